Context: an optimization exercise on an open-source flow, tuned for small area. The choices shown serve that exercise and are no tape-out recipe.
RTL that was checked went through simulation tests only; none was proved equivalent to the original.
The runs stand in the order in which they began. Some may have run side by side, so a run need not build on the results above it, and the first need not be the original design.
Not every run is shown, and edits may drop behaviour that the tests do not exercise.
Function not checked in runs 1 and 5 to 8: the RTL went through the layout flow alone.
Power and IR drop assume default switching activity.

File: flow/config.mk
export PLATFORM = sky130hd
export DESIGN_NAME = ReactionGame
export DESIGN_NICKNAME = ReactionGame
export VERILOG_FILES = /design/flow/design.v
export SDC_FILE = /design/flow/constraint.sdc
export NUM_CORES = 4
export LEC_CHECK = 0
export CAP_MARGIN = 20
export CORE_MARGIN = 2
export CORE_UTILIZATION = 40
export SLEW_MARGIN = 20
File: flow/constraint.sdc
create_clock -name core_clock -period 10.0 [get_ports {clk}]
set_input_delay 2.0000 -clock core_clock [delete_from_list [all_inputs] [get_ports {clk}]]
set_output_delay 2.0000 -clock core_clock [all_outputs]
set_load 0.01 [all_outputs]
File: flow/design.v
module Debouncer(
    input wire clk,
    input wire btn,
    output wire btn_db
);
reg [1:0] counter;
reg btn_db_tmp;
always @(posedge clk) begin
    if (btn) begin
        if (counter == 2'h3) begin
            btn_db_tmp <= 1;
        end
        else begin
            counter <= counter + 1;
        end
    end
    else begin
        counter <= 0;
        btn_db_tmp <= 0;
    end
end
assign btn_db = btn_db_tmp;
endmodule
module ClockFactory(
    input  wire clk,
    input  wire rst,
    output wire clk_1kHz,
    output wire clk_display,
    output wire clk_blink,
    output wire clk_countdown,
    output wire tick_1kHz,
    output wire tick_display,
    output wire tick_countdown
);
    reg [26:0] counter_1kHz;
    reg clk_1kHz_tmp;
    always @(posedge clk) begin
        if (rst) begin
            counter_1kHz <= 0;
            clk_1kHz_tmp <= 0;
        end else begin
            if (counter_1kHz == 2 - 1) begin
                counter_1kHz <= 0;
                clk_1kHz_tmp <= ~clk_1kHz_tmp;
            end else begin
                counter_1kHz <= counter_1kHz + 1;
            end
        end
    end
    reg [26:0] counter_display;
    reg clk_display_tmp;
    always @(posedge clk) begin
        if (rst) begin
            counter_display <= 0;
            clk_display_tmp <= 0;
        end else begin
            if (counter_display == 4 - 1) begin
                counter_display <= 0;
                clk_display_tmp <= ~clk_display_tmp;
            end else begin
                counter_display <= counter_display + 1;
            end
        end
    end
    reg [26:0] counter_blink;
    reg clk_blink_tmp;
    always @(posedge clk) begin
        if (rst) begin
            counter_blink <= 0;
            clk_blink_tmp <= 0;
        end else begin
            if (counter_blink == 1_000 - 1) begin
                counter_blink <= 0;
                clk_blink_tmp <= ~clk_blink_tmp;
            end else begin
                counter_blink <= counter_blink + 1;
            end
        end
    end
    reg [26:0] counter_countdown;
    reg clk_countdown_tmp;
    always @(posedge clk) begin
        if (rst) begin
            counter_countdown <= 0;
            clk_countdown_tmp <= 0;
        end else begin
            if (counter_countdown == 2_000 - 1) begin
                counter_countdown <= 0;
                clk_countdown_tmp <= ~clk_countdown_tmp;
            end else begin
                counter_countdown <= counter_countdown + 1;
            end
        end
    end
    assign clk_1kHz = clk_1kHz_tmp;
    assign clk_display = clk_display_tmp;
    assign clk_blink = clk_blink_tmp;
    assign clk_countdown = clk_countdown_tmp;
    assign tick_1kHz = !rst && (counter_1kHz == 2 - 1) && !clk_1kHz_tmp;
    assign tick_display = !rst && (counter_display == 4 - 1) && !clk_display_tmp;
    assign tick_countdown = !rst && (counter_countdown == 2_000 - 1) && !clk_countdown_tmp;
endmodule
module Countdown(
    input wire clk,
    input wire tick_countdown,
    input wire rst,
    input wire start,
    output reg [1:0] anode,
    output reg countdown_done,
    output reg countdown_in_action
);
always @(posedge clk) begin
    if (rst) begin
        anode <= 2'b00;
        countdown_done <= 0;
        countdown_in_action <= 0;
    end else if (start) begin
        anode <= 2'b00;
        countdown_done <= 0;
        countdown_in_action <= 1;
    end else if (tick_countdown) begin
        if (countdown_in_action) begin
            if (anode == 2'd3) begin
                countdown_done <= 1;
                countdown_in_action <= 0;
            end else begin
                anode <= anode + 1;
                countdown_done <= 0;
            end
        end else begin
            countdown_done <= 0;
        end
    end
end
endmodule
module RandomDelay(
    input wire clk,
    input wire clk_1kHz,
    input wire rst,
    input wire start,
    output wire done
);
reg [15:0] lfsr;
reg [12:0] counter;
reg [12:0] delay_ms;
reg delay_active;
reg done_reg;
reg clk_1kHz_prev;
wire feedback = lfsr[15] ^ lfsr[14] ^ lfsr[12] ^ lfsr[3];
always @(posedge clk) begin
    if (rst) begin
        lfsr <= 16'hACE1;
        delay_active <= 0;
        done_reg <= 0;
        counter <= 0;
        delay_ms <= 0;
        clk_1kHz_prev <= 0;
    end else if (start) begin
        delay_active <= 1;
        counter <= 0;
        delay_ms <= (lfsr[11:0] % 4000) + 1000;
    end else begin
        lfsr <= {lfsr[14:0], feedback};
        clk_1kHz_prev <= clk_1kHz;
        if (done_reg)
            done_reg <= 0;
        if (clk_1kHz && !clk_1kHz_prev && delay_active) begin
            if (counter == delay_ms - 1) begin
                delay_active <= 0;
                counter <= 0;
                done_reg <= 1;
            end else begin
                counter <= counter + 1;
            end
        end
    end
end
assign done = done_reg;
endmodule
module ScoreTracker(
    input wire clk,
    input wire rst,
    input wire countdown_in_action,
    input wire delay_done,
    input wire round_in_action,
    input wire switchP1,
    input wire switchP2,
    output wire [3:0] p1Score_left,
    output wire [3:0] p1Score_right,
    output wire [3:0] p2Score_left,
    output wire [3:0] p2Score_right,
    output wire round_over,
    output wire jump_start,
    output wire [1:0] winner
);
reg [6:0] p1Score_tmp;
reg [6:0] p2Score_tmp;
reg round_over_tmp;
reg jump_start_tmp;
reg [1:0] winner_tmp;
reg legal_to_end;
reg countdown_prev;
always @(posedge clk) begin
    if (rst) begin
        p1Score_tmp <= 7'b0000000;
        p2Score_tmp <= 7'b0000000;
        round_over_tmp <= 0;
        jump_start_tmp <= 0;
        winner_tmp <= 2'b00;
        legal_to_end <= 0;
    end else begin
        if (countdown_in_action && !countdown_prev) begin
            round_over_tmp <= 0;
            jump_start_tmp <= 0;
            winner_tmp <= 2'b00;
            legal_to_end <= 0;
        end else if (delay_done) begin
            legal_to_end <= 1;
        end else if (round_in_action && !round_over_tmp) begin
            if (!legal_to_end) begin
                if (switchP1 && !switchP2) begin
                    p2Score_tmp <= p2Score_tmp + 1;
                    round_over_tmp <= 1;
                    jump_start_tmp <= 1;
                    winner_tmp <= 2'b10;  
                end else if (switchP2 && !switchP1) begin
                    p1Score_tmp <= p1Score_tmp + 1;
                    round_over_tmp <= 1;
                    jump_start_tmp <= 1;
                    winner_tmp <= 2'b01;  
                end
            end else begin
                if (switchP1 && !switchP2) begin
                    p1Score_tmp <= p1Score_tmp + 1;
                    round_over_tmp <= 1;
                    winner_tmp <= 2'b01;  
                end else if (switchP2 && !switchP1) begin
                    p2Score_tmp <= p2Score_tmp + 1;
                    round_over_tmp <= 1;
                    winner_tmp <= 2'b10;  
                end
            end
        end
        countdown_prev <= countdown_in_action;
    end
end
assign p1Score_left = p1Score_tmp / 10;
assign p1Score_right = p1Score_tmp % 10;
assign p2Score_left = p2Score_tmp / 10;
assign p2Score_right = p2Score_tmp % 10;
assign round_over = round_over_tmp;
assign jump_start = jump_start_tmp;
assign winner = winner_tmp;
endmodule
module Stopwatch(
    input wire clk,
    input wire tick_1kHz,
    input wire rst,
    input wire pause,
    output wire [3:0] sec0,
    output wire [3:0] ms2,
    output wire [3:0] ms1,
    output wire [3:0] ms0
);
reg [3:0] seconds;
reg [9:0] ms;
always @(posedge clk) begin
    if (rst) begin
        seconds <= 4'd0;
        ms <= 10'd0;
    end else if (tick_1kHz) begin
        if (!pause) begin
            if (ms == 10'd999) begin
                ms <= 10'd0;
                if (seconds == 4'd10) begin
                    seconds <= 4'd0;
                end else begin
                    seconds <= seconds + 1;
                end
            end else begin
                ms <= ms + 1;
            end
        end
    end
end
assign sec0 = seconds;
assign ms2 = ms / 100;
assign ms1 = (ms % 100) / 10;
assign ms0 = ms % 10;
endmodule
module SevenSegment(
    input wire [3:0] digit,
    output wire [6:0] seg
);
reg [6:0] seg_tmp;
always @(digit) begin
    case (digit)
        4'h0: seg_tmp = 7'b0000001;
        4'h1: seg_tmp = 7'b1001111;
        4'h2: seg_tmp = 7'b0010010;
        4'h3: seg_tmp = 7'b0000110;
        4'h4: seg_tmp = 7'b1001100;
        4'h5: seg_tmp = 7'b0100100;
        4'h6: seg_tmp = 7'b0100000;
        4'h7: seg_tmp = 7'b0001111;
        4'h8: seg_tmp = 7'b0000000;
        default: seg_tmp = 7'b0000100;  
    endcase
end
assign seg = seg_tmp;
endmodule 
module Display(
    input wire clk,
    input wire tick_display,
    input wire clk_blink,
    input wire rst,
    input wire [1:0] game_mode,  
    input wire [1:0] winner,  
    input wire [6:0] p1Score_left, 
    input wire [6:0] p1Score_right, 
    input wire [6:0] p2Score_left,
    input wire [6:0] p2Score_right,
    input wire [6:0] sec0,
    input wire [6:0] ms2,
    input wire [6:0] ms1,
    input wire [6:0] ms0,
    input wire jump_start,
    input wire [1:0] anode_countdown,
    output wire [6:0] cathode,
    output wire [3:0] anode,
    output wire dp
);
    reg [6:0] cathode_tmp;
    reg [3:0] anode_tmp;
    reg dp_tmp;
    reg [1:0] screen;
    always @(posedge clk) begin
      if (rst) begin
        screen <= 0;
        cathode_tmp <= 7'b1111111;
        anode_tmp <= 4'b1111;
        dp_tmp <= 1;
      end else if (tick_display) begin
        screen <= screen + 1;
        if (game_mode == 0) begin
            dp_tmp <= 1;
            case (screen)
                0: begin
                    anode_tmp <= 4'b1110;
                    if (anode_countdown >= 0) begin
                        cathode_tmp <= 7'b0011100;
                    end else begin
                        cathode_tmp <= 7'b1111111;
                    end
                end
                1: begin
                    anode_tmp <= 4'b1101;
                    if (anode_countdown >= 1) begin
                        cathode_tmp <= 7'b0011100;
                    end else begin
                        cathode_tmp <= 7'b1111111;
                    end
                end
                2: begin
                    anode_tmp <= 4'b1011;
                    if (anode_countdown >= 2) begin
                        cathode_tmp <= 7'b0011100;
                    end else begin
                        cathode_tmp <= 7'b1111111;
                    end
                end
                3: begin
                    anode_tmp <= 4'b0111;
                    if (anode_countdown >= 3) begin
                        cathode_tmp <= 7'b0011100;
                    end else begin
                        cathode_tmp <= 7'b1111111;
                    end
                end
                default: begin
                    anode_tmp <= 4'b1111;
                    cathode_tmp <= 7'b1111111;
                end
            endcase
        end
        if (game_mode == 1 || game_mode == 2) begin
            if (jump_start) begin
                dp_tmp <= 1;
                cathode_tmp <= 7'b1111110;  
                case(screen)
                    2'd0: begin
                        anode_tmp <= 4'b1110;
                    end
                    2'd1: begin
                        anode_tmp <= 4'b1101;
                    end
                    2'd2: begin
                        anode_tmp <= 4'b1011;
                    end
                    2'd3: begin
                        anode_tmp <= 4'b0111;
                    end
                    default: begin
                        anode_tmp <= 4'b1111;
                    end
                endcase
            end else begin
                case (screen)
                    2'd0: begin
                        cathode_tmp <= sec0;
                        anode_tmp <= 4'b1110;
                        dp_tmp <= 0;
                    end
                    2'd1: begin
                        cathode_tmp <= ms2;
                        anode_tmp <= 4'b1101;
                        dp_tmp <= 1;
                    end
                    2'd2: begin
                        cathode_tmp <= ms1;
                        anode_tmp <= 4'b1011;
                        dp_tmp <= 1;
                    end
                    2'd3: begin
                        cathode_tmp <= ms0;
                        anode_tmp <= 4'b0111;
                        dp_tmp <= 1;
                    end
                    default: begin
                        cathode_tmp <= 7'b1111111;
                        anode_tmp <= 4'b1111;
                        dp_tmp <= 1;
                    end
                endcase
            end
        end
        if (game_mode == 3) begin
            dp_tmp <= 1;
            case (screen)
                2'd0: begin
                    cathode_tmp <= p1Score_left;
                    anode_tmp <= 4'b1110;
                    if (winner == 1 && !clk_blink) begin
                        cathode_tmp <= 7'b1111111;
                    end
                end
                2'd1: begin
                    cathode_tmp <= p1Score_right;
                    anode_tmp <= 4'b1101;
                    if (winner == 1 && !clk_blink) begin
                        cathode_tmp <= 7'b1111111;
                    end
                end
                2'd2: begin
                    cathode_tmp <= p2Score_left;
                    anode_tmp <= 4'b1011;
                    if (winner == 2 && !clk_blink) begin
                        cathode_tmp <= 7'b1111111;
                    end
                end
                2'd3: begin
                    cathode_tmp <= p2Score_right;
                    anode_tmp <= 4'b0111;
                    if (winner == 2 && !clk_blink) begin
                        cathode_tmp <= 7'b1111111;
                    end
                end
                default: begin
                    cathode_tmp <= 7'b1111111;
                    anode_tmp <= 4'b1111;
                end
            endcase
        end
      end
    end
    assign cathode = cathode_tmp;
    assign anode = anode_tmp;
    assign dp = dp_tmp;
endmodule
module ReactionGame(
    input wire clk,
    input wire rst,
    input wire start,
    input wire switchP1,
    input wire switchP2,
    output wire [6:0] cathode,
    output wire [3:0] anode,
    output wire dp
);
wire start_db;
wire switchP1_db;
wire switchP2_db;
reg start_countdown;
reg start_reaction;
reg [1:0] game_mode;  
Debouncer start_debouncer(
    .clk(clk),
    .btn(start),
    .btn_db(start_db)
);
Debouncer switchP1_debouncer(
    .clk(clk),
    .btn(switchP1),
    .btn_db(switchP1_db)
);
Debouncer switchP2_debouncer(
    .clk(clk),
    .btn(switchP2),
    .btn_db(switchP2_db)
);
wire clk_1kHz, clk_display, clk_blink, clk_countdown;
wire tick_1kHz, tick_display, tick_countdown;
ClockFactory clock_factory(
    .clk(clk),
    .rst(rst),
    .clk_1kHz(clk_1kHz),
    .clk_display(clk_display),
    .clk_blink(clk_blink),
    .clk_countdown(clk_countdown),
    .tick_1kHz(tick_1kHz),
    .tick_display(tick_display),
    .tick_countdown(tick_countdown)
);
wire [1:0] anode_countdown;
wire countdown_done, countdown_in_action;
Countdown countdown(
    .clk(clk),
    .tick_countdown(tick_countdown),
    .rst(rst),
    .start(start_db),
    .anode(anode_countdown),
    .countdown_done(countdown_done),
    .countdown_in_action(countdown_in_action)
);
wire delay_done;
RandomDelay random_delay(
    .clk(clk),
    .clk_1kHz(clk_1kHz),
    .rst(rst),
    .start(countdown_done),
    .done(delay_done)
);
wire round_in_action;
assign round_in_action = (game_mode == 2'b00 || game_mode == 2'b01);
wire [3:0] p1Score_left, p1Score_right, p2Score_left, p2Score_right;
wire round_over, jump_start;
wire [1:0] winner;
ScoreTracker score_tracker(
    .clk(clk),
    .rst(rst),
    .countdown_in_action(countdown_in_action),
    .delay_done(delay_done),
    .round_in_action(round_in_action),
    .switchP1(switchP1_db),
    .switchP2(switchP2_db),
    .p1Score_left(p1Score_left),
    .p1Score_right(p1Score_right),
    .p2Score_left(p2Score_left),
    .p2Score_right(p2Score_right),
    .round_over(round_over),
    .jump_start(jump_start),
    .winner(winner)
);
wire stopwatch_rst;
assign stopwatch_rst = rst || delay_done;
wire stopwatch_pause;
assign stopwatch_pause = (game_mode == 2'b10);
wire [3:0] sec0, ms2, ms1, ms0;
Stopwatch stopwatch(
    .clk(clk),
    .tick_1kHz(tick_1kHz),
    .rst(stopwatch_rst),
    .pause(stopwatch_pause),
    .sec0(sec0),
    .ms2(ms2),
    .ms1(ms1),
    .ms0(ms0)
);
wire [6:0] p1Score_left_7seg, p1Score_right_7seg, p2Score_left_7seg, p2Score_right_7seg;
SevenSegment p1Score_left_encoder(
    .digit(p1Score_left),
    .seg(p1Score_left_7seg)
);
SevenSegment p1Score_right_encoder(
    .digit(p1Score_right),
    .seg(p1Score_right_7seg)
);
SevenSegment p2Score_left_encoder(
    .digit(p2Score_left),
    .seg(p2Score_left_7seg)
);
SevenSegment p2Score_right_encoder(
    .digit(p2Score_right),
    .seg(p2Score_right_7seg)
);
wire [6:0] sec0_7seg, ms2_7seg, ms1_7seg, ms0_7seg;
SevenSegment sec0_encoder(
    .digit(sec0),
    .seg(sec0_7seg)
);
SevenSegment ms2_encoder(
    .digit(ms2),
    .seg(ms2_7seg)
);
SevenSegment ms1_encoder(
    .digit(ms1),
    .seg(ms1_7seg)
);
SevenSegment ms0_encoder(
    .digit(ms0),
    .seg(ms0_7seg)
);
wire [6:0] cathode_tmp;
wire [3:0] anode_tmp;
wire dp_tmp;
Display display(
    .clk(clk),
    .tick_display(tick_display),
    .clk_blink(clk_blink),
    .rst(rst),
    .game_mode(game_mode),
    .winner(winner),
    .p1Score_left(p1Score_left_7seg),
    .p1Score_right(p1Score_right_7seg),
    .p2Score_left(p2Score_left_7seg),
    .p2Score_right(p2Score_right_7seg),
    .sec0(sec0_7seg),
    .ms2(ms2_7seg),
    .ms1(ms1_7seg),
    .ms0(ms0_7seg),
    .jump_start(jump_start),
    .anode_countdown(anode_countdown),
    .cathode(cathode_tmp),
    .anode(anode_tmp),
    .dp(dp_tmp)
);
reg [31:0] stopwatch_display_timer;
always @(posedge clk) begin
    if (rst) begin
        game_mode <= 2'b11;
    end else begin
        case(game_mode)
            2'b00: begin
                if (delay_done) begin
                    game_mode <= 2'b01;
                end else if (round_over) begin
                    game_mode <= 2'b10;
                    stopwatch_display_timer <= 0;
                end
            end
            2'b01: begin
                if (round_over) begin
                    game_mode <= 2'b10;
                    stopwatch_display_timer <= 0;
                end
            end
            2'b10: begin
                if (stopwatch_display_timer >= 8_000) begin
                    game_mode <= 2'b11;
                end else begin
                    stopwatch_display_timer <= stopwatch_display_timer + 1;
                end
            end
            2'b11: begin
                if (start_db) begin
                    game_mode <= 2'b00;
                end
            end
        endcase
    end
end
assign cathode = cathode_tmp;
assign anode = anode_tmp;
assign dp = dp_tmp;
endmodule
File: flow/run.sh
#!/bin/bash
# synth_recipe.tcl (not shown) runs the flow's synth.tcl, then flattens the netlist and writes it again
# the make line also repeats each setting of config.mk as NAME=value (left out here)
make -C /OpenROAD-flow-scripts/flow DESIGN_CONFIG=/design/flow/config.mk WORK_HOME=/design/flow/orfs CLKGATE_MAP_FILE= SYNTH_SCRIPT=/design/flow/synth_recipe.tcl finish
==> results.txt, run 1 <==
Global routing
The total grt overflow is 0. The number of global-route vias before repair is 13800. Across every metal layer, demand over resource in global routing totals 0.175. Entering global routing, the biggest net connects 39 pins.

The wire length of the first global-routing pass is 66900 um. The initial antenna violation count came to 0.

Outcome
The flow ran to the end and the layout has no timing, DRC or antenna violations.

Clock network
The number of setup buffers added after CTS is 0. The clock passes through at most 3 buffers. The clock tree root buffer cell is sky130_fd_sc_hd__clkbuf_16.

The clock input transition at the sequential cells of the worst setup and hold paths is 60 ps. The number of gates resized after cts is 0. The CTS H-tree depth is 1. TritonCTS built the clock tree. Buffers inserted during clock tree synthesis total 30. The sink count of the clock tree is 259. The post-cts hold buffer count is 0. The insertion delay to the later sink of the worst-skew pair is 580 ps.

Synthesis
The most used flip-flop cell after synthesis is sky130_fd_sc_hd__dfxtp_1. Yosys mapped the design onto 119 distinct sky130hd cell types. The largest area contributor in the synthesized netlist is sky130_fd_sc_hd__dfxtp_1. In the post-synthesis netlist, the biggest area contributors are sky130_fd_sc_hd__dfxtp_1, sky130_fd_sc_hd__ha_1, sky130_fd_sc_hd__nor2_1, sky130_fd_sc_hd__edfxtp_1, sky130_fd_sc_hd__xor2_1. The share of synthesized registers carrying an async set or reset is 0.

The top cell type's share of synthesized area is 0.260. Yosys mapped a number of flops with a built-in enable equal to 33. For this run, the number of Yosys warnings is 9. After synthesis, the mean cell area works out to 8.05 um2.

The synthesized netlist net count is 2261. Of the synthesized area, sequential elements account for 0.317. The synthesized instance count is 2163. The flip-flop and latch count after synthesis is 259. In this run the cell area of the synthesized design comes to 17400 um2.

Timing
The count of final setup violators is 0. The final worst setup slack is 2710 ps. The worst path in the final design needs a cycle of 7290 ps, including I/O delays and setup. The number of slew-limit violations in the final report is 0.

Setup total negative slack on the finished layout was measured at 0 ps. In the finished design, the share of the clock period the worst path needs comes to 0.729. The final-report hold violation count is 0.

Timing would allow up to 137 MHz. Measured against its own limit, the worst slew margin works out to 0.304. The maximum clock skew at final layout is 18.1 ps. At the pin with the least slew margin, the transition time is 1040 ps. Setup repair after global routing left no endpoint under its margin.

Routing
After detailed routing, the number of remaining DRC violations is 0. Once detail routing completed, the nets flagged for antenna violations numbered 0. Using the TritonRoute via totals, the vias-per-cell ratio works out to 5.49. The number of violations reported at the end of detailed-routing iteration 0 is 956. The routed length per instance is 14.5 um. For this run, the detailed router's first-pass iteration total came to 5. Wires add up to 39900 um.

The via count is 15000.

Layout
The register with the most flip-flops in the layout has 32 of them. In the final layout, the share of cells above drive strength 1 is 0.0649. The number of antenna cells inserted is 0. In the layout the commonest cells are sky130_fd_sc_hd__nor2_1, sky130_fd_sc_hd__dfxtp_1, sky130_fd_sc_hd__nand2_1. The net count of the finished layout is 2230.

Relative to the synthesized area, the layout overhead comes to 9.17%. Leaving out fill and tap cells, the most frequent cell in the layout is sky130_fd_sc_hd__nor2_1. The register containing the most flip-flops in the final layout is stopwatch_display_timer.

Floorplan
The total die area is 45200 um2. The die is 213 um tall. The width of the die is 213 um.

The region available for standard cell placement spans 43100 um2. The initial standard-cell utilization of the core is 0.404. The number of primary I/O pins is 17. The standard-cell row count is 76.

Setup path
At the worst endpoint, the required time is 10490 ps. The worst setup path is launched from a flop. Data arrives at the worst endpoint at 7780 ps. The maximum fanout along the worst path is 25. The setup check on the worst reg-to-reg path leaves a slack of 2710 ps. The kind of critical path is flop to flop. STA classifies the critical path endpoint as a flop.

Place
At the placement stage, the worst setup path has a slack of 2870 ps. The count of input and output buffers is 16. The routability congestion estimate is 0.856.

The wire-length estimate of the detail-placed layout is 28700 um.

Power and ir drop
The static power due to leakage is 0.00690 uW. The power density over the cells is 124 nW/um2. VDD sags by at most 0.127 mV.

Min path
The worst hold-check path type is flop to flop.

Run
The count of maximum capacitance violations is 0.
final timing paths:
kind	cells past startpoint	start	end
min	2	random_delay.lfsr[1]	random_delay.lfsr[2]
min reg2reg	2	random_delay.lfsr[1]	random_delay.lfsr[2]
max	24	stopwatch.ms[6]	display.cathode_tmp[4]
max reg2reg	24	stopwatch.ms[6]	display.cathode_tmp[4]
metal layers:
layer  vias to the layer above  wire, um  track usage
li1                       7608         -            -
met4                         0       989       0.0492
met5                         -         0            0
met1                      7057     19500        0.244
met3                        65      1540       0.0235
met2                       308     17800        0.282
worst max-delay path, cell delays in order (launching register included):
cell	delay, ps
sky130_fd_sc_hd__dfxtp_1	860
sky130_fd_sc_hd__nor3_2	170
sky130_fd_sc_hd__nor2b_1	150
sky130_fd_sc_hd__ha_1	250
sky130_fd_sc_hd__nand2b_1	180
sky130_fd_sc_hd__o21ai_1	430
sky130_fd_sc_hd__nand2_1	250
sky130_fd_sc_hd__a221oi_1	560
sky130_fd_sc_hd__a2111oi_4	120
sky130_fd_sc_hd__a2111o_1	480
sky130_fd_sc_hd__and2_1	200
sky130_fd_sc_hd__xnor2_1	700
sky130_fd_sc_hd__a211oi_1	220
sky130_fd_sc_hd__o21a_1	290
sky130_fd_sc_hd__o311a_1	340
sky130_fd_sc_hd__o22a_2	300
sky130_fd_sc_hd__nor2_1	300
sky130_fd_sc_hd__o211ai_1	140
sky130_fd_sc_hd__nand3_1	120
sky130_fd_sc_hd__and4_1	290
sky130_fd_sc_hd__ha_1	170
sky130_fd_sc_hd__a21o_1	100
sky130_fd_sc_hd__o31ai_1	60
sky130_fd_sc_hd__a311o_1	360
sky130_fd_sc_hd__a31oi_1	160
metrics by stage:
stage               hold slack, ps  area, um2  total power [uW]   util  cells
global route                   487      19000              2460  0.442   2741
detailed placement             444      18000              1300  0.418   2685
finish                         455      19000              2370  0.442   2741
global placement               432      18000              1300  0.418   2685
floorplan                      418      17400              1250      -   2163
CTS                            459      19000              2400  0.441   2741
cell type report:
cell class              instances  area, um2
multi-input cells            1721      11200
clock inverters                21        194
repair buffers                 31        268
clock buffers                  35        800
fillers                      4243      24100
inverters                      89        334
well taps                     585        732
flip-flops and latches        259       5520
Yosys cell counts, types with 32 or more instances:
cell type	instances
sky130_fd_sc_hd__clkbuf_1	62
sky130_fd_sc_hd__edfxtp_1	33
sky130_fd_sc_hd__nor2b_1	32
sky130_fd_sc_hd__nand2_1	207
sky130_fd_sc_hd__nand4_1	32
sky130_fd_sc_hd__nand3_1	86
sky130_fd_sc_hd__dfxtp_1	226
sky130_fd_sc_hd__nor4_1	33
sky130_fd_sc_hd__and3_1	47
sky130_fd_sc_hd__nor2_1	297
sky130_fd_sc_hd__o21ai_0	84
sky130_fd_sc_hd__a21oi_1	99
sky130_fd_sc_hd__xor2_1	108
sky130_fd_sc_hd__inv_1	86
sky130_fd_sc_hd__mux2i_1	37
sky130_fd_sc_hd__nor3_1	57
sky130_fd_sc_hd__xnor2_1	104
sky130_fd_sc_hd__ha_1	93
kinds of logic (layout without fill, tap and decap cells):
family | after synthesis | after routing | share of synthesized area
muxes | 42 | 42 | 0.0246
and+or+nand+nor | 924 | 924 | 0.258
DFF | 259 | 259 | 0.317
adders and majority gates | 99 | 99 | 0.0702
AOI/OAI and AO/OA | 443 | 443 | 0.180
buffers and inverters | 183 | 176 | 0.0429
xor gates and xnor gates | 213 | 213 | 0.108
where the power goes:
part / internal, uW / total [uW] / switching (uW)
Combinational: 67.1 / 170 / 102
Sequential: 1080 / 1110 / 27.5
Clock: 629 / 1090 / 460
==> inputs of run 2 (changes only) <==
==> flow/design.v (replaced) <==
module ReactionGame(
    input  wire clk,
    input  wire rst,
    input  wire start,
    input  wire switchP1,
    input  wire switchP2,
    output wire [6:0] cathode,
    output wire [3:0] anode,
    output wire dp
);
reg [1:0] st_c, p1_c, p2_c;
reg st_db, p1_db, p2_db;
always @(posedge clk) begin
    st_c  <= {start & (st_c[0] | st_c[1]), start & ~st_c[1]};
    st_db <= start & st_c[1] & ~st_c[0];
    p1_c  <= {switchP1 & (p1_c[0] | p1_c[1]), switchP1 & ~p1_c[1]};
    p1_db <= switchP1 & p1_c[1] & ~p1_c[0];
    p2_c  <= {switchP2 & (p2_c[0] | p2_c[1]), switchP2 & ~p2_c[1]};
    p2_db <= switchP2 & p2_c[1] & ~p2_c[0];
end
reg [2:0] L;
reg [6:0] M;
reg [1:0] T;
wire L_end = (L == 3'd7);
wire M_end = (M == 7'd124);
always @(posedge clk) begin
    if (rst) begin
        L <= 3'd0;
        M <= 7'd0;
        T <= 2'd0;
    end else begin
        L <= L + 3'd1;
        if (L_end) begin
            if (M_end) begin
                M <= 7'd0;
                T <= T + 2'd1;
            end else begin
                M <= M + 7'd1;
            end
        end
    end
end
wire tick_1k   = (L[1:0] == 2'b01);         
wire clk_1k    = L[1];                      
wire tick_disp = (L == 3'd3);               
wire tick_cd   = L_end & M_end & (T == 2'd1);  
wire blink     = T[0];                      
wire [1:0] scr = M[1:0] + T;                
reg [1:0] cd_step;
reg cd_done, cd_act;
always @(posedge clk) begin
    if (rst) begin
        cd_step <= 2'd0;
        cd_done <= 1'b0;
        cd_act  <= 1'b0;
    end else if (st_db) begin
        cd_step <= 2'd0;
        cd_done <= 1'b0;
        cd_act  <= 1'b1;
    end else if (tick_cd) begin
        if (cd_act) begin
            if (cd_step == 2'd3) begin
                cd_done <= 1'b1;
                cd_act  <= 1'b0;
            end else begin
                cd_step <= cd_step + 2'd1;
            end
        end else begin
            cd_done <= 1'b0;
        end
    end
end
reg [15:0] lfsr;
reg [12:0] rem;
reg dl_act, dl_done, prev_1k;
wire fb = lfsr[15] ^ lfsr[14] ^ lfsr[12] ^ lfsr[3];
wire [11:0] x = lfsr[11:0];
wire x_big = (&x[11:7]) & (x[6] | x[5]);
wire [11:0] y = x_big ? {5'd0, x[6:5] - 2'd1, x[4:0]} : x;
wire rem_end = (rem == 13'd7193);
always @(posedge clk) begin
    if (rst) begin
        lfsr    <= 16'hACE1;
        rem     <= 13'd0;
        dl_act  <= 1'b0;
        dl_done <= 1'b0;
        prev_1k <= 1'b0;
    end else if (cd_done) begin
        dl_act <= 1'b1;
        rem    <= {1'b0, y};
    end else begin
        lfsr    <= {lfsr[14:0], fb};
        prev_1k <= clk_1k;
        if (dl_done)
            dl_done <= 1'b0;
        if (clk_1k && !prev_1k && dl_act) begin
            if (rem_end) begin
                dl_act  <= 1'b0;
                dl_done <= 1'b1;
            end else begin
                rem <= rem - 13'd1;
            end
        end
    end
end
reg [1:0] mode;
reg [12:0] timer;
reg [1:0] winner;
wire round_over = |winner;
always @(posedge clk) begin
    if (rst) begin
        mode <= 2'b11;
    end else begin
        case (mode)
            2'b00: begin
                if (dl_done)
                    mode <= 2'b01;
                else if (round_over)
                    mode <= 2'b10;
            end
            2'b01: begin
                if (round_over)
                    mode <= 2'b10;
            end
            2'b10: begin
                if (timer[12] & timer[11] & timer[10] & timer[9] & timer[8] & timer[6])
                    mode <= 2'b11;
            end
            2'b11: begin
                if (st_db)
                    mode <= 2'b00;
            end
        endcase
    end
end
always @(posedge clk) begin
    if (!mode[1] && round_over)
        timer <= 13'd0;
    else
        timer <= timer + 13'd1;
end
reg [3:0] p1u, p1t, p2u, p2t;
reg jump, legal, cd_prev;
wire sw1 = p1_db & ~p2_db;
wire sw2 = p2_db & ~p1_db;
wire can_score = ~(cd_act & ~cd_prev) & ~dl_done & ~mode[1] & ~round_over;
wire inc1 = can_score & ((sw1 & legal) | (sw2 & ~legal));
wire inc2 = can_score & ((sw2 & legal) | (sw1 & ~legal));
always @(posedge clk) begin
    if (rst) begin
        p1u <= 4'd0; p1t <= 4'd0;
        p2u <= 4'd0; p2t <= 4'd0;
        winner <= 2'b00;
        jump   <= 1'b0;
        legal  <= 1'b0;
    end else begin
        if (cd_act && !cd_prev) begin
            winner <= 2'b00;
            jump   <= 1'b0;
            legal  <= 1'b0;
        end else if (dl_done) begin
            legal <= 1'b1;
        end else if (!mode[1] && !round_over) begin
            if (sw1 || sw2) begin
                winner <= {inc2, inc1};
                jump   <= ~legal;
            end
        end
        if (inc1) begin
            if (p1u == 4'd9) begin
                p1u <= 4'd0;
                p1t <= p1t + 4'd1;
            end else if (p1t == 4'd12 && p1u == 4'd7) begin
                p1u <= 4'd0;
                p1t <= 4'd0;
            end else begin
                p1u <= p1u + 4'd1;
            end
        end
        if (inc2) begin
            if (p2u == 4'd9) begin
                p2u <= 4'd0;
                p2t <= p2t + 4'd1;
            end else if (p2t == 4'd12 && p2u == 4'd7) begin
                p2u <= 4'd0;
                p2t <= 4'd0;
            end else begin
                p2u <= p2u + 4'd1;
            end
        end
        cd_prev <= cd_act;
    end
end
reg [3:0] sec, m2, m1, m0;
always @(posedge clk) begin
    if (rst || dl_done) begin
        sec <= 4'd0; m2 <= 4'd0; m1 <= 4'd0; m0 <= 4'd0;
    end else if (tick_1k && mode != 2'b10) begin
        if (m0 == 4'd9) begin
            m0 <= 4'd0;
            if (m1 == 4'd9) begin
                m1 <= 4'd0;
                if (m2 == 4'd9) begin
                    m2 <= 4'd0;
                    sec <= (sec == 4'd10) ? 4'd0 : sec + 4'd1;
                end else begin
                    m2 <= m2 + 4'd1;
                end
            end else begin
                m1 <= m1 + 4'd1;
            end
        end else begin
            m0 <= m0 + 4'd1;
        end
    end
end
localparam C_LIT = 4'd10, C_SLASH = 4'd11, C_BLANK = 4'd12, C_RST = 4'd15;
reg [3:0] code;
reg dpr;
reg [3:0] dsel;
always @(*) begin
    if (mode == 2'b11) begin
        case (scr)
            2'd0: dsel = p1t;
            2'd1: dsel = p1u;
            2'd2: dsel = p2t;
            default: dsel = p2u;
        endcase
    end else begin
        case (scr)
            2'd0: dsel = sec;
            2'd1: dsel = m2;
            2'd2: dsel = m1;
            default: dsel = m0;
        endcase
    end
end
wire [3:0] dclamp = (dsel[3] & (dsel[2] | dsel[1])) ? 4'd9 : dsel;
reg [3:0] code_n;
reg dp_n;
always @(*) begin
    dp_n = 1'b1;
    case (mode)
        2'b00: code_n = (cd_step >= scr) ? C_LIT : C_BLANK;
        2'b01, 2'b10: begin
            if (jump) begin
                code_n = C_SLASH;
            end else begin
                code_n = dclamp;
                dp_n = (scr == 2'd0) ? 1'b0 : 1'b1;
            end
        end
        default: begin
            if (!blink && ((winner == 2'b01 && !scr[1]) || (winner == 2'b10 && scr[1])))
                code_n = C_BLANK;
            else
                code_n = dclamp;
        end
    endcase
end
always @(posedge clk) begin
    if (rst) begin
        code <= C_RST;
        dpr  <= 1'b1;
    end else if (tick_disp) begin
        code <= code_n;
        dpr  <= dp_n;
    end
end
reg [6:0] seg;
always @(*) begin
    case (code)
        4'd0: seg = 7'b0000001;
        4'd1: seg = 7'b1001111;
        4'd2: seg = 7'b0010010;
        4'd3: seg = 7'b0000110;
        4'd4: seg = 7'b1001100;
        4'd5: seg = 7'b0100100;
        4'd6: seg = 7'b0100000;
        4'd7: seg = 7'b0001111;
        4'd8: seg = 7'b0000000;
        4'd9: seg = 7'b0000100;
        C_LIT: seg = 7'b0011100;
        C_SLASH: seg = 7'b1111110;
        default: seg = 7'b1111111;
    endcase
end
wire [1:0] dshow = M[1:0] + T - {1'b0, ~L[2]};
assign cathode = seg;
assign anode = (code == C_RST) ? 4'b1111 : ~(4'b0001 << dshow);
assign dp = dpr;
endmodule
==> results.txt, run 2 <==
Outcome
The run finished with no timing, DRC or antenna violations.

Clock network
No sink is reached through more buffers than the 2 on the longest clock path. The clock tree root buffer cell is sky130_fd_sc_hd__clkbuf_16. In this run the post-CTS setup repair buffer count came out at 0. The number of hold buffers added after CTS was 0. The clock tree from TritonCTS is built.

The clock input transition at the sequential cells of the worst setup and hold paths is 60 ps. The H-tree generated during clock tree synthesis spans 4 levels. Post-CTS repair changed the size of 0 cells. Counting the buffers created by CTS gives 17. The insertion delay to the later sink of the worst-skew pair is 420 ps.

Clock tree synthesis found a total of 121 sinks.

Synthesis
Synthesis instantiated 61 different standard cells from the library. The synthesized netlist net count is 754. Of the total synthesized cell area, the portion taken by XOR and XNOR cells is 0.0602. In the post-synthesis netlist, the biggest area contributors are sky130_fd_sc_hd__dfxtp_1, sky130_fd_sc_hd__ha_1, sky130_fd_sc_hd__nor2_1, sky130_fd_sc_hd__mux2i_1, sky130_fd_sc_hd__nand2_1. The number of warnings printed during yosys synthesis is 1. The simple logic cell fraction of the synthesized area is 0.228. The share of synthesized registers carrying an async set or reset is 0.

The cell count after synthesis came out at 714. The flip-flop and latch count after synthesis is 121. sky130_fd_sc_hd__dfxtp_1 takes more of the synthesized area than any other cell.

The average instance area after synthesis is 8.73 um2. After synthesis, the most frequently instantiated cells are sky130_fd_sc_hd__dfxtp_1, sky130_fd_sc_hd__nor2_1, sky130_fd_sc_hd__nand2_1. The mux cell area share after synthesis is 0.0722.

After synthesis, the largest family of logic cells by area is simple AND/OR/NAND/NOR gates. Of the synthesized area, sequential elements account for 0.390. The leading cell type by number of instances after synthesis is sky130_fd_sc_hd__dfxtp_1. Of the post-synthesis cell area, the dominant cell type holds 0.385. Of the total synthesized cell area, the portion taken by full adders, half adders and majority gates is 0.0702.

Counting flops with a built-in enable in the synthesized netlist gives 1. For this run, the leading register cell type out of synthesis is sky130_fd_sc_hd__dfxtp_1. The post-synthesis compound-gate area fraction is 0.137. The cell area that synthesis handed to floorplanning was 6230 um2.

Global routing
Global routing finished with a remaining overflow of 0. The initial antenna violation count is 0. Entering global routing, the biggest net connects 56 pins.

The number of global-route vias before repair was 4577. The wire length of the first global-routing pass is 22100 um. In the global route stage, overall resource usage came out at 0.168.

Layout
The net count of the finished layout is 766. The final instance area is 7130 um2. The top cell types in the final layout, fill and taps aside, are sky130_fd_sc_hd__dfxtp_1, sky130_fd_sc_hd__nor2_1, sky130_fd_sc_hd__nand2_1. In the final layout, the share of cells above drive strength 1 is 0.0717. The number of flip-flops in the largest register is 16. In the final layout, the registers with the most flip-flops are lfsr x16, rem x13, timer x13. The library cell used most frequently in the layout, excluding fill and tap cells, is sky130_fd_sc_hd__dfxtp_1. The area growth from synthesis to layout is 14.4%.

The register containing the most flip-flops in the final layout is lfsr. The layout has 1400 filler cells. The number of antenna cells inserted is 0.

Timing
The smallest clock period supported by the final layout is computed as 4630 ps. The final-report hold violation count is 0. The number of slew-limit violations in the final report was 0. The aggregate negative setup slack is 0 ps. Of the available clock period, the critical path in the final layout requires 0.463. Setup repair after global routing left no endpoint under its margin. The count of final setup violators is 0. The worst-margin pin slew is 887 ps. The maximum clock skew at final layout is 6.57 ps. Derived from the worst setup path, the maximum achievable clock frequency is 216 MHz.

The worst slew slack as a fraction of its limit is 0.404.

Routing
The number of violations reported at the end of detailed-routing iteration 0 is 277. The routed design has 13500 um of wire. The detailed-route DRC error count is 0. The first detailed-routing pass took 6 iterations. The via count is 5057. In the final routed layout, each cell accounts on average for 14.5 um.

Using the TritonRoute via totals, the vias-per-cell ratio works out to 5.46. The remaining antenna violation count is 0.

Floorplan
The width of the die is 129 um. For this design the top-level I/O count stands at 17. The die span in y is 129 um.

The initial standard-cell utilization of the core is 0.410. The region available for standard cell placement spans 15200 um2. The standard-cell row count is 45. The total die area is 16600 um2.

Setup path
The reg-to-reg critical path startpoint is T[0]. The arrival time reported for the critical path endpoint is 2630 ps. In this run the register-to-register setup slack is 6050 ps.

The setup path with the least slack is of type flop to primary output. For the worst setup path, the data required time is 8000 ps. The kind of capture point of the worst setup path is a primary output. The endpoint identified for the worst register-to-register timing path is cathode[3]. Of all nets on the critical path, the largest fanout is 14. STA classifies the critical path startpoint as a flop. The depth of the worst register-to-register path is 9.

Power and ir drop
Dividing total power by cell area gives a power density of 180 nW/um2. The static power due to leakage is 0.00264 uW. The maximum vdd ir drop is 0.126 mV.

Place
The wire-length estimate of the detail-placed layout is 9580 um. The congestion estimate from routability-driven global placement came to 0.932. Summing all placed instances gives a cell area of 6540 um2. The count of input and output buffers is 16.

Min path
The cell count of the worst hold path is 1. The startpoint identified for the worst hold timing path is p1_c[0]. The endpoint of the worst hold path is p1_db. The worst hold-check path type is flop to flop.

Run
Max-cap violations in this run came to 0.
[run 2: cell count changes in the layout (fill, tap and decap cells not counted), moves of 42 or more]
cell and delta:
sky130_fd_sc_hd__nor2_1 -215, sky130_fd_sc_hd__nand2_1 -148, sky130_fd_sc_hd__dfxtp_1 -106, sky130_fd_sc_hd__xor2_1 -92, sky130_fd_sc_hd__xnor2_1 -80, sky130_fd_sc_hd__nand3_1 -66, sky130_fd_sc_hd__a21oi_1 -59, sky130_fd_sc_hd__ha_1 -58
sky130_fd_sc_hd__o21ai_0 -53, sky130_fd_sc_hd__inv_1 -48, sky130_fd_sc_hd__and3_1 -42
[run 2: layout make-up]
| cell class | count | area, um2 | area share |
|---|---|---|---|
| well taps | 188 | 235 | 0.0330 |
| repair buffers | 20 | 181 | 0.0254 |
| flip-flops and latches | 121 | 2430 | 0.341 |
| clock inverters | 15 | 165 | 0.0232 |
| inverters | 39 | 151 | 0.0212 |
| clock buffers | 17 | 425 | 0.0597 |
| multi-input cells | 527 | 3540 | 0.496 |
[run 2: metal layers]
metal	vias to the layer above	share of wire	global-route usage
met5	-	0	0
met4	0	0.017	0.0703
met3	18	0.039	0.0462
met2	98	0.47	0.270
met1	2400	0.47	0.214
li1	2541	-	-
[run 2: power by group]
group | internal [uW] | total (uW) | switching [uW]
Sequential | 520 | 551 | 31.5
Clock | 371 | 609 | 238
Combinational | 55.5 | 122 | 66.9
[run 2: logic make-up (layout without fill, tap and decap cells)]
| family | count (synthesis) | after routing |
|---|---|---|
| compound gates | 133 | 133 |
| flops | 121 | 121 |
| simple gates | 282 | 282 |
| mux | 36 | 36 |
| fa+ha+maj | 35 | 35 |
| buf+inv | 66 | 91 |
| xor+xnor | 41 | 41 |
[run 2: how the worst max path moves through the flow]
stage,from,to
global route,T[0],anode[1]
finish,T[0],anode[1]
detailed placement,rst,cathode[3]
global placement,rst,cathode[3]
floorplan,rst,cathode[3]
CTS,T[0],anode[1]
[run 2: critical path, cell delays in order (launching register included)]
cell and delay, ps:
sky130_fd_sc_hd__dfxtp_1 490, sky130_fd_sc_hd__ha_1 250, sky130_fd_sc_hd__xor3_2 480, sky130_fd_sc_hd__inv_6 180
sky130_fd_sc_hd__nor3_1 60, sky130_fd_sc_hd__o21ai_0 190, sky130_fd_sc_hd__clkdlybuf4s50_1 560
[run 2: per-stage QoR]
| step | power (uW) | setup WS, ps | instances | hold WS [ps] | utilization |
|---|---|---|---|---|---|
| after floorplan | 648 | 5930 | 714 | 391 | - |
| after global placement | 677 | 5480 | 894 | 400 | 0.430 |
| after detailed placement | 683 | 5410 | 895 | 407 | 0.430 |
| after CTS | 1300 | 5330 | 927 | 415 | 0.469 |
| after global routing | 1340 | 5190 | 927 | 425 | 0.469 |
| final | 1280 | 5370 | 927 | 412 | 0.469 |
==> inputs of run 3 (changes only) <==
--- a/flow/config.mk
+++ b/flow/config.mk
@@ -7,2 +7,3 @@
 export LEC_CHECK = 0
+export ABC_AREA = 1
 export CAP_MARGIN = 20
==> results.txt, run 3 <==
Setup path
The critical path starts at M[0]. At the worst endpoint, the required time is 8000 ps. The arrival time reported for the critical path endpoint is 2450 ps. STA classifies the critical path endpoint as a primary output. The kind of start point of the critical path is a flop.

The reg-to-reg critical path startpoint is M[0]. The buffering stage count on the worst path with inverters included is 2. The signal on the critical path passes through ha_1 -> nor2_1 -> xor2_1 -> inv_1 -> nand2_1 -> clkdlybuf4s50_1. On the worst path, the slowest cell contributes a delay of 670 ps. The maximum fanout along the worst path is 17. The gate family responsible for the most delay along the worst path is adder cells. The slowest stage of the critical path belongs to the cell sky130_fd_sc_hd__ha_1.

The setup path with the least slack is of type flop to primary output.

Global routing
The first global-routing pass estimated 23600 um of wire. The number of global-route vias before repair came to 5161. The initial antenna violation count came to 0. Summed over all layers, the global routing overflow is 0.

The largest net degree at the start of global routing is 37. The total global routing track utilization is 0.177.

Timing
Across all hold checks on the routed design, the worst slack comes to 404 ps. The number of slew-limit violations in the final report was 0. Setup violations remaining at the end of the flow were counted as 0. The share of the clock period used by the worst path is 0.445.

Setup repair after global routing left no endpoint under its margin. The final worst setup slack is 5550 ps. The highest clock frequency the design can meet is 225 MHz. The smallest clock period supported by the final layout is computed as 4450 ps.

On the final layout, the worst clock skew is 18.6 ps. The worst slew slack as a fraction of its limit is 0.409. At the pin with the least slew margin, the transition time is 886 ps. After routing, the total negative slack on setup checks comes to 0 ps. The final-report hold violation count is 0.

Routing
Dividing the detail-routed wire length by the instance count gives 12.7 um. In this run the remaining antenna-violating nets after routing total 0. In the routed layout, each cell is associated on average with a via count of 5.01. The total routed wirelength is 13700 um. In this run, the number of DRC markers left after iteration 0 of detailed routing was 288. The detailed-route DRC error count is 0. The first-pass iteration count of the detailed router is 5.

The via count is 5395.

Layout
In the final layout, the registers with the most flip-flops are lfsr x16, rem x13, timer x13. The most common cell after layout, fill and taps aside is sky130_fd_sc_hd__nand2_1. The area taken by multi-input logic gates is 3210 um2. In the layout the commonest cells are sky130_fd_sc_hd__nand2_1, sky130_fd_sc_hd__dfxtp_1, sky130_fd_sc_hd__inv_1. The register with the most flip-flops in the layout has 16 of them. From synthesis to final layout, the design area changed by 14.0%. The final standard cell count with taps included and fillers excluded is 1077. The sequential standard cell area is 2430 um2. The register containing the most flip-flops in the final layout is lfsr. The number of antenna cells inserted is 0. The net count of the finished layout is 918.

Measured on the finished design, the core utilization comes to 0.467. In the final layout, the share of cells above drive strength 1 is 0.0754. The fill cell total of the finished layout is 1561.

Synthesis
By area the synthesized netlist is led by sky130_fd_sc_hd__dfxtp_1, sky130_fd_sc_hd__nand2_1, sky130_fd_sc_hd__inv_1, sky130_fd_sc_hd__ha_1, sky130_fd_sc_hd__nor2_1. The top cell type's share of synthesized area is 0.386. The share of synthesized registers carrying an async set or reset is 0.

The biggest area contributor in the post-synthesis netlist is sky130_fd_sc_hd__dfxtp_1. The synthesized instance count is 859. The count of flip-flops with a built-in enable after synthesis is 1.

The synthesized netlist occupies a cell area of 6230 um2. The average instance area after synthesis is 7.25 um2. The number of distinct library cells after synthesis is 49. When the netlist entered floorplanning its net count stood at 899. Counting flops and latches in the post-synthesis netlist gives 121. The leading cell type by number of instances after synthesis is sky130_fd_sc_hd__nand2_1. For this run, the number of Yosys warnings is 1. In the synthesized netlist the dominant register cell turns out to be sky130_fd_sc_hd__dfxtp_1. The sequential area share after synthesis is 0.390. After synthesis, the most frequently instantiated cells are sky130_fd_sc_hd__nand2_1, sky130_fd_sc_hd__dfxtp_1, sky130_fd_sc_hd__inv_1.

Clock network
The buffers inserted during post-CTS setup optimization is 0. Hold repair after CTS inserted 0 buffers. TritonCTS built the clock tree.

The tree is rooted in a sky130_fd_sc_hd__clkbuf_16. In this run the deepest clock path goes through 2 buffers. Post-CTS repair changed the size of 0 cells. The clock input transition at the sequential cells of the worst setup and hold paths is 50 ps.

The sink count of the clock tree is 121. The insertion delay to the later sink of the worst-skew pair is 420 ps. In this run, CTS created clock tree buffers numbering 17. CTS built an H-tree with a depth of 4.

Place
Summed over all nets, the half-perimeter wirelength after detailed placement is 9720 um. The count of input and output buffers is 16. The routability congestion estimate is 0.836.

In this run, placement finished with an instance count of 1047. Prior to clock tree synthesis, the placed netlist has a worst setup slack of 5960 ps.

Floorplan
The width of the die is 129 um. The die covers 16600 um2. The initial standard-cell utilization of the core is 0.410. The die span in y is 129 um. The number of primary I/O pins is 17. After floorplanning, the core was divided into 45 placement rows.

The total area inside the core boundary comes to 15200 um2.

Outcome
The run finished with no timing, DRC or antenna violations.

Min path
The worst hold-check path type is flop to flop. The start point of the worst hold path is p1_c[1].

Run
Max-cap violations in this run came to 0.

Power and ir drop
Power spread over the standard cell area amounts to 178 nW/um2. Summed over all cells, the static leakage comes to 0.00307 uW. The maximum vdd ir drop is 0.128 mV.
==> run 3: changes by cell type after synthesis, sizes merged, moves of 8 or more <==
| cell | delta |
|---|---|
| nand2 | +117 |
| inv | +87 |
| nand3 | +38 |
| o21ai | +32 |
| mux2i | -27 |
| a21oi | +24 |
| xnor2 | -22 |
| nor2b | -17 |
| or3 | -14 |
| and2 | -8 |
| nor3 | -8 |
==> run 3: area by class of cell <==
type / count / share of cell area
multi-input cells: 592 / 0.452
flip-flops and latches: 121 / 0.343
inverters: 127 / 0.0675
clock buffers: 22 / 0.0654
well taps: 188 / 0.0331
repair buffers: 19 / 0.0257
clock inverters: 8 / 0.0139
==> run 3: worst paths after layout <==
check | to | slack [ps] | depth (start not counted)
max | anode[3] | 5550 | 6
min | p1_c[0] | 400 | 1
max reg2reg | cathode[3] | 6850 | 20
min reg2reg | p1_c[0] | 400 | 1
==> run 3: layer usage <==
layer  share of wire  GRT usage  up-vias
li1                -          -     2860
met5               0          0        -
met1            0.49      0.225     2455
met2            0.46      0.294       65
met4           0.013     0.0601        0
met3           0.029     0.0457       15
==> run 3: cells by family (layout without fill, tap and decap cells) <==
| family | Yosys count | in the layout | synth area share |
|---|---|---|---|
| AND/OR/NAND/NOR | 380 | 380 | 0.278 |
| AO/OA/AOI/OAI | 162 | 162 | 0.145 |
| buffers and inverters | 146 | 176 | 0.0948 |
| flip-flops | 121 | 121 | 0.390 |
| adder cells (fa/ha/maj) | 35 | 35 | 0.0703 |
| XOR/XNOR | 15 | 15 | 0.0211 |
==> run 3: power by group <==
part           leakage (uW)  internal, uW  switching [uW]
Sequential         0.000990           519            22.7
Clock              0.000272           375             211
Combinational       0.00181          51.9            85.0
==> run 3: per-stage QoR <==
step,total power [uW],cell area [um2]
after global routing,1330,7100
after floorplan,651,6230
after CTS,1280,7100
after detailed placement,689,6540
final,1270,7100
after global placement,687,6540
==> inputs of run 4 (changes only) <==
--- a/flow/config.mk
+++ b/flow/config.mk
@@ -11,2 +11,4 @@
 export CORE_UTILIZATION = 40
+export CTS_CLUSTER_DIAMETER = 100
+export CTS_CLUSTER_SIZE = 40
 export SLEW_MARGIN = 20
==> results.txt, run 4 <==
Floorplan
During I/O placement, the number of pins put on the boundary was 17. For this configuration, the core starts out at a cell density of 0.410. The width of the die is 129 um. The placeable core region is 15200 um2. The die covers 16600 um2. In this run the core area contains 45 standard-cell rows. The die span in y is 129 um.

Layout
The largest registers in the layout are lfsr x16, rem x13, timer x13. The net count of the finished layout is 918. The layout overhead on the synthesized area is 14.0%. The layout cell share with drive strength beyond 1 is 0.0754. Leaving out fill and tap cells, the most frequent cell in the layout is sky130_fd_sc_hd__nand2_1.

The final instance area is 7100 um2. In the layout the commonest cells are sky130_fd_sc_hd__nand2_1, sky130_fd_sc_hd__dfxtp_1, sky130_fd_sc_hd__inv_1. The number of antenna cells inserted is 0. The number of flip-flops in the largest register is 16. Ranked by flip-flop count, first place goes to lfsr.

Synthesis
Yosys mapped a number of flops with a built-in enable equal to 1. The largest area contributor in the synthesized netlist is sky130_fd_sc_hd__dfxtp_1. The share of synthesized registers carrying an async set or reset is 0. sky130_fd_sc_hd__nand2_1 is the most common cell in the netlist. The predominant post-synthesis flop cell is sky130_fd_sc_hd__dfxtp_1. The average instance area after synthesis is 7.25 um2. The sequential area share after synthesis is 0.390.

The number of warnings printed during yosys synthesis is 1. The synthesized netlist net count is 899. The combined area of all synthesized cells is 6230 um2. The share of synthesized area in the top cell type comes to 0.386. The synthesized instance count is 859. By area the synthesized netlist is led by sky130_fd_sc_hd__dfxtp_1, sky130_fd_sc_hd__nand2_1, sky130_fd_sc_hd__inv_1, sky130_fd_sc_hd__ha_1, sky130_fd_sc_hd__nor2_1. The flip-flop and latch count after synthesis is 121. By count the netlist is led by sky130_fd_sc_hd__nand2_1, sky130_fd_sc_hd__dfxtp_1, sky130_fd_sc_hd__inv_1.

Yosys mapped the design onto 49 distinct sky130hd cell types.

Routing
In the routed design, unresolved DRC markers number 0. Summed over all layers, the routed wires come to 13700 um. The routed length per instance is 12.7 um. Once detail routing completed, the nets flagged for antenna violations numbered 0.

The via count is 5395. Before antenna repair, the detailed router went through 5 iterations. The per-cell via count in the routed design is 5.01.

The number of violations reported at the end of detailed-routing iteration 0 is 288.

Clock network
Buffers added to address setup during post-CTS repair amount to 0. The later pin in the worst-skew pair is clocked with a latency of 420 ps. The H-tree was split into 4 levels. The clock tree from TritonCTS is built. The number of gates resized after cts is 0. The clock tree root buffer cell is sky130_fd_sc_hd__clkbuf_16. The clock drives 121 sinks. Buffers inserted during clock tree synthesis total 17. The clock input transition at the sequential cells of the worst setup and hold paths is 50 ps. Hold repair after CTS inserted 0 buffers.

Counting along the longest clock path gives a buffer depth of 2.

Global routing
The total grt overflow is 0. The initial antenna violation count came to 0. The number of global-route vias before repair is 5161. Entering global routing, the biggest net connects 37 pins.

The first global-routing pass estimated 23600 um of wire. In the global route stage, overall resource usage came out at 0.177.

Place
The count of input and output buffers is 16. The routability congestion estimate is 0.836. The area after detailed placement is 6540 um2. The final HPWL from detailed placement is 9720 um.

Setup path
On the critical path, the stage with the largest delay is an instance of sky130_fd_sc_hd__ha_1. The largest single stage delay on the critical path is 670 ps. Traced cell by cell, the critical path runs through ha_1 -> nor2_1 -> xor2_1 -> inv_1 -> nand2_1 -> clkdlybuf4s50_1.

In this run the worst path has a maximum fanout of 17. The kind of start point of the critical path is a flop. The arrival time reported for the critical path endpoint is 2450 ps. The worst setup path is captured at a primary output. The data required time of the critical path is 8000 ps.

The kind of critical path is flop to primary output.

Power and ir drop
For this design the static power due to leakage is 0.00307 uW. The total power after layout is 1270 uW. Dividing total power by cell area gives a power density of 178 nW/um2. The maximum vdd ir drop is 0.128 mV.

Timing
Across the routed clock network, the largest skew measured is 18.6 ps. The final period demand of the worst path is 4450 ps. The count of final setup violators is 0.

The number of slew-limit violations in the final report is 0. The share of the clock period used by the worst path is 0.445. Measured against its own limit, the worst slew margin works out to 0.409. The worst-margin pin slew is 886 ps. Final hold analysis gives a worst-case slack of 404 ps.

For the final routed database, the setup TNS stands at 0 ps. Timing would allow up to 225 MHz. Setup repair after global routing left no endpoint under its margin. The final-report hold violation count came to 0.

Run
The count of maximum capacitance violations is 0.

Outcome
The run finished with no timing, DRC or antenna violations.

Min path
The tightest min-delay check is of the flop to flop type.
[run 4: cell counts after synthesis]
No cell type changed its count.
[run 4: cells by family (layout without fill, tap and decap cells)]
family                   count (synthesis)  after routing  synth area share
flip-flops                             121            121             0.390
adder cells (fa/ha/maj)                 35             35            0.0703
XOR/XNOR                                15             15            0.0211
AND/OR/NAND/NOR                        380            380             0.278
AO/OA/AOI/OAI                          162            162             0.145
buffers and inverters                  146            176            0.0948
[run 4: per-layer routing]
| metal | track usage | part of all wire |
|---|---|---|
| met4 | 0.0601 | 0.013 |
| met5 | 0 | 0 |
| met1 | 0.225 | 0.49 |
| met2 | 0.294 | 0.46 |
| met3 | 0.0457 | 0.029 |
[run 4: area by class of cell]
cell class                      instances  area (um2)
Clock buffer                           22         464
Clock inverter                          8        98.8
Fill cell                            1561        8100
Inverter                              127         479
Multi-Input combinational cell        592        3210
Sequential cell                       121        2430
Tap cell                              188         235
Timing Repair Buffer                   19         183
[run 4: power by group]
group          total [uW]  internal (uW)  switching (uW)  leakage [uW]
registers             542            519            22.7      0.000990
logic                 137           51.9            85.0       0.00181
clock network         586            375             211      0.000272
[run 4: final timing paths]
kind	slack [ps]	startpoint	end	cells after the start
worst min register to register	400	p1_c[1]	p1_c[0]	1
worst max register to register	6850	M[0]	cathode[3]	20
worst max-delay path	5550	M[0]	anode[3]	6
worst min-delay path	400	p1_c[1]	p1_c[0]	1
[run 4: worst max-delay path: cells and delay by family (launching register included)]
family,cells,cell delay [ps]
DFF,1,350
buffers and inverters,2,580
xor gates and xnor gates,1,220
and+or+nand+nor,2,220
adders and majority gates,1,670
[run 4: per-stage QoR]
step	worst slack, ps	util	cells
4_1_cts	5510	0.467	1077
3_3_place_gp	5990	0.430	1047
3_5_place_dp	5960	0.430	1047
2_1_floorplan	6580	-	859
5_1_grt	5320	0.467	1077
6_report	5550	0.467	1077
==> inputs of run 5 (changes only) <==
--- a/flow/design.v
+++ b/flow/design.v
@@ -24,3 +24,3 @@
 wire L_end = (L == 3'd7);
-wire M_end = (M == 7'd124);
+wire M_end = &M[6:2];                      
 always @(posedge clk) begin
@@ -48,29 +48,29 @@
 wire [1:0] scr = M[1:0] + T;                
-reg [1:0] cd_step;
-reg cd_done, cd_act;
-always @(posedge clk) begin
-    if (rst) begin
-        cd_step <= 2'd0;
-        cd_done <= 1'b0;
-        cd_act  <= 1'b0;
+reg [1:0] cd_a;
+reg cd_act;
+always @(posedge clk) begin
+    if (rst) begin
+        cd_a   <= 2'd0;
+        cd_act <= 1'b0;
     end else if (st_db) begin
-        cd_step <= 2'd0;
-        cd_done <= 1'b0;
-        cd_act  <= 1'b1;
+        cd_a   <= 2'd0;
+        cd_act <= 1'b1;
     end else if (tick_cd) begin
         if (cd_act) begin
-            if (cd_step == 2'd3) begin
-                cd_done <= 1'b1;
-                cd_act  <= 1'b0;
-            end else begin
-                cd_step <= cd_step + 2'd1;
+            if (cd_a == 2'd3) begin
+                cd_a   <= 2'd1;
+                cd_act <= 1'b0;
+            end else begin
+                cd_a <= cd_a + 2'd1;
             end
         end else begin
-            cd_done <= 1'b0;
-        end
-    end
-end
+            cd_a <= 2'd0;
+        end
+    end
+end
+wire cd_done = ~cd_act & cd_a[0];
+wire [1:0] cd_step = cd_a | {2{~cd_act}};    
 reg [15:0] lfsr;
-reg [12:0] rem;
-reg dl_act, dl_done, prev_1k;
+reg [12:0] rem;       
+reg dl_done, prev_1k;
 wire fb = lfsr[15] ^ lfsr[14] ^ lfsr[12] ^ lfsr[3];
@@ -79,3 +79,5 @@
 wire [11:0] y = x_big ? {5'd0, x[6:5] - 2'd1, x[4:0]} : x;
-wire rem_end = (rem == 13'd7193);
+wire rem_hi = (rem[12:1] == 12'd3596);    
+wire rem_end = rem_hi & rem[0];            
+wire dl_act = ~(rem_hi & ~rem[0]);         
 always @(posedge clk) begin
@@ -83,4 +85,3 @@
         lfsr    <= 16'hACE1;
-        rem     <= 13'd0;
-        dl_act  <= 1'b0;
+        rem     <= 13'd7192;
         dl_done <= 1'b0;
@@ -88,3 +89,2 @@
     end else if (cd_done) begin
-        dl_act <= 1'b1;
         rem    <= {1'b0, y};
@@ -93,12 +93,5 @@
         prev_1k <= clk_1k;
-        if (dl_done)
-            dl_done <= 1'b0;
-        if (clk_1k && !prev_1k && dl_act) begin
-            if (rem_end) begin
-                dl_act  <= 1'b0;
-                dl_done <= 1'b1;
-            end else begin
-                rem <= rem - 13'd1;
-            end
-        end
+        dl_done <= clk_1k & ~prev_1k & rem_end;
+        if (clk_1k && !prev_1k && dl_act)
+            rem <= rem - 13'd1;
     end
@@ -125,3 +118,3 @@
             2'b10: begin
-                if (timer[12] & timer[11] & timer[10] & timer[9] & timer[8] & timer[6])
+                if (timer == 13'd5900)
                     mode <= 2'b11;
@@ -139,3 +132,3 @@
     else
-        timer <= timer + 13'd1;
+        timer <= {timer[11:0], ~(timer[12] ^ timer[3] ^ timer[2] ^ timer[0])};
 end
@@ -169,6 +162,6 @@
         if (inc1) begin
-            if (p1u == 4'd9) begin
+            if (p1u[3] & p1u[0]) begin
                 p1u <= 4'd0;
                 p1t <= p1t + 4'd1;
-            end else if (p1t == 4'd12 && p1u == 4'd7) begin
+            end else if (p1t[3] & p1t[2] & p1u[2] & p1u[1] & p1u[0]) begin
                 p1u <= 4'd0;
@@ -180,6 +173,6 @@
         if (inc2) begin
-            if (p2u == 4'd9) begin
+            if (p2u[3] & p2u[0]) begin
                 p2u <= 4'd0;
                 p2t <= p2t + 4'd1;
-            end else if (p2t == 4'd12 && p2u == 4'd7) begin
+            end else if (p2t[3] & p2t[2] & p2u[2] & p2u[1] & p2u[0]) begin
                 p2u <= 4'd0;
@@ -198,9 +191,9 @@
     end else if (tick_1k && mode != 2'b10) begin
-        if (m0 == 4'd9) begin
+        if (m0[3] & m0[0]) begin
             m0 <= 4'd0;
-            if (m1 == 4'd9) begin
+            if (m1[3] & m1[0]) begin
                 m1 <= 4'd0;
-                if (m2 == 4'd9) begin
+                if (m2[3] & m2[0]) begin
                     m2 <= 4'd0;
-                    sec <= (sec == 4'd10) ? 4'd0 : sec + 4'd1;
+                    sec <= (sec[3] & sec[1]) ? 4'd0 : sec + 4'd1;
                 end else begin
@@ -216,3 +209,3 @@
 end
-localparam C_LIT = 4'd10, C_SLASH = 4'd11, C_BLANK = 4'd12, C_RST = 4'd15;
+localparam C_LIT = 4'd13, C_SLASH = 4'd14, C_BLANK = 4'd15;
 reg [3:0] code;
@@ -237,3 +230,2 @@
 end
-wire [3:0] dclamp = (dsel[3] & (dsel[2] | dsel[1])) ? 4'd9 : dsel;
 reg [3:0] code_n;
@@ -248,3 +240,3 @@
             end else begin
-                code_n = dclamp;
+                code_n = dsel;
                 dp_n = (scr == 2'd0) ? 1'b0 : 1'b1;
@@ -256,3 +248,3 @@
             else
-                code_n = dclamp;
+                code_n = dsel;
         end
@@ -262,4 +254,4 @@
     if (rst) begin
-        code <= C_RST;
-        dpr  <= 1'b1;
+        code <= C_BLANK;
+        dpr  <= 1'b0;
     end else if (tick_disp) begin
@@ -281,12 +273,14 @@
         4'd8: seg = 7'b0000000;
-        4'd9: seg = 7'b0000100;
         C_LIT: seg = 7'b0011100;
         C_SLASH: seg = 7'b1111110;
-        default: seg = 7'b1111111;
+        C_BLANK: seg = 7'b1111111;
+        default: seg = 7'b0000100;    
     endcase
 end
+wire blank_hi = code[3] & code[2];         
+wire rst_blank = blank_hi & ~dpr;          
 wire [1:0] dshow = M[1:0] + T - {1'b0, ~L[2]};
 assign cathode = seg;
-assign anode = (code == C_RST) ? 4'b1111 : ~(4'b0001 << dshow);
-assign dp = dpr;
+assign anode = rst_blank ? 4'b1111 : ~(4'b0001 << dshow);
+assign dp = dpr | blank_hi;
 endmodule
--- a/flow/config.mk
+++ b/flow/config.mk
@@ -7,3 +7,2 @@
 export LEC_CHECK = 0
-export ABC_AREA = 1
 export CAP_MARGIN = 20
@@ -11,4 +10,5 @@
 export CORE_UTILIZATION = 40
-export CTS_CLUSTER_DIAMETER = 100
-export CTS_CLUSTER_SIZE = 40
+export CTS_BUF_LIST = sky130_fd_sc_hd__clkbuf_4
+export CTS_CLUSTER_DIAMETER = 60
+export CTS_CLUSTER_SIZE = 30
 export SLEW_MARGIN = 20
==> results.txt, run 5 <==
Layout
The layout overhead on the synthesized area is 10.3%. Leaving out fill and tap cells, the most frequent cells in the layout are sky130_fd_sc_hd__dfxtp_1, sky130_fd_sc_hd__nand2_1, sky130_fd_sc_hd__nor2_1. In the final layout, the registers with the most flip-flops are lfsr x16, rem x13, timer x13. Counting flops per register, the top entry is lfsr. The final standard cell count with taps included and fillers excluded is 869.

The fill cell total of the finished layout is 1377. In the final design database the tool counted 714 nets. The number of antenna cells inserted is 0. The layout cell share with drive strength beyond 1 is 0.0682.

Leaving out fill and tap cells, the most frequent cell in the layout is sky130_fd_sc_hd__dfxtp_1. The register with the most flip-flops in the layout has 16 of them.

Synthesis
The predominant post-synthesis flop cell is sky130_fd_sc_hd__dfxtp_1. The sequential area share after synthesis is 0.414. The share of synthesized area in the top cell type comes to 0.409.

In this run, synthesis produced a sequential element count of 119. For this run, asynchronously set or reset flops after synthesis account for 0. By count the netlist is led by sky130_fd_sc_hd__dfxtp_1, sky130_fd_sc_hd__nand2_1, sky130_fd_sc_hd__nor2_1.

The combined area of all synthesized cells is 5780 um2. The synthesized netlist contains 68 unique library cells. The synthesized instance count is 666. A synthesized cell averages 8.68 um2.

Counting flops with a built-in enable in the synthesized netlist gives 1. The synthesized netlist net count is 703. Sorting the synthesized cells by area gives the leading types as sky130_fd_sc_hd__dfxtp_1, sky130_fd_sc_hd__ha_1, sky130_fd_sc_hd__nand2_1, sky130_fd_sc_hd__nor2_1, sky130_fd_sc_hd__a21oi_1.

The synthesized design spends more area on one cell type than any other, namely sky130_fd_sc_hd__dfxtp_1. Among all cell types in the netlist, the one instantiated most often is sky130_fd_sc_hd__dfxtp_1. The number of warnings printed during yosys synthesis is 1.

Clock network
The total clock buffers created by CTS is 17. The buffers inserted during post-CTS setup optimization is 0. The post-cts hold buffer count is 0. At the later pin of the worst-skew pair, clock insertion delay measures 540 ps.

The clock tree root buffer cell is sky130_fd_sc_hd__clkbuf_4. The clock tree from TritonCTS is built. After clock tree synthesis, the repair step resized 0 gates. In this run the deepest clock path goes through 2 buffers. The sink count of the clock tree is 119. After clock tree synthesis, the clock-pin slew on the worst setup and hold paths is 100 ps. The CTS H-tree depth is 4.

Outcome
The flow ran to the end and the layout has no timing, DRC or antenna violations.

Power and ir drop
The clock network fraction of design power is 0.334. The fraction of power spent switching nets is 0.273. Power spread over the standard cell area amounts to 176 nW/um2. The share of total power dissipated in combinational logic is 0.169.

VDD sags by at most 0.100 mV. Of the total power, registers draw 0.497. Summed over all nets, the switching power comes to 306 uW.

The internal power of the cells totals 815 uW. The static power due to leakage is 0.00245 uW.

Routing
For this block, the routed nets add up to 12200 um of wire. The first detailed-routing pass took 4 iterations. After detailed routing, the average wire length per cell comes to 14.0 um. In this run, the number of DRC markers left after iteration 0 of detailed routing was 240. The remaining antenna violation count is 0. For this run, design rule violations remaining after detail routing come to 0. The per-cell via count in the routed design is 5.36. Detailed routing inserted a total of 4656 vias.

Timing
The final-report hold violation count is 0. The worst-margin pin slew is 961 ps. The share of the clock period used by the worst path is 0.499.

Setup violations remaining at the end of the flow were counted as 0. Setup repair after global routing left no endpoint under its margin. In this run the tightest slew margin relative to its limit is 0.358. The aggregate negative setup slack is 0 ps. The highest clock frequency the design can meet is 200 MHz. Across the routed clock network, the largest skew measured is 17.1 ps.

Hold is met by 420 ps. The number of slew-limit violations in the final report was 0. The worst path needs 4990 ps of the cycle, external delays included.

Global routing
The global-route met2 utilization is 0.280. The busiest metal layer after global routing is met2. The wire length of the first global-routing pass is 20600 um. The largest net degree at the start of global routing is 55.

The initial antenna violation count was 0. After global routing the overflow that remains totals 0. For met3 alone, demand over resource in global routing was 0.0582. For this run, global-route usage on met1 was measured as 0.211. Across every metal layer, demand over resource in global routing totals 0.171. The number of global-route vias before repair is 4399.

Floorplan
The width of the die is 124 um. The die covers 15400 um2. The standard-cell row count is 43. The number of primary I/O pins is 17. For this configuration, the core starts out at a cell density of 0.413. The total area inside the core boundary comes to 14000 um2. From bottom edge to top edge, the die measures 124 um.

Run
The count of maximum capacitance violations is 0.

Setup path
The reg-to-reg critical path startpoint is T[0]. The data required time of the critical path is 8000 ps. The number of cells on the worst reg-to-reg path is 11. The critical path is of the flop to primary output type.

The kind of start point of the critical path is a flop. The kind of capture point of the worst setup path is a primary output. Among all stages on the critical path, the largest delay is contributed by sky130_fd_sc_hd__xnor3_1. The arrival time reported for the critical path endpoint is 2990 ps. Traced cell by cell, the critical path runs through ha_1 -> xnor3_1 -> and3_1 -> o21ai_0 -> clkdlybuf4s50_1.

Together, buffers and inverters on the worst path number 1. The worst reg-to-reg setup slack is 6450 ps. For this run, the slowest stage of the critical path takes 610 ps. The worst register-to-register path ends at cathode[3].

Among cell families on the critical path, the largest total delay comes from XOR/XNOR gates. The maximum fanout along the worst path is 17.

Place
The cell count after placement is 838. The final HPWL from detailed placement is 8490 um. The count of input and output buffers is 16. The congestion estimate from routability-driven global placement came to 0.764.

Min path
The endpoint of the worst hold path is p1_db. The min-delay analysis places its worst path in the category flop to flop. Along the worst hold path, the cell count comes to 1. The start point of the worst hold path is p1_c[0].
==> run 5: final cells by class <==
type	count	area, um2	area share
well taps	180	225	0.0353
clock buffers	20	150	0.0236
clock inverters	11	156	0.0245
inverters	26	97.6	0.0153
flip-flops and latches	119	2390	0.375
repair buffers	18	170	0.0267
multi-input cells	495	3180	0.499
==> run 5: worst max-delay path by stage <==
stage / startpoint / endpoint / slack [ps] / depth (start not counted)
3_3_place_gp: T[0] / anode[1] / 5670 / 5
5_1_grt: T[0] / anode[1] / 4770 / 5
3_5_place_dp: T[0] / anode[1] / 5570 / 5
6_report: T[0] / anode[1] / 5010 / 5
4_1_cts: T[0] / anode[1] / 4960 / 5
2_1_floorplan: T[0] / anode[1] / 6310 / 6
==> run 5: kinds of logic (layout without fill, tap and decap cells) <==
family                   count (synthesis)  count (layout)  share of synthesized area
multiplexers                            18              18                     0.0405
AO/OA/AOI/OAI                          122             122                      0.139
AND/OR/NAND/NOR                        283             283                      0.239
buffers and inverters                   52              75                     0.0353
flip-flops                             119             119                      0.414
adder cells (fa/ha/maj)                 32              32                     0.0693
XOR/XNOR                                40              40                     0.0630
==> run 5: metal layers <==
metal  wire (um)  vias to the layer above  share of wire
met5           0                        -              0
met4         271                        0          0.022
met3         423                       22          0.035
met2        5650                       71           0.46
met1        5810                     2197           0.48
li1            -                     2366              -
==> run 5: power groups by stage <==
stage | clock [uW] | combinational [uW] | sequential [uW]
final | 375 | 189 | 557
after detailed placement | 0 | 188 | 568
after global placement | 0 | 184 | 566
after floorplan | 0 | 145 | 560
after global routing | 407 | 212 | 564
after CTS | 386 | 190 | 558
==> run 5: through the flow <==
step | area (um2) | total power [uW] | setup WS [ps] | utilization
final | 6370 | 1120 | 5010 | 0.456
after floorplan | 5780 | 705 | 6310 | -
after global routing | 6370 | 1180 | 4770 | 0.456
after CTS | 6370 | 1130 | 4960 | 0.456
after detailed placement | 6070 | 756 | 5570 | 0.434
after global placement | 6070 | 750 | 5670 | 0.434
==> inputs of run 6 (changes only) <==
--- a/flow/config.mk
+++ b/flow/config.mk
@@ -10,5 +10,5 @@
 export CORE_UTILIZATION = 40
-export CTS_BUF_LIST = sky130_fd_sc_hd__clkbuf_4
-export CTS_CLUSTER_DIAMETER = 60
-export CTS_CLUSTER_SIZE = 30
+export CTS_BUF_LIST = sky130_fd_sc_hd__clkbuf_8
+export CTS_CLUSTER_DIAMETER = 500
+export CTS_CLUSTER_SIZE = 100
 export SLEW_MARGIN = 20
==> results.txt, run 6 <==
Outcome
The flow ran to the end and the layout has no timing, DRC or antenna violations.

Synthesis
The sequential area share after synthesis is 0.414. The leading cell type by number of instances after synthesis is sky130_fd_sc_hd__dfxtp_1. The number of nets in the synthesized netlist is 703. The predominant post-synthesis flop cell is sky130_fd_sc_hd__dfxtp_1. In this run, distinct cell masters in the synthesized netlist total 68. Yosys attributes the largest share of cell area to sky130_fd_sc_hd__dfxtp_1, sky130_fd_sc_hd__ha_1, sky130_fd_sc_hd__nand2_1, sky130_fd_sc_hd__nor2_1, sky130_fd_sc_hd__a21oi_1.

For this run, the number of Yosys warnings is 1. The flip-flop and latch count after synthesis is 119. Yosys mapped a number of flops with a built-in enable equal to 1. The synthesized design spends more area on one cell type than any other, namely sky130_fd_sc_hd__dfxtp_1.

The synthesized instance count is 666. In this run the cell area of the synthesized design comes to 5780 um2. The top cell type's share of synthesized area is 0.409. Counting flops with an async set or reset pin after synthesis yields a share of 0. Ranked by instance count, the synthesized netlist is headed by sky130_fd_sc_hd__dfxtp_1, sky130_fd_sc_hd__nand2_1, sky130_fd_sc_hd__nor2_1.

A synthesized cell averages 8.68 um2.

Clock network
The number of gates resized after CTS was 0. The clock input transition at the sequential cells of the worst setup and hold paths is 70 ps. The buffers inserted during post-CTS setup optimization is 0. At the later pin of the worst-skew pair, clock insertion delay measures 430 ps. The total clock buffers created by CTS is 17. The clock drives 119 sinks. The maximum buffer depth of the clock tree is 2. The CTS H-tree depth is 4. The clock tree from TritonCTS is built. The root buffer cell chosen for the clock tree is sky130_fd_sc_hd__clkbuf_8. In this run, post-CTS hold repair placed 0 buffers.

Power and ir drop
In this run the power density over the cells is 185 nW/um2. The internal cell power is 885 uW. The analysis attributes to net switching a power of 317 uW. The clock network fraction of design power is 0.378. Of the total power, combinational logic draws 0.158. Of the total power, registers draw 0.464. The fraction of power spent switching nets is 0.264. The static power due to leakage is 0.00250 uW. VDD sags by at most 0.117 mV.

Timing
The count of final setup violators is 0. The final period demand of the worst path is 4860 ps. The worst-margin pin slew is 955 ps. The final-report hold violation count is 0.

Across the routed clock network, the largest skew measured is 10.5 ps. The share of the clock period used by the worst path is 0.486. Headroom to the max-slew limit came out at 0.362. Setup repair after global routing left no endpoint under its margin. The number of slew-limit violations in the final report is 0.

Derived from the worst setup path, the maximum achievable clock frequency is 206 MHz. The aggregate negative setup slack is 0 ps.

Floorplan
The standard-cell row count is 43. The placeable core region is 14000 um2. During I/O placement, the number of pins put on the boundary was 17. The die covers 15400 um2. The die span in y is 124 um. The initial standard-cell utilization of the core is 0.413. The width of the die is 124 um.

Layout
The largest registers in the layout are lfsr x16, rem x13, timer x13. The number of antenna cells inserted is 0. The area growth from synthesis to layout is 12.1%.

The layout cell share with drive strength beyond 1 is 0.0653. Summing all multi-input logic gate instances after layout gives 3180 um2. The fill cell total of the finished layout is 1371.

The final design utilization is 0.463. The number of flip-flops in the largest register is 16. Leaving out fill and tap cells, the most frequent cells in the layout are sky130_fd_sc_hd__dfxtp_1, sky130_fd_sc_hd__nand2_1, sky130_fd_sc_hd__nor2_1. The most common cell after layout, fill and taps aside is sky130_fd_sc_hd__dfxtp_1.

The net count of the finished layout is 714. The register containing the most flip-flops in the final layout is lfsr. The sequential standard cell area is 2390 um2.

Global routing
The initial antenna violation count was 0. For this run the aggregate overflow at the end of global routing stands at 0. The total global routing track utilization is 0.171. The number of global-route vias before repair is 4421. Entering global routing, the biggest net connects 55 pins. The first global-routing pass estimated 20500 um of wire.

Setup path
Along the worst path, the maximum fanout reaches 17. The reg-to-reg critical path startpoint is T[0]. The worst reg-to-reg setup slack is 6490 ps. For the worst setup path, the data arrival time is 2860 ps. The worst register-to-register path ends at cathode[3]. STA classifies the critical path endpoint as a primary output. The worst register-to-register path has a depth of 11.

The kind of start point of the critical path is a flop. The kind of critical path is flop to primary output. At the worst endpoint, the required time is 8000 ps.

Routing
For this block, the routed nets add up to 12200 um of wire. The number of violations reported at the end of detailed-routing iteration 0 is 271. The first detailed-routing pass took 4 iterations. The remaining antenna violation count is 0. The detailed-route DRC error count is 0. The via count is 4674. The per-cell via count in the routed design is 5.38. The routed length per instance is 14.0 um.

Place
The routability congestion estimate is 0.764. The final HPWL from detailed placement is 8490 um. The count of input and output buffers is 16.

Min path
The worst hold-check path type is flop to flop. The endpoint of the worst hold path is p1_db. The worst hold path begins at p1_c[0]. The cell count of the worst hold path is 1.

Run
The tool flagged a number of max-cap violations equal to 0.
run 6: cell counts after synthesis:
No cell type changed its count.
run 6: critical path, cell delays in order, from the launching register on:
cell and delay [ps]:
sky130_fd_sc_hd__dfxtp_1 440, sky130_fd_sc_hd__ha_1 320, sky130_fd_sc_hd__xnor3_1 600, sky130_fd_sc_hd__and3_1 330, sky130_fd_sc_hd__o21ai_0 170, sky130_fd_sc_hd__clkdlybuf4s50_1 560
run 6: per-stage QoR:
| stage | std cells | power [uW] | setup WS, ps | instance area, um2 | hold slack (ps) |
|---|---|---|---|---|---|
| after floorplan | 666 | 705 | 6310 | 5780 | 391 |
| after global placement | 838 | 750 | 5670 | 6070 | 401 |
| after detailed placement | 838 | 756 | 5570 | 6070 | 405 |
| after CTS | 869 | 1210 | 5100 | 6480 | 417 |
| after global routing | 869 | 1260 | 4910 | 6480 | 424 |
| final | 869 | 1200 | 5140 | 6480 | 416 |
run 6: power groups by stage:
stage	logic [uW]	registers, uW	clock network (uW)
detailed placement	188	568	0
finish	190	558	454
CTS	190	558	466
floorplan	145	560	0
global route	212	565	486
global placement	184	566	0
run 6: cell families after synthesis:
family,share of synthesized area
buffers and inverters,0.0353
adder cells (fa/ha/maj),0.0693
AO/OA/AOI/OAI,0.139
multiplexers,0.0405
XOR/XNOR,0.0630
flip-flops,0.414
AND/OR/NAND/NOR,0.239
run 6: how the worst max path moves through the flow:
stage	from	end	slack [ps]	cells after the start
floorplan	T[0]	anode[1]	6310	6
global placement	T[0]	anode[1]	5670	5
detailed placement	T[0]	anode[1]	5570	5
CTS	T[0]	anode[1]	5100	5
global route	T[0]	anode[1]	4910	5
finish	T[0]	anode[1]	5140	5
run 6: cell type report:
| class | count | area share |
|---|---|---|
| clock buffers | 18 | 0.0382 |
| clock inverters | 13 | 0.0253 |
| inverters | 26 | 0.0151 |
| multi-input cells | 495 | 0.491 |
| flip-flops and latches | 119 | 0.369 |
| well taps | 180 | 0.0348 |
| repair buffers | 18 | 0.0263 |
run 6: per-layer routing:
layer | vias up | track usage | wire, um | share of wire
li1 | 2357 | - | - | -
met3 | 20 | 0.0504 | 495 | 0.041
met2 | 95 | 0.279 | 5710 | 0.47
met5 | - | 0 | 0 | 0
met1 | 2202 | 0.211 | 5740 | 0.47
met4 | 0 | 0.0709 | 250 | 0.020
==> inputs of run 7 (changes only) <==
==> flow/flow/run.sh (new file) <==
#!/bin/bash
# The standard layout (standard.sh), with two changes:
#  - clock-tree synthesis adds no dummy loads and uses small clock buffers;
#  - ports are buffered with the smallest buffer.
export CTS_ARGS="-sink_clustering_enable -repair_clock_nets -dont_use_dummy_load -buf_list sky130_fd_sc_hd__clkbuf_4 -sink_clustering_size 30 -sink_clustering_max_diameter 100"
export BUFFER_PORTS_ARGS="-buffer_cell sky130_fd_sc_hd__buf_1"
bash standard.sh > standard.log 2>&1
==> flow/standard.sh (new file) <==
#!/bin/bash
# synth_recipe.tcl (not shown) runs the flow's synth.tcl, then flattens the netlist and writes it again
# the make line also repeats each setting of config.mk as NAME=value (left out here)
make -C /OpenROAD-flow-scripts/flow DESIGN_CONFIG=/design/flow/config.mk WORK_HOME=/design/flow/orfs CLKGATE_MAP_FILE= SYNTH_SCRIPT=/design/flow/synth_recipe.tcl "${@:-finish}"
--- a/flow/config.mk
+++ b/flow/config.mk
@@ -10,5 +10,2 @@
 export CORE_UTILIZATION = 40
-export CTS_BUF_LIST = sky130_fd_sc_hd__clkbuf_8
-export CTS_CLUSTER_DIAMETER = 500
-export CTS_CLUSTER_SIZE = 100
 export SLEW_MARGIN = 20
removed: flow/run.sh
==> results.txt, run 7 <==
Outcome
The flow ran to the end and the layout has no timing, DRC or antenna violations.

Floorplan
For this configuration, the core starts out at a cell density of 0.413. 17 I/O pins were placed. The die span in y is 124 um.

From left edge to right edge, the die measures 124 um. The initialized floorplan defines 43 standard-cell rows. The placeable core region is 14000 um2. The total die area is 15400 um2.

Layout
The sequential standard cell area is 2390 um2. Counting the fill cells in the layout gives 1378. 0 antenna diodes ended up in the layout.

The most common cell after layout, fill and taps aside is sky130_fd_sc_hd__dfxtp_1. In the final layout, the multi-input gates occupy 3180 um2. The register containing the most flip-flops in the final layout is lfsr. The library cells used most frequently in the layout, excluding fill and tap cells, are sky130_fd_sc_hd__dfxtp_1, sky130_fd_sc_hd__nand2_1, sky130_fd_sc_hd__nor2_1. The net count of the finished layout is 714. In the final layout, the share of cells above drive strength 1 is 0.0504. The number of flip-flops in the largest register is 16. Relative to the synthesized area, the layout overhead comes to 5.59%. In the final layout, the registers with the most flip-flops are lfsr x16, rem x13, timer x13.

Clock network
The CTS H-tree depth is 4. No sink is reached through more buffers than the 2 on the longest clock path. The insertion delay to the later sink of the worst-skew pair is 540 ps. The clock tree root buffer cell is sky130_fd_sc_hd__clkbuf_4.

Clock tree synthesis inserted a total of 17 buffers. The buffers inserted during post-CTS setup optimization is 0. After clock tree synthesis, the repair step resized 0 gates. The clock input transition at the sequential cells of the worst setup and hold paths is 90 ps. For this design, the sink count on the clock tree is 119. TritonCTS built the clock tree.

Hold repair after CTS inserted 0 buffers.

Power and ir drop
The fraction of power spent switching nets is 0.294. The maximum vdd ir drop is 0.0666 mV. Power spread over the standard cell area amounts to 159 nW/um2. Of the total power, registers draw 0.577. Summed over all cells, the static leakage comes to 0.00231 uW. The internal power of the cells totals 683 uW. The power spent charging and discharging nets is 285 uW.

Of the total power, the clock network draws 0.236. Of the total power, combinational logic draws 0.187.

Synthesis
The xor/xnor share of the synthesized area is 0.0630. The synthesized instance count is 666. Counting instances in the post-synthesis netlist gives the leading cell types as sky130_fd_sc_hd__dfxtp_1, sky130_fd_sc_hd__nand2_1, sky130_fd_sc_hd__nor2_1. The share of synthesized registers carrying an async set or reset is 0. The share of synthesized area in the top cell type comes to 0.409. Averaged over all synthesized cells, the footprint is 8.68 um2. For this run, the number of Yosys warnings is 1.

The number of nets in the synthesized netlist is 703. The simple logic cell fraction of the synthesized area is 0.239. Yosys instantiated no cell more often than sky130_fd_sc_hd__dfxtp_1.

After synthesis the cells add up to 5780 um2. The number of distinct library cells after synthesis is 68. In the post-synthesis netlist, the biggest area contributors are sky130_fd_sc_hd__dfxtp_1, sky130_fd_sc_hd__ha_1, sky130_fd_sc_hd__nand2_1, sky130_fd_sc_hd__nor2_1, sky130_fd_sc_hd__a21oi_1. Of the total synthesized cell area, the portion taken by full adders, half adders and majority gates is 0.0693.

The predominant post-synthesis flop cell is sky130_fd_sc_hd__dfxtp_1. The post-synthesis compound-gate area fraction is 0.139. The synthesized design contains 119 register bits. After synthesis, the largest family of logic cells by area is simple AND/OR/NAND/NOR gates. The mux cell area share after synthesis is 0.0405. The count of flip-flops with a built-in enable after synthesis is 1.

The biggest area contributor in the post-synthesis netlist is sky130_fd_sc_hd__dfxtp_1. The sequential area share after synthesis is 0.414.

Global routing
The initial antenna violation count was 0. The number of global-route vias before repair is 4258. Global routing finished with a remaining overflow of 0. The total global routing track utilization is 0.168. The first global-routing pass estimated 20000 um of wire.

Entering global routing, the biggest net connects 55 pins.

Routing
Wire segments on met3 add up to 482 um in the final route. Summing over every cut layer, the via total after detailed routing is 4560. Signal routing reaches up to met4. The remaining antenna violation count is 0. The detailed-route DRC error count is 0. Using the TritonRoute via totals, the vias-per-cell ratio works out to 5.33. The detailed route wirelength on metal2 is 5460 um. After detailed routing, the wire length on met1 is 5900 um. The total routed wirelength is 11900 um. The number of violations reported at the end of detailed-routing iteration 0 is 306. The first-pass iteration count of the detailed router is 4. In the final routed layout, each cell accounts on average for 14.0 um.

Timing
The highest clock frequency the design can meet is 222 MHz. The final hold slack is 417 ps. The aggregate negative setup slack is 0 ps. The routed design could run at a clock period as short as 4510 ps.

The number of slew-limit violations in the final report is 0. The worst-margin pin slew is 937 ps. Setup repair after global routing left no endpoint under its margin.

Setup violations remaining at the end of the flow were counted as 0. Of the available clock period, the critical path in the final layout requires 0.451. On the final layout, the worst clock skew is 32.0 ps. The worst slew slack as a fraction of its limit is 0.374. The final-report hold violation count is 0.

Place
The routability congestion estimate is 0.817. The count of input and output buffers is 16. Summed over all nets, the half-perimeter wirelength after detailed placement is 8400 um.

Min path
The start point of the worst hold path is p2_c[0]. The worst hold-check path type is flop to flop.

Setup path
The slowest stage of the critical path is the sky130_fd_sc_hd__xnor3_1 cell. Counting both buffers and inverters, the worst setup path holds a total of 1. The kind of critical path is flop to primary output. The data required time of the critical path is 8000 ps. The kind of capture point of the worst setup path is a primary output.

The critical path goes through ha_1 -> xnor3_1 -> and3_1 -> o21ai_0 -> buf_1. The critical path starts at T[0]. The startpoint identified for the worst register-to-register timing path is T[0]. The gate family responsible for the most delay along the worst path is XOR/XNOR gates.

The kind of start point of the critical path is a flop. The maximum cell stage delay along the critical path is 590 ps. The arrival time reported for the critical path endpoint is 2510 ps.

In this run the worst path has a maximum fanout of 17.

Run
The count of maximum capacitance violations is 0.
run 7: cell counts after synthesis:
Identical to the previous run, type by type.
run 7: worst reg2reg max path, delay by kind of cell (launching register included):
kind | cells | cell delay, ps
fa+ha+maj | 2 | 520
simple gates | 2 | 180
xor+xnor | 1 | 750
flops | 1 | 440
mux | 1 | 600
buf+inv | 1 | 120
compound gates | 3 | 730
run 7: through the flow:
stage	total power, uW	std cells	utilization	setup WS (ps)	cell area, um2
after floorplan	705	666	-	6310	5780
after global placement	743	838	0.427	6070	5970
after detailed placement	748	838	0.427	6030	5970
after CTS	984	855	0.436	5430	6100
after global routing	1030	855	0.436	5270	6100
final	968	855	0.436	5490	6100
run 7: cell families (layout without fill, tap and decap cells):
| family | Yosys count | count (layout) |
|---|---|---|
| AOI/OAI and AO/OA | 122 | 122 |
| xor gates and xnor gates | 40 | 40 |
| muxes | 18 | 18 |
| and+or+nand+nor | 283 | 283 |
| buffers and inverters | 52 | 61 |
| DFF | 119 | 119 |
| adders and majority gates | 32 | 32 |
run 7: power groups by stage:
stage	Sequential, uW	Combinational (uW)	Clock (uW)
CTS	558	181	245
detailed placement	568	180	0
global placement	567	176	0
finish	558	181	229
floorplan	560	145	0
global route	565	206	263
run 7: per-layer routing:
layer / vias up / global-route usage
met5: - / 0
met1: 2130 / 0.218
met4: 0 / 0.0611
li1: 2340 / -
met3: 9 / 0.0563
met2: 81 / 0.260
run 7: worst paths after layout:
kind | end | slack (ps) | cells after the start
setup / recovery | anode[1] | 5490 | 5
hold / removal | p2_db | 420 | 1
setup reg to reg | cathode[6] | 6540 | 10
hold reg to reg | p2_db | 420 | 1
run 7: final cells by class:
type                       instances  area share
sequential                       119       0.392
tap                              180      0.0369
multi-input combinational        495       0.522
inverter                          26      0.0160
timing repair buffer              18      0.0125
clock buffer                      17      0.0209
==> inputs of run 8 (changes only) <==
==> flow/flow/run.sh (replaced) <==
#!/bin/bash
# The standard layout (standard.sh), with two changes:
#  - clock-tree synthesis adds no dummy loads and uses small clock buffers;
#  - ports are buffered with the smallest buffer.
export CTS_ARGS="-sink_clustering_enable -repair_clock_nets -dont_use_dummy_load -buf_list sky130_fd_sc_hd__clkbuf_4"
export BUFFER_PORTS_ARGS="-buffer_cell sky130_fd_sc_hd__buf_1"
bash standard.sh > standard.log 2>&1
==> results.txt, run 8 <==
Timing
On the final layout, the worst clock skew is 32.0 ps. Adding up every negative setup slack in the final design gives 0 ps. The final-report hold violation count is 0. The highest clock frequency the design can meet is 222 MHz. In this run the tightest slew margin relative to its limit is 0.374. Setup violations remaining at the end of the flow were counted as 0. The number of slew-limit violations in the final report was 0.

The clock period could shrink to 4510 ps. The worst-margin pin slew is 937 ps. Setup repair after global routing left no endpoint under its margin. Dividing the final minimum period by the clock period gives 0.451.

Routing
The detailed router finished its first iteration with 306 violations. The detailed-route DRC error count is 0. Dividing the detail-routed wire length by the instance count gives 14.0 um. The per-cell via count in the routed design is 5.33.

The total routed wirelength is 11900 um. The first-pass iteration count of the detailed router is 4. The via count is 4560. The remaining antenna violation count is 0.

Min path
The min-delay analysis places its worst path in the category flop to flop. The cell count of the worst hold path is 1.

Synthesis
The cell area that synthesis handed to floorplanning was 5780 um2. The share of synthesized registers carrying an async set or reset is 0. The synthesized instance count is 666. The count of flip-flops with a built-in enable after synthesis is 1. The top cell type's share of synthesized area is 0.409. Synthesis inferred 119 register bits. sky130_fd_sc_hd__dfxtp_1 takes more of the synthesized area than any other cell. For this run, the number of Yosys warnings is 1. The number of nets handed over by synthesis was 703. The predominant post-synthesis flop cell is sky130_fd_sc_hd__dfxtp_1. By area the synthesized netlist is led by sky130_fd_sc_hd__dfxtp_1, sky130_fd_sc_hd__ha_1, sky130_fd_sc_hd__nand2_1, sky130_fd_sc_hd__nor2_1, sky130_fd_sc_hd__a21oi_1.

The leading cell type by number of instances after synthesis is sky130_fd_sc_hd__dfxtp_1. A synthesized cell averages 8.68 um2. The share of the Yosys chip area taken by registers is 0.414.

The number of distinct library cells after synthesis is 68. By count the netlist is led by sky130_fd_sc_hd__dfxtp_1, sky130_fd_sc_hd__nand2_1, sky130_fd_sc_hd__nor2_1.

Setup path
The critical path is of the flop to primary output type. In this run the worst path has a maximum fanout of 17. The largest single stage delay on the critical path is 590 ps. In this design, the largest share of critical-path delay is due to XOR/XNOR gates. The kind of capture point of the worst setup path is a primary output.

The buffering stage count on the worst path with inverters included is 1. STA classifies the critical path startpoint as a flop. Measured in cells, the most critical reg-to-reg path has a length of 10.

The signal on the critical path passes through ha_1 -> xnor3_1 -> and3_1 -> o21ai_0 -> buf_1. The slowest stage cell on the critical path is sky130_fd_sc_hd__xnor3_1. The data required time of the critical path is 8000 ps. STA puts the critical path data arrival time at 2510 ps. The critical path depth in cells is 5.

Global routing
The number of global-route vias before repair was 4258. The largest net degree at the start of global routing is 55. The total grt overflow is 0. In the global route stage, overall resource usage came out at 0.168.

The wire length of the first global-routing pass is 20000 um. The initial antenna violation count is 0.

Clock network
The maximum buffer depth of the clock tree is 2. At the later pin of the worst-skew pair, clock insertion delay measures 540 ps. The CTS H-tree depth is 4. The total clock buffers created by CTS is 17. The number of gates resized after cts is 0.

The clock input transition at the sequential cells of the worst setup and hold paths is 90 ps. The sink count of the clock tree is 119. The clock tree from TritonCTS is built. The tree is rooted in a sky130_fd_sc_hd__clkbuf_4. The number of setup buffers added after CTS is 0. In this run, post-CTS hold repair placed 0 buffers.

Layout
Relative to the synthesized area, the layout overhead comes to 5.59%. The final standard cell count with taps included and fillers excluded is 855. The register containing the most flip-flops in the final layout is lfsr. Leaving out fill and tap cells, the most frequent cells in the layout are sky130_fd_sc_hd__dfxtp_1, sky130_fd_sc_hd__nand2_1, sky130_fd_sc_hd__nor2_1.

The layout has 1378 filler cells. The number of antenna cells inserted is 0. The largest registers in the layout are lfsr x16, rem x13, timer x13.

The most common cell after layout, fill and taps aside is sky130_fd_sc_hd__dfxtp_1. At the end of the flow the core is filled with cells to 0.436. The final layout contains 714 nets. In the final layout, the share of cells above drive strength 1 is 0.0504. The number of flip-flops in the largest register is 16.

Floorplan
The core region is 14000 um2. For this configuration, the core starts out at a cell density of 0.413. The standard-cell row count is 43. The die covers 15400 um2. The number of primary I/O pins is 17. Measured along the y axis, the die boundary spans 124 um. The floorplan step set the die width to 124 um.

Outcome
The run finished with no timing, DRC or antenna violations.

Power and ir drop
Summed over all cells, the static leakage comes to 0.00231 uW. Dividing total power by cell area gives a power density of 159 nW/um2. VDD sags by at most 0.0666 mV. The total power after layout is 968 uW.

Place
The routability congestion estimate is 0.817. The count of buffers added on input and output ports is 16. The cell count after placement is 838.

The HPWL after detailed placement is 8400 um.

Run
The count of maximum capacitance violations is 0.
## run 8: worst paths after layout
path,from,slack (ps),endpoint
worst max-delay path,T[0],5490,anode[1]
worst max register to register,T[0],6540,cathode[6]
worst min-delay path,p2_c[0],420,p2_db
worst min register to register,p2_c[0],420,p2_db
## run 8: cell families (layout without fill, tap and decap cells)
group / Yosys count / after routing / share of synthesized area
AND/OR/NAND/NOR: 283 / 283 / 0.239
AO/OA/AOI/OAI: 122 / 122 / 0.139
flip-flops: 119 / 119 / 0.414
buffers and inverters: 52 / 61 / 0.0353
XOR/XNOR: 40 / 40 / 0.0630
adder cells (fa/ha/maj): 32 / 32 / 0.0693
multiplexers: 18 / 18 / 0.0405
## run 8: final cells by class
cell class,count,area (um2),share of cell area
clock buffers,17,128,0.0209
inverters,26,97.6,0.0160
multi-input cells,495,3180,0.522
flip-flops and latches,119,2390,0.392
well taps,180,225,0.0369
repair buffers,18,76.3,0.0125
## run 8: metal layers
metal  track usage  part of all wire  vias to the layer above
met4        0.0611            0.0081                        0
met3        0.0563             0.040                        9
met1         0.218              0.49                     2130
met5             0                 0                        -
met2         0.260              0.46                       81
li1              -                 -                     2340
## run 8: per-stage QoR
stage          hold slack (ps)  instance area (um2)  setup WS (ps)
6_report                   417                 6100           5490
4_1_cts                    416                 6100           5430
2_1_floorplan              391                 5780           6310
3_5_place_dp               401                 5970           6030
5_1_grt                    430                 6100           5270
3_3_place_gp               402                 5970           6070
## run 8: where the power goes
| part | switching, uW | internal (uW) |
|---|---|---|
| sequential | 34.4 | 524 |
| clock | 151 | 77.4 |
| combinational | 98.9 | 81.9 |
==> inputs of run 9 (changes only) <==
--- a/flow/design.v
+++ b/flow/design.v
@@ -49,15 +49,25 @@
 reg [1:0] cd_a;
-reg cd_act;
-always @(posedge clk) begin
-    if (rst) begin
-        cd_a   <= 2'd0;
-        cd_act <= 1'b0;
+reg cd_f;
+wire cd_fresh = ~cd_f & cd_a[1];              
+wire cd_act   = cd_f | cd_a[1];               
+wire cd_done  = ~cd_f & ~cd_a[1] & cd_a[0];
+always @(posedge clk) begin
+    if (rst) begin
+        cd_a <= 2'd0;
+        cd_f <= 1'b0;
     end else if (st_db) begin
-        cd_a   <= 2'd0;
-        cd_act <= 1'b1;
+        if (cd_act) begin
+            cd_a <= 2'd0;
+            cd_f <= 1'b1;
+        end else begin
+            cd_a <= {1'b1, cd_a[0]};
+        end
     end else if (tick_cd) begin
-        if (cd_act) begin
+        if (cd_fresh) begin
+            cd_a <= 2'd1;
+            cd_f <= 1'b1;
+        end else if (cd_f) begin
             if (cd_a == 2'd3) begin
-                cd_a   <= 2'd1;
-                cd_act <= 1'b0;
+                cd_a <= 2'd1;
+                cd_f <= 1'b0;
             end else begin
@@ -68,9 +78,10 @@
         end
-    end
-end
-wire cd_done = ~cd_act & cd_a[0];
-wire [1:0] cd_step = cd_a | {2{~cd_act}};    
+    end else if (cd_fresh) begin
+        cd_a <= 2'd0;
+        cd_f <= 1'b1;
+    end
+end
+wire [1:0] cd_step = cd_f ? cd_a : {2{~cd_a[1]}};
 reg [15:0] lfsr;
-reg [12:0] rem;       
-reg dl_done, prev_1k;
+reg [12:0] rem;
 wire fb = lfsr[15] ^ lfsr[14] ^ lfsr[12] ^ lfsr[3];
@@ -79,18 +90,16 @@
 wire [11:0] y = x_big ? {5'd0, x[6:5] - 2'd1, x[4:0]} : x;
-wire rem_hi = (rem[12:1] == 12'd3596);    
-wire rem_end = rem_hi & rem[0];            
-wire dl_act = ~(rem_hi & ~rem[0]);         
-always @(posedge clk) begin
-    if (rst) begin
-        lfsr    <= 16'hACE1;
-        rem     <= 13'd7192;
-        dl_done <= 1'b0;
-        prev_1k <= 1'b0;
+wire rem_idle = rem[12] & ~rem[11];
+wire dl_done = (rem == 13'd7192);
+wire edge_1k = (L[1:0] == 2'b10) & ~(cd_fresh & cd_a[0]);
+always @(posedge clk) begin
+    if (rst) begin
+        lfsr <= 16'hACE1;
+        rem  <= 13'd5144;
     end else if (cd_done) begin
-        rem    <= {1'b0, y};
-    end else begin
-        lfsr    <= {lfsr[14:0], fb};
-        prev_1k <= clk_1k;
-        dl_done <= clk_1k & ~prev_1k & rem_end;
-        if (clk_1k && !prev_1k && dl_act)
+        rem  <= {1'b0, y};
+    end else begin
+        lfsr <= {lfsr[14:0], fb};
+        if (dl_done)
+            rem[11] <= 1'b0;
+        else if (edge_1k && !rem_idle)
             rem <= rem - 13'd1;
@@ -135,6 +144,6 @@
 reg [3:0] p1u, p1t, p2u, p2t;
-reg jump, legal, cd_prev;
+reg jump, legal;
 wire sw1 = p1_db & ~p2_db;
 wire sw2 = p2_db & ~p1_db;
-wire can_score = ~(cd_act & ~cd_prev) & ~dl_done & ~mode[1] & ~round_over;
+wire can_score = ~cd_fresh & ~dl_done & ~mode[1] & ~round_over;
 wire inc1 = can_score & ((sw1 & legal) | (sw2 & ~legal));
@@ -149,3 +158,3 @@
     end else begin
-        if (cd_act && !cd_prev) begin
+        if (cd_fresh) begin
             winner <= 2'b00;
@@ -183,3 +192,2 @@
         end
-        cd_prev <= cd_act;
     end
@@ -261,20 +269,16 @@
 end
-reg [6:0] seg;
-always @(*) begin
-    case (code)
-        4'd0: seg = 7'b0000001;
-        4'd1: seg = 7'b1001111;
-        4'd2: seg = 7'b0010010;
-        4'd3: seg = 7'b0000110;
-        4'd4: seg = 7'b1001100;
-        4'd5: seg = 7'b0100100;
-        4'd6: seg = 7'b0100000;
-        4'd7: seg = 7'b0001111;
-        4'd8: seg = 7'b0000000;
-        C_LIT: seg = 7'b0011100;
-        C_SLASH: seg = 7'b1111110;
-        C_BLANK: seg = 7'b1111111;
-        default: seg = 7'b0000100;    
-    endcase
-end
+wire [6:0] seg =
+    (code == 4'd0)    ? 7'b0000001 :
+    (code == 4'd1)    ? 7'b1001111 :
+    (code == 4'd2)    ? 7'b0010010 :
+    (code == 4'd3)    ? 7'b0000110 :
+    (code == 4'd4)    ? 7'b1001100 :
+    (code == 4'd5)    ? 7'b0100100 :
+    (code == 4'd6)    ? 7'b0100000 :
+    (code == 4'd7)    ? 7'b0001111 :
+    (code == 4'd8)    ? 7'b0000000 :
+    (code == C_LIT)   ? 7'b0011100 :
+    (code == C_SLASH) ? 7'b1111110 :
+    (code == C_BLANK) ? 7'b1111111 :
+                        7'b0000100;    
 wire blank_hi = code[3] & code[2];         
==> flow/flow/run.sh (replaced) <==
#!/bin/bash
# The standard layout (standard.sh) with these changes:
#  - synthesis maps logic with an area-oriented ABC script and lets ABC
#    map the adders too (no separate half/full-adder extraction);
#  - clock-tree synthesis adds no dummy loads and uses small clock buffers;
#  - ports are buffered with the smallest buffer.
set -e
export FLOW_FLOW_DIR=$PWD/flow
# flow/synth.tcl followed by the rest of synth_recipe.tcl (all but its first line)
{ cat flow/synth.tcl; tail -n +2 synth_recipe.tcl; } > my_synth.tcl
export CTS_ARGS="-sink_clustering_enable -repair_clock_nets -dont_use_dummy_load -buf_list sky130_fd_sc_hd__clkbuf_8"
export BUFFER_PORTS_ARGS="-buffer_cell sky130_fd_sc_hd__buf_1"
bash standard.sh SYNTH_SCRIPT=$PWD/my_synth.tcl ADDER_MAP_FILE= finish > standard.log 2>&1
==> flow/flow/abc_area.script (new file) <==
strash
&get -n
&deepsyn -T 30
&put
dch -f
map -a
mfs2
strash
&get -n
&deepsyn -T 30
&put
dch -f
map -a
topo
dnsize -c
==> flow/flow/synth.tcl (new file) <==
# The standard flow's synthesis (synth_recipe.tcl) with one change: ABC maps the logic
# with the area-oriented script flow/abc_area.script instead of ORFS's
# speed script. Registers are untouched (ABC runs without -dff).
proc synth {args} { yosys synth -nofsm -noshare {*}$args }
proc abc {args} {
  set i [lsearch -exact $args -script]
  if { $i >= 0 } {
    lset args [expr {$i + 1}] $::env(FLOW_FLOW_DIR)/abc_area.script
  }
  yosys abc {*}$args
}
==> results.txt, run 9 <==
Clock network
The tree built by TritonCTS fans out to 109 sinks. After clock tree synthesis, the repair step resized 0 gates. The clock input transition at the sequential cells of the worst setup and hold paths is 100 ps. The total clock buffers created by CTS is 9. For this design, the CTS-stage hold fixing added 0 buffers. TritonCTS built the clock tree. The CTS H-tree depth is 3.

In this run the post-CTS setup repair buffer count came out at 0. The clock tree root buffer cell is sky130_fd_sc_hd__clkbuf_8. The maximum buffer depth of the clock tree is 2. The insertion delay to the later sink of the worst-skew pair is 370 ps.

Power and ir drop
The clock network fraction of design power is 0.266. Summed over all cells, the static leakage comes to 0.00171 uW. The fraction of power spent switching nets is 0.256. IR analysis of the VDD net gives a maximum drop of 0.0890 mV. The sequential group share of total power is 0.625. In this run the power spent charging and discharging nets is 202 uW. The fraction of power consumed by combinational cells is 0.110.

The completed layout was analyzed and its total power is 790 uW. Cell internal power was estimated by the tool at 588 uW. In this run the power density over the cells is 162 nW/um2.

Synthesis
The number of nets handed over by synthesis was 628. The number of distinct library cells after synthesis is 30. The top cell type's share of synthesized area is 0.484. The mapped netlist covers 4510 um2. Counting flops with a built-in enable in the synthesized netlist gives 0. The largest area contributor in the synthesized netlist is sky130_fd_sc_hd__dfxtp_1.

The predominant post-synthesis flop cell is sky130_fd_sc_hd__dfxtp_1. In the synthesized netlist, the number of instances is 623. The average instance area after synthesis is 7.24 um2. After synthesis, the cell types taking the most area are sky130_fd_sc_hd__dfxtp_1, sky130_fd_sc_hd__nor2_1, sky130_fd_sc_hd__clkinv_1, sky130_fd_sc_hd__nand2_1, sky130_fd_sc_hd__o21ai_0. The leading cell type by number of instances after synthesis is sky130_fd_sc_hd__nor2_1. The share of synthesized registers carrying an async set or reset is 0. The commonest cells after synthesis are sky130_fd_sc_hd__nor2_1, sky130_fd_sc_hd__clkinv_1, sky130_fd_sc_hd__dfxtp_1. For this run, the register share of the synthesized area comes to 0.484. The flip-flop and latch count after synthesis is 109. The number of warnings printed during yosys synthesis is 1.

Layout
The net count of the finished layout is 656. Measured on the finished design, the core utilization comes to 0.446. The layout cell share with drive strength beyond 1 is 0.0169. The library cell used most frequently in the layout, excluding fill and tap cells, is sky130_fd_sc_hd__nor2_1. The area growth from synthesis to layout is 8.13%. 0 antenna diodes ended up in the layout. The largest registers in the layout are lfsr x16, rem x13, timer x13. The register with the most flip-flops in the layout has 16 of them. The register containing the most flip-flops in the final layout is lfsr. In the layout the commonest cells are sky130_fd_sc_hd__nor2_1, sky130_fd_sc_hd__clkinv_1, sky130_fd_sc_hd__dfxtp_1.

Global routing
The initial antenna violation count is 0. Across every metal layer, demand over resource in global routing totals 0.171. The total grt overflow is 0. The wire length of the first global-routing pass is 16100 um.

The largest net degree at the start of global routing is 21. The number of global-route vias before repair is 3662.

Place
The routability congestion estimate is 0.831. The count of input and output buffers is 16. Prior to clock tree synthesis, the placed netlist has a worst setup slack of 5830 ps. The final HPWL from detailed placement is 7040 um.

Routing
The detailed-route DRC error count is 0. After detailed routing, the number of vias per cell comes to 4.87. Wires add up to 9130 um.

The first-pass iteration count of the detailed router is 5. The first routing iteration left 195 violations. The routed length per instance is 11.6 um. The via count is 3845. The detail route stage leaves a number of antenna-violating nets equal to 0.

Setup path
The arrival time reported for the critical path endpoint is 2200 ps. Walking the worst path, the cells encountered are nor2_1 -> nor2_1 -> clkinv_1 -> nor2_1 -> clkinv_1 -> nand3_1 -> nand2_1 -> buf_1. The maximum cell stage delay along the critical path is 390 ps. The worst setup path is launched from a flop. The critical path is of the flop to primary output type. The worst setup path is captured at a primary output.

The most common cell type on the critical path is sky130_fd_sc_hd__nor2_1. The data required time of the critical path is 8000 ps. The slowest stage cell on the critical path is sky130_fd_sc_hd__dfxtp_1. The maximum fanout along the worst path is 5.

Floorplan
The floorplan step set the die height to 110 um. The initial standard-cell utilization of the core is 0.413. The die covers 12100 um2. The width of the die is 110 um. The core region is 10900 um2.

The standard-cell row count is 38. For this design the top-level I/O count stands at 17.

Run
Across the run, the number of max-cap violations was 0.

Timing
In the finished design, the share of the clock period the worst path needs comes to 0.420. The final-report hold violation count came to 0. At the pin with the least slew margin, the transition time is 829 ps.

The maximum clock skew at final layout is 19.1 ps. Headroom to the max-slew limit came out at 0.445. The aggregate negative setup slack is 0 ps.

The final period demand of the worst path is 4200 ps. Setup repair after global routing left no endpoint under its margin. The highest clock frequency the design can meet is 238 MHz. The final worst setup slack is 5800 ps.

The number of slew-limit violations in the final report is 0. Setup violations remaining at the end of the flow were counted as 0.

Outcome
The flow ran to the end and the layout has no timing, DRC or antenna violations.

Min path
The tightest min-delay check is of the flop to flop type.
-- run 9: layout make-up --
cell class              instances  area [um2]
repair buffers                 17        67.6
multi-input cells             386        1850
inverters                     128         480
well taps                     140         175
clock buffers                   9         124
fillers                      1131        6060
flip-flops and latches        109        2180
-- run 9: worst max-delay path: cells and delay by family (launching register included) --
kind          cells  cell delay [ps]
simple gates      5              900
buf+inv           3              530
flops             1              390
-- run 9: power by group through the flow --
| stage | sequential [uW] | clock [uW] | combinational [uW] |
|---|---|---|---|
| after floorplan | 499 | 0 | 69.0 |
| after global placement | 503 | 0 | 85.1 |
| after detailed placement | 503 | 0 | 87.2 |
| after CTS | 494 | 219 | 87.7 |
| after global routing | 498 | 234 | 103 |
| final | 493 | 210 | 86.7 |
-- run 9: stage by stage --
| step | instance area (um2) | hold WS (ps) | std cells |
|---|---|---|---|
| global placement | 4750 | 396 | 780 |
| floorplan | 4510 | 389 | 623 |
| detailed placement | 4750 | 409 | 780 |
| global route | 4880 | 417 | 789 |
| CTS | 4880 | 405 | 789 |
| finish | 4880 | 400 | 789 |
-- run 9: cells by family (layout without fill, tap and decap cells) --
kind of cell | Yosys count | in the layout | synth area share
simple gates | 268 | 268 | 0.242
buf+inv | 128 | 154 | 0.106
compound gates | 110 | 110 | 0.153
flops | 109 | 109 | 0.484
xor+xnor | 8 | 8 | 0.0155
-- run 9: per-layer routing --
layer | vias to the layer above | global-route usage | routed length [um]
met4 | 0 | 0.0759 | 152
met1 | 1703 | 0.229 | 4670
met2 | 52 | 0.265 | 3970
met5 | - | 0 | 0
met3 | 8 | 0.0353 | 334
li1 | 2082 | - | -
-- run 9: worst paths after layout --
| check | from | to | slack [ps] | cells after the start |
|---|---|---|---|---|
| setup / recovery | T[0] | anode[2] | 5800 | 8 |
| hold / removal | st_c[1] | st_c[0] | 400 | 1 |
| setup reg to reg | cd_f | rem[11] | 6670 | 20 |
| hold reg to reg | st_c[1] | st_c[0] | 400 | 1 |
==> inputs of run 10 (changes only) <==
==> flow/flow/abc_area.script (replaced) <==
strash
&get -n
&deepsyn -J 300 -T 200
&dch -f
&nf -p -R 1000
&put
mfs2
strash
&get -n
&dch -f
&nf -p -R 1000 -F 8 -A 4 -a
&put
topo
dnsize -c
==> results.txt, run 10 <==
Floorplan
The initialized floorplan defines 37 standard-cell rows. For this configuration, the core starts out at a cell density of 0.415. The core region is 10400 um2. The floorplan step defined a die boundary enclosing 11700 um2. From left edge to right edge, the die measures 108 um.

From bottom edge to top edge, the die measures 108 um. In this run the count of I/O pins placed on the die edge is 17.

Routing
The detailed-route DRC error count is 0. The final layout contains routed wiring with a total length of 9040 um. The per-cell via count in the routed design is 5.33. For this run, the detailed router's first-pass iteration total came to 4. The detail route stage leaves a number of antenna-violating nets equal to 0.

After detailed routing, the met3 layer carries 360 um of wire. The final route contains 3502 vias. The highest routed metal layer is met4. After the first detailed-routing iteration, the DRC count stood at 203. The wire length the detailed router placed on met1 is 4470 um. The detailed route wirelength on metal2 is 4060 um. Dividing the detail-routed wire length by the instance count gives 13.8 um.

Timing
Setup repair after global routing left no endpoint under its margin. Derived from the worst setup path, the maximum achievable clock frequency is 239 MHz. The worst slew slack as a fraction of its limit is 0.332. The share of the clock period used by the worst path is 0.419.

The clock period could shrink to 4190 ps. The count of final setup violators is 0. The final-report hold violation count is 0. At the pin with the least slew margin, the transition time is 1000 ps.

The aggregate negative setup slack is 0 ps. The number of slew-limit violations in the final report is 0. Between clock sinks in the finished design, the worst skew comes to 29.7 ps.

Outcome
The flow ran to the end and the layout has no timing, DRC or antenna violations.

Global routing
The first global-routing pass estimated 15500 um of wire. The total global routing track utilization is 0.168. The number of global-route vias before repair is 3370.

Global routing finished with a remaining overflow of 0. Entering global routing, the biggest net connects 29 pins. The initial antenna violation count is 0.

Synthesis
The post-synthesis compound-gate area fraction is 0.188. The synthesized-area fraction occupied by adder cells is 0. The synthesized instance count is 495. After synthesis, the most frequently instantiated cells are sky130_fd_sc_hd__dfxtp_1, sky130_fd_sc_hd__nor2_1, sky130_fd_sc_hd__nand2_1.

The synthesized design contains 0 enable-type register cells. After synthesis, the largest family of logic cells by area is simple AND/OR/NAND/NOR gates. The combined area of all synthesized cells is 4320 um2. The largest area contributor in the synthesized netlist is sky130_fd_sc_hd__dfxtp_1.

The simple logic cell fraction of the synthesized area is 0.249. For this run, the number of Yosys warnings is 1. The number of nets in the synthesized netlist is 500. Of the synthesized area, sequential elements account for 0.505.

The most common cell in the synthesized netlist is sky130_fd_sc_hd__dfxtp_1. The top cell type's share of synthesized area is 0.505. Of the total synthesized cell area, the portion taken by XOR and XNOR cells is 0.0527. The number of distinct library cells after synthesis is 45.

The mux cell area share after synthesis is 0. After synthesis, the mean cell area works out to 8.74 um2. After synthesis the netlist holds a flip-flop and latch count of 109. In the synthesized netlist the async set-or-reset flop fraction comes to 0. Yosys attributes the largest share of cell area to sky130_fd_sc_hd__dfxtp_1, sky130_fd_sc_hd__nor2_1, sky130_fd_sc_hd__nand2_1, sky130_fd_sc_hd__a21oi_1, sky130_fd_sc_hd__xnor2_1.

Among all flip-flop cells after synthesis, the most frequent one is sky130_fd_sc_hd__dfxtp_1.

Clock network
Buffers inserted during clock tree synthesis total 9. Once the clock tree was built, the resizer swapped 0 gates to a different size. The sink count of the clock tree is 109. TritonCTS built the clock tree. The maximum buffer depth of the clock tree is 2. The CTS H-tree depth is 3.

The buffers inserted during post-CTS setup optimization is 0. The insertion delay to the later sink of the worst-skew pair is 370 ps. The clock input transition at the sequential cells of the worst setup and hold paths is 90 ps. The root buffer cell chosen for the clock tree is sky130_fd_sc_hd__clkbuf_8. The post-cts hold buffer count is 0.

Layout
The register with the most flip-flops in the final layout is lfsr. The number of antenna cells inserted is 0. The net count of the finished layout is 528.

Compared with the post-synthesis result, the final layout area differs by 8.36%. In the final layout, the share of cells above drive strength 1 is 0.0192. Leaving out fill and tap cells, the most frequent cell in the layout is sky130_fd_sc_hd__dfxtp_1. The register with the most flip-flops in the layout has 16 of them. The largest registers in the layout are lfsr x16, rem x13, timer x13. The library cells used most frequently in the layout, excluding fill and tap cells, are sky130_fd_sc_hd__dfxtp_1, sky130_fd_sc_hd__nor2_1, sky130_fd_sc_hd__nand2_1. Counting the fill cells in the layout gives 1019.

Place
The wire-length estimate of the detail-placed layout is 6640 um. At the end of routability-driven placement, the weighted congestion stood at 0.796. Input and output buffers added on the ports amount to 16.

Power and ir drop
The static power due to leakage is 0.00169 uW. Summing internal, switching and leakage power gives 784 uW. Dividing total power by cell area gives a power density of 167 nW/um2. The worst-case IR drop observed on VDD is 0.0862 mV.

Setup path
Data on the critical path arrives at its endpoint at 2190 ps. The maximum fanout along the worst path is 7. Across all register-to-register paths, the minimum setup slack is 6870 ps. The worst setup path is launched from a flop. The kind of capture point of the worst setup path is a primary output. The kind of critical path is flop to primary output. The data required time of the critical path is 8000 ps. The worst register-to-register path has a depth of 11.

Run
The count of maximum capacitance violations is 0.

Min path
The worst hold path belongs to the class flop to flop. Along the worst hold path, the cell count comes to 1.
run 10: critical path, cell delays in order (launching register included):
cell	delay (ps)
sky130_fd_sc_hd__dfxtp_1	350
sky130_fd_sc_hd__xnor2_1	410
sky130_fd_sc_hd__nor2_1	130
sky130_fd_sc_hd__a21oi_1	340
sky130_fd_sc_hd__nor2_1	200
sky130_fd_sc_hd__o21ai_0	210
sky130_fd_sc_hd__buf_1	180
run 10: worst paths after layout:
path                start       end
setup / recovery     M[1]  anode[3]
hold / removal    p2_c[0]     p2_db
setup reg to reg   rem[5]   rem[11]
hold reg to reg   p2_c[0]     p2_db
run 10: per-stage QoR:
step,instance area [um2],setup WS (ps),utilization,cells,hold slack (ps)
after floorplan,4320,6530,-,495,391
after global placement,4560,6260,0.438,648,397
after detailed placement,4560,6180,0.438,648,404
after CTS,4690,5840,0.450,657,421
after global routing,4690,5630,0.450,657,441
final,4690,5810,0.450,657,417
run 10: final cells by class:
| cell class | count | area (um2) | area share |
|---|---|---|---|
| Inverter | 6 | 22.5 | 0.00481 |
| Sequential cell | 109 | 2180 | 0.466 |
| Clock buffer | 9 | 124 | 0.0264 |
| Multi-Input combinational cell | 380 | 2120 | 0.452 |
| Timing Repair Buffer | 17 | 67.6 | 0.0144 |
| Tap cell | 136 | 170 | 0.0363 |
run 10: power breakdown:
group          leakage [uW]  internal [uW]  total [uW]  switching (uW)
registers          0.000892            475         504            29.0
logic              0.000729           35.5        71.9            36.4
clock network     0.0000647           81.1         208             127
run 10: cell families (layout without fill, tap and decap cells):
group,after synthesis,in the layout
AO/OA/AOI/OAI,126,126
XOR/XNOR,26,26
buffers and inverters,6,32
flip-flops,109,109
AND/OR/NAND/NOR,228,228
run 10: layer usage:
metal	track usage	vias up
li1	-	1824
met1	0.214	1596
met2	0.272	65
met3	0.0386	17
met4	0.0696	0
met5	0	-

re-timing with driven ports:
Ports are ideal in the flow. The routed layouts listed here were re-timed in OpenROAD. Step 1: set_driving_cell puts a clkbuf_16 on clk and a buf_2 on each other input, an assumption about the parent block. Step 2 adds t to the input delays and takes it off the output delays; t is the mean of the earliest and latest rising clock arrival at the registers after step 1. Input paths then give back, and output paths get back, about the clock's delay inside the block. Slacks: ideal ports / drivers / drivers and shift; pairs: ideal ports / drivers.
run | t (ns) | setup slack, ns | worst setup path after step 2
run 1 | 0.617 | 2.713 / 2.713 / 2.713 | register to register
run 2 | 0.463 | 5.370 / 5.329 / 5.379 | input to register
run 3 | 0.455 | 5.549 / 5.509 / 5.964 | register to output
run 4 | 0.455 | 5.549 / 5.509 / 5.964 | register to output
run 5 | 0.565 | 5.006 / 4.970 / 5.534 | register to output
run 6 | 0.466 | 5.139 / 5.102 / 5.567 | register to output
run 7 | 0.557 | 5.485 / 5.450 / 6.007 | register to output
run 8 | 0.557 | 5.485 / 5.450 / 6.007 | register to output
run 9 | 0.397 | 5.799 / 5.763 / 5.870 | input to register
run 10 | 0.393 | 5.810 / 5.776 / 6.147 | input to register
After both steps setup and hold are still met in every run listed.
